What follows belongs to an exercise in optimizing a design on an open flow for small area; a production flow would make more cautious choices. In this exercise RTL edits were held to simulation tests only and were not proved equivalent to the original. Runs are listed by start time; runs that overlapped did not see each other's results, and the first one shown may already differ from the original design. The series may have gaps, and a smaller design here may also do less where the tests do not look. In runs 5 to 8 the design's own scripts or RTL, not TritonCTS, make the clock network. The clock port is modelled as an ideal driver, which makes a skipped or thinned clock tree look cheaper than it is; a real chip needs a root buffer or a tree.

<file path="flow/design.v">
module Index
#(
  parameter CincoSegundos = 500000,  
  parameter UmSegundo = 100,      
  parameter MeioSegundo = 50      
)
(
  input reset, clock,
  input [1:0] Nivel_Jogo,                                
  input Modo_Jogo,                                       
  input Iniciar_Jogo,                                    
  input Bot_Ultima_Sequencia,                            
  input Bot_Vermelho, Bot_Azul, Bot_Amarelo, Bot_Verde,  
  output reg [2:0] Led_RGB,                              
  output [2:0] Fase                                      
);
  reg exibindo_sequencia;
  reg Copia_Modo_Jogo;
  reg [1:0] botao;
  reg [2:0] estado;
  reg [63:0] Sequencia_Cores;  
  integer ContaSegundo, ContaMeioSegundo, ContaCincoSegundos,
          Sequencia_Maxima, AUXSequencia_Atual, Sequencia_Atual;
  assign Fase = estado;
  function automatic logic bit_cor(input [63:0] s, input integer i);
    if (i >= 0 && i < 64) bit_cor = s[i];
    else bit_cor = 1'b0;
  endfunction
  always @(posedge clock) begin : maquina
    reg        v_exib, v_copia;
    reg [1:0]  v_botao;
    reg [2:0]  v_prox, v_led;
    reg [63:0] v_seq;
    integer    v_cs, v_cms, v_c5, v_max, v_aux, v_atual;
    v_exib = exibindo_sequencia; v_copia = Copia_Modo_Jogo; v_botao = botao;
    v_prox = estado; v_led = Led_RGB; v_seq = Sequencia_Cores;
    v_cs = ContaSegundo; v_cms = ContaMeioSegundo; v_c5 = ContaCincoSegundos;
    v_max = Sequencia_Maxima; v_aux = AUXSequencia_Atual; v_atual = Sequencia_Atual;
    case (estado)
    3'b000: begin  
      if (Iniciar_Jogo & v_exib == 0)
        v_prox = 3'b001;
      else if (Bot_Ultima_Sequencia | v_exib)
        if ((v_aux/2) <= v_atual) begin
          v_botao[0] = bit_cor(v_seq, v_aux);
          v_botao[1] = bit_cor(v_seq, v_aux+1);
          case (v_botao)
            2'b00: v_led = 3'b011;  
            2'b01: v_led = 3'b110;  
            2'b10: v_led = 3'b001;  
            2'b11: v_led = 3'b101;  
          endcase
          if (v_cs < UmSegundo)
            v_cs = v_cs + 1;
          else begin
            v_aux = v_aux + 2;
            v_cs = 0;
          end
          v_exib = 1'b1;
        end else
          v_exib = 1'b0;
    end
    3'b001: begin  
      v_cs = 0;
      v_cms = 0;
      v_c5 = 0;
      v_aux = 0;
      v_atual = 0;
      v_led = 3'b111;
      v_copia = Modo_Jogo;
      if (v_copia == 0) begin  
        v_prox = 3'b010;
        case (Nivel_Jogo)
          2'b00: v_max = 8;
          2'b01: v_max = 16;
          2'b10: v_max = 20;
          2'b11: v_max = 32;
          default: v_max = 8;
        endcase
        v_seq = 64'b1110001001101000110010001011110110100011111000101110011110010111;
      end else begin  
        v_prox = 3'b011;
        v_max = 32;
      end
    end
    3'b010: begin  
      if (v_cms < MeioSegundo) begin
        v_led = 3'b100;
        v_cms = v_cms + 1;
      end else if ((v_aux/2) <= v_atual) begin
        v_botao[0] = bit_cor(v_seq, v_aux);
        v_botao[1] = bit_cor(v_seq, v_aux+1);
        case (v_botao)
          2'b00: v_led = 3'b011;
          2'b01: v_led = 3'b110;
          2'b10: v_led = 3'b001;
          2'b11: v_led = 3'b101;
        endcase
        if (v_cs < UmSegundo)
          v_cs = v_cs + 1;
        else begin
          v_aux = v_aux + 2;
          v_cs = 0;
        end
        v_prox = 3'b010;
      end else begin
        v_cms = 0;
        v_cs = 0;
        v_c5 = 55;
        v_aux = 0;
        v_prox = 3'b100;
      end
    end
    3'b011: begin  
      if (v_cms < MeioSegundo) begin
        v_led = 3'b100;
        v_cms = v_cms + 1;
        v_prox = 3'b011;
      end else
        v_prox = 3'b100;
      v_led = 3'b111;
      if (Bot_Vermelho) begin
        v_c5 = 0;
        if (v_aux >= 0 && v_aux < 64)     v_seq[v_aux]   = 1'b0;
        if (v_aux+1 >= 0 && v_aux+1 < 64) v_seq[v_aux+1] = 1'b0;
        v_led = 3'b011;
      end else if (Bot_Azul) begin
        v_c5 = 0;
        if (v_aux >= 0 && v_aux < 64)     v_seq[v_aux]   = 1'b1;
        if (v_aux+1 >= 0 && v_aux+1 < 64) v_seq[v_aux+1] = 1'b0;
        v_led = 3'b110;
      end else if (Bot_Amarelo) begin
        v_c5 = 0;
        if (v_aux >= 0 && v_aux < 64)     v_seq[v_aux]   = 1'b0;
        if (v_aux+1 >= 0 && v_aux+1 < 64) v_seq[v_aux+1] = 1'b1;
        v_led = 3'b001;
      end else if (Bot_Verde) begin
        v_c5 = 0;
        if (v_aux >= 0 && v_aux < 64)     v_seq[v_aux]   = 1'b1;
        if (v_aux+1 >= 0 && v_aux+1 < 64) v_seq[v_aux+1] = 1'b1;
        v_led = 3'b101;
      end else
        if (v_c5 < CincoSegundos) begin
          v_c5 = v_c5 + 1;
          v_prox = 3'b011;
        end else
          v_prox = 3'b110;
    end
    3'b100: begin  
      v_prox = 3'b101;
      if (Bot_Vermelho)
        v_botao = 2'b00;
      else if (Bot_Azul)
        v_botao = 2'b01;
      else if (Bot_Amarelo)
        v_botao = 2'b10;
      else if (Bot_Verde)
        v_botao = 2'b11;
      else
        if (v_c5 < CincoSegundos) begin
          v_c5 = v_c5 + 1;
          v_prox = 3'b100;
        end else
          v_prox = 3'b110;
    end
    3'b101: begin  
      v_c5 = 0;
      if ((bit_cor(v_seq, v_aux) == v_botao[0]) &&
          (bit_cor(v_seq, v_aux+1) == v_botao[1]))
        if ((v_aux/2) == v_max)
          v_prox = 3'b111;  
        else if ((v_aux/2) == v_atual) begin
          v_atual = v_atual + 1;
          if (v_copia == 0)
            v_prox = 3'b010;
          else
            v_prox = 3'b011;
        end else begin
          v_aux = v_aux + 2;
          v_prox = 3'b100;
        end
      else
        v_prox = 3'b110;  
    end
    3'b110: begin  
      v_led = 3'b010;
      v_prox = 3'b000;
    end
    3'b111: begin  
      v_led = 3'b000;
      v_prox = 3'b000;
    end
    default: v_prox = 3'b000;
    endcase
    if (reset) begin
      estado <= 3'b000;
      exibindo_sequencia <= 1'b0;
      Copia_Modo_Jogo <= 1'b0;
      botao <= 2'b00;
      Led_RGB <= 3'b111;
      Sequencia_Cores <= 64'd0;
      ContaSegundo <= 0;
      ContaMeioSegundo <= 0;
      ContaCincoSegundos <= 0;
      Sequencia_Maxima <= 0;
      AUXSequencia_Atual <= 0;
      Sequencia_Atual <= 0;
    end else begin
      estado <= v_prox;
      exibindo_sequencia <= v_exib;
      Copia_Modo_Jogo <= v_copia;
      botao <= v_botao;
      Led_RGB <= v_led;
      Sequencia_Cores <= v_seq;
      ContaSegundo <= v_cs;
      ContaMeioSegundo <= v_cms;
      ContaCincoSegundos <= v_c5;
      Sequencia_Maxima <= v_max;
      AUXSequencia_Atual <= v_aux;
      Sequencia_Atual <= v_atual;
    end
  end
endmodule
</file>
<file path="flow/constraint.sdc">
create_clock -name core_clock -period 10.0 [get_ports {clock}]
set_input_delay 2.0000 -clock core_clock [delete_from_list [all_inputs] [get_ports {clock}]]
set_output_delay 2.0000 -clock core_clock [all_outputs]
set_load 0.01 [all_outputs]
</file>
<file path="flow/config.mk">
export PLATFORM = sky130hd
export DESIGN_NAME = Index
export DESIGN_NICKNAME = Index
export VERILOG_FILES = /design/flow/design.v
export SDC_FILE = /design/flow/constraint.sdc
export NUM_CORES = 4
export LEC_CHECK = 0
export CAP_MARGIN = 20
export CORE_MARGIN = 2
export CORE_UTILIZATION = 40
export SLEW_MARGIN = 20
</file>
<file path="flow/run.sh">
#!/bin/bash
# synth_recipe.tcl (not shown) runs the flow's synth.tcl, then flattens the netlist and writes it again
# the make line also repeats each setting of config.mk as NAME=value (left out here)
make -C /OpenROAD-flow-scripts/flow DESIGN_CONFIG=/design/flow/config.mk WORK_HOME=/design/flow/orfs CLKGATE_MAP_FILE= SYNTH_SCRIPT=/design/flow/synth_recipe.tcl finish
</file>
==> impl_metrics.csv, run 1 <==
group,metric,value,unit
synth,ys_ff_latch,237,
routing,route.detailed.drc,0,
clocking,cts_htree_levels,1,
final_layout,fin_util,44.0,%
sta,fin_setup_tns,0,ps
final_layout,final_common_cell,"dfxtp_1",
sta,setup_ws,4090,ps
placed_design,port_buffers,16,
sta,fmax,0.169,GHz
placed_design,hpwl,32800,um
worst_setup_path,cpMaxStageDelayCell,"or4_1",
sta,setup_viol_count_final,0,
floorplanning,fp.dieH,201,um
worst_setup_path,cp_common_cell,"nand3_1",
global_route,antenna_found_initial,0,
synth,seq_area_frac_synth,30.4,%
routing,first_pass_iters,5,
sta,slew-limit-headroom,28.2,%
worst_setup_path,crit_arrival,6360,ps
final_layout,num_antenna_cells,0,
clocking,cts_buffers,29,
synth,syn_nets,2099,
floorplanning,start_util,40.4,%
run_status,outcome,"complete, no violations",
synth,synthDistinctLibCells,83,
worst_setup_path,timing_worst_setup_path_type,"flip-flop to flip-flop",
synth,synth.avg_cell_area,7.63,um2
clocking,cts_resized,0,
final_layout,stdcell_area,17000,um2
floorplanning,die_x,201,um
routing,num_vias,15500,
final_layout,fin_nets,2014,
synth,synthCells,2043,
clocking,post-cts-setup-buffers,0,
sta,tightest_slew,1070,ps
placed_design,gp_congestion,0.924,
floorplanning,row_count,72,
worst_setup_path,worstPathRequired,10460,ps
synth,synth_area,15600,um2
clocking,clk_latency,570,ps
global_route,gr-total-overflow,0,
sta,post-route-min-period,5910,ps
sta,post-route-period-util,59.1,%
worst_setup_path,r2r_cells,15,
job,maxCapViolations,0,
synth,synth_edf_count,0,
worst_setup_path,worstSetupStartpointType,"flip-flop",
synth,synthArstFlopShare,0,%
clocking,clk_root_buffer_cell,"clkbuf_16",
worst_setup_path,end_kind,"flip-flop",
placed_design,pre_cts_ws,4330,ps
worst_setup_path,crit_chain,"or4_1, nor2_1, nand3_1, or3_1, ha_1, nor3_1, o31ai_1, a211oi_1, nand3_1, xnor2_1, nor4_2, and3_1, o21ai_0, buf_4, o41ai_1",
sta,drv_slew,0,
final_layout,n_fill_cell,3919,
global_route,grt_pass1_wl,78300,um
clocking,hold_buffers,0,
sta,finClkSkew,9.91,ps
worst_setup_path,crit_fanout,16,
clocking,cts_max_path_buffers,3,
worst_hold_path,worstHoldPathCells,2,
sta,hold_viol_final,0,
worst_hold_path,holdCritPathClass,"flip-flop to flip-flop",
placed_design,dpl_cell_area,16000,um2
routing,drt_iter0_markers,1598,
final_layout,area_delta_synth_final,8.81,%
synth,ys_warn_count,1,
floorplanning,fp.dieArea,40600,um2
routing,vias_per_cell,6.21,
synth,synth_ff_type,"dfxtp_1",
floorplanning,io-pin-count,17,
clocking,cts.sinks,237,
final_layout,layout_common_cells,"dfxtp_1 (237), nor2_1 (163), nand2_1 (159)",
final_layout,drive_gt1_share,6.71,%
routing,drtAntennaViolNets,0,
routing,drt-total-wl,47300,um
routing,wire_per_inst,18.9,um
global_route,track_usage,22.9,%
clocking,cts_tree,"yes",
worst_setup_path,crit_path_max_incr_delay,720,ps
global_route,grt_max_degree,63,
floorplanning,core_region_area,38600,um2
global_route,grt_pass1_vias,14700,
clocking,clk_pin_slew,60,ps
sta,rsz0062_at_grt,"false",
worst max-delay path: cells and delay by family (launching register included):
kind                     cells  cell delay, ps
XOR/XNOR                     1             220
AND/OR/NAND/NOR              8            3460
buffers and inverters        1             320
flip-flops                   1             480
AO/OA/AOI/OAI                4            1040
adder cells (fa/ha/maj)      1             240
area by class of cell:
cell class                      count  area [um2]  area share [%]
Multi-Input combinational cell   1569        9960            58.7
Sequential cell                   237        4740            28.0
Clock buffer                       43         858            5.06
Tap cell                          518         648            3.82
Timing Repair Buffer               49         414            2.44
Inverter                           72         270            1.59
Clock inverter                     11        72.6           0.428
kinds of logic (layout without fill, tap and decap cells):
logic type               count (synthesis)  after routing  synth area share [%]
other                                    2              2                0.0482
multiplexers                            39             39                  3.63
flip-flops                             237            237                  30.4
XOR/XNOR                                85             85                  4.77
adder cells (fa/ha/maj)                 45             45                  3.61
buffers and inverters                  237            175                  5.96
AND/OR/NAND/NOR                        881            881                  29.7
AO/OA/AOI/OAI                          517            517                  21.9
synth_stat cells (28+ instances only):
cell type / instances / area (um2)
ha_1: 45 / 563
inv_1: 70 / 263
o21ai_0: 106 / 531
dfxtp_1: 237 / 4740
a211oi_1: 29 / 218
nand2_1: 160 / 601
nor4_1: 43 / 269
nand4_1: 75 / 469
clkbuf_1: 138 / 518
xor2_1: 28 / 245
nor2_1: 164 / 616
or3_1: 64 / 400
nand3_1: 97 / 485
nor3_1: 96 / 480
o31ai_1: 36 / 270
xnor2_1: 57 / 499
a21oi_1: 156 / 781
and3_1: 54 / 338
stage by stage:
stage               hold slack, ps  cells
floorplan                      424   2043
global placement               441   2442
detailed placement             444   2443
CTS                            453   2497
global route                   482   2499
finish                         454   2499
routing by layer:
| layer | GRT usage [%] | share of wire, % |
|---|---|---|
| met5 | 0 | 0 |
| met4 | 5.83 | 2.0 |
| met3 | 3.74 | 7.7 |
| met2 | 37.0 | 45 |
| met1 | 31.8 | 46 |
flip-flops by register name, indices dropped and copies added, names as in the netlist, 3 cells and up:
| register | cells |
|---|---|
| ContaMeioSegundo | 32 |
| Sequencia_Cores | 64 |
| ContaSegundo | 32 |
| estado | 3 |
| Sequencia_Atual | 32 |
| AUXSequencia_Atual | 31 |
| Led_RGB | 3 |
| ContaCincoSegundos | 32 |
| Sequencia_Maxima | 4 |
final timing paths:
check,from,end,slack (ps)
hold reg to reg,ContaMeioSegundo[31]$_SDFFE_PP0P_,ContaMeioSegundo[31]$_SDFFE_PP0P_,450
setup / recovery,AUXSequencia_Atual[10]$_SDFFE_PP0P_,AUXSequencia_Atual[27]$_SDFFE_PP0P_,4090
setup reg to reg,AUXSequencia_Atual[10]$_SDFFE_PP0P_,AUXSequencia_Atual[27]$_SDFFE_PP0P_,4090
hold / removal,ContaMeioSegundo[31]$_SDFFE_PP0P_,ContaMeioSegundo[31]$_SDFFE_PP0P_,450
Power of run 1 is not shown: the default activity estimate is doubtful for this run.
==> inputs of run 2 (changes only) <==
==> flow/design.v (replaced) <==
module Index
#(
  parameter CincoSegundos = 500000,  
  parameter UmSegundo = 100,      
  parameter MeioSegundo = 50      
)
(
  input reset, clock,
  input [1:0] Nivel_Jogo,
  input Modo_Jogo,
  input Iniciar_Jogo,
  input Bot_Ultima_Sequencia,
  input Bot_Vermelho, Bot_Azul, Bot_Amarelo, Bot_Verde,
  output reg [2:0] Led_RGB,
  output [2:0] Fase
);
  localparam [63:0] SIMON = 64'b1110001001101000110010001011110110100011111000101110011110010111;
  function automatic [5:0] nx6(input [5:0] q);
    nx6 = {q[4:0], ~(q[5] ^ q[4])};
  endfunction
  function automatic [5:0] code6(input integer k);
    integer i;
    code6 = 6'd0;
    for (i = 0; i < k; i = i + 1) code6 = nx6(code6);
  endfunction
  function automatic [18:0] nx19(input [18:0] q);
    nx19 = {q[17:0], ~(q[18] ^ q[17] ^ q[16] ^ q[13])};
  endfunction
  localparam [18:0] C19_55     = 19'b0011110001010010001;
  localparam [18:0] C19_100    = 19'b1001001101010010011;
  localparam [18:0] C19_500000 = 19'b1010110100010010111;
  localparam [5:0]  C6_50 = code6(MeioSegundo);
  reg [2:0]  estado;
  reg        exib, copia, acerto;
  reg [1:0]  nivel;           
  reg [5:0]  aux, atual;      
  reg [5:0]  cms;             
  reg [18:0] cnt;             
  reg [63:0] seq;
  assign Fase = estado;
  wire st0 = estado == 3'd0;
  wire st1 = estado == 3'd1;
  wire st2 = estado == 3'd2;
  wire st3 = estado == 3'd3;
  wire st4 = estado == 3'd4;
  wire st5 = estado == 3'd5;
  wire st6 = estado == 3'd6;
  wire st7 = estado == 3'd7;
  wire [31:0] dec;
  genvar g;
  generate for (g = 0; g < 32; g = g + 1) begin : g_dec
    assign dec[g] = (aux == code6(g));
  end endgenerate
  reg [1:0] col;
  integer j;
  always @* begin
    col = 2'b00;
    for (j = 0; j < 32; j = j + 1)
      col = col | ({2{dec[j]}} & seq[2*j +: 2]);
  end
  function automatic [2:0] ledcol(input [1:0] c);
    case (c)
      2'b00: ledcol = 3'b011;
      2'b01: ledcol = 3'b110;
      2'b10: ledcol = 3'b001;
      default: ledcol = 3'b101;
    endcase
  endfunction
  wire btn = Bot_Vermelho | Bot_Azul | Bot_Amarelo | Bot_Verde;
  wire [1:0] bcol = Bot_Vermelho ? 2'b00 : Bot_Azul ? 2'b01 : Bot_Amarelo ? 2'b10 : 2'b11;
  wire inr    = aux != nx6(atual);            
  wire t100   = cnt == C19_100;
  wire t5     = cnt == C19_500000;
  wire cmsok  = cms == C6_50;
  wire eqat   = aux == atual;
  wire eqmax  = (nivel == 2'd0) ? (aux == code6(8))  :
                (nivel == 2'd1) ? (aux == code6(16)) :
                (nivel == 2'd2) ? (aux == code6(20)) : (aux == code6(32));
  wire go    = st0 & Iniciar_Jogo & ~exib;
  wire rep   = st0 & ~go & (Bot_Ultima_Sequencia | exib);
  wire disp  = (rep | (st2 & cmsok)) & inr;
  wire fim2  = st2 & cmsok & ~inr;
  wire wr    = st3 & btn;
  wire ok5   = st5 & acerto;
  always @(posedge clock) begin
    if (reset) estado <= 3'd0;
    else case (estado)
      3'd0: estado <= go ? 3'd1 : 3'd0;
      3'd1: estado <= Modo_Jogo ? 3'd3 : 3'd2;
      3'd2: estado <= fim2 ? 3'd4 : 3'd2;
      3'd3: estado <= btn ? (cmsok ? 3'd4 : 3'd3) : (t5 ? 3'd6 : 3'd3);
      3'd4: estado <= btn ? 3'd5 : (t5 ? 3'd6 : 3'd4);
      3'd5: estado <= ~acerto ? 3'd6 : eqmax ? 3'd7 : eqat ? (copia ? 3'd3 : 3'd2) : 3'd4;
      default: estado <= 3'd0;
    endcase
    if (reset | st1) Led_RGB <= 3'b111;
    else if (st6) Led_RGB <= 3'b010;
    else if (st7) Led_RGB <= 3'b000;
    else if (st2 & ~cmsok) Led_RGB <= 3'b100;
    else if (disp) Led_RGB <= ledcol(col);
    else if (st3) Led_RGB <= btn ? ledcol(bcol) : 3'b111;
    exib <= ~reset & rep & inr;
    acerto <= bcol == col;
    if (st1) begin
      copia <= Modo_Jogo;
      nivel <= Modo_Jogo ? 2'd3 : Nivel_Jogo;
    end
    if (reset | st1 | fim2) aux <= 6'd0;
    else if ((disp & t100) | (ok5 & ~eqmax & ~eqat)) aux <= nx6(aux);
    if (reset | st1) atual <= 6'd0;
    else if (ok5 & ~eqmax & eqat) atual <= nx6(atual);
    if (reset) cnt <= 19'd0;
    else if ((disp & ~t100) | ((st3 | st4) & ~btn & ~t5)) cnt <= nx19(cnt);
    else if (fim2) cnt <= C19_55;
    else cnt <= 19'd0;
    if (st1 | fim2) cms <= 6'd0;
    else if ((st2 | st3) & ~cmsok) cms <= nx6(cms);
    if (reset) seq <= 64'd0;
    else if (st1 & ~Modo_Jogo) seq <= SIMON;
    else if (wr)
      for (j = 0; j < 32; j = j + 1)
        if (dec[j]) seq[2*j +: 2] <= bcol;
  end
endmodule
==> impl_metrics.csv, run 2 <==
group,metric,value,unit
floorplanning,die_x,124,um
routing,drt-total-wl,15100,um
placed_design,pre_cts_ws,5100,ps
synth,ys_warn_count,1,
synth,synth_compound_area_share,14.9,%
global_route,grt_max_degree,44,
synth,synth_top_cell_area_share,38.1,%
synth,synth_top_cell_by_area,"dfxtp_1",
floorplanning,start_util,41.1,%
global_route,antenna_found_initial,1,
synth,seq_area_frac_synth,39.7,%
global_route,grt_pass1_wl,24400,um
routing,drt_iter0_markers,339,
run_status,outcome,"complete, no violations",
worst_setup_path,crit_fanout,13,
job,maxCapViolations,0,
sta,setup_viol_count_final,0,
sta,tightest_slew,951,ps
sta,fmax,0.217,GHz
global_route,track_usage,20.7,%
worst_setup_path,crit_start,"Bot_Vermelho",
clocking,cts_tree,"yes",
synth,synth_top_family_by_area,"simple AND/OR/NAND/NOR gates",
final_layout,stdcell_count,830,
final_layout,final_common_cell,"dfxtp_1",
synth,yosys-top-cells-count,"dfxtp_1 (109), mux2i_1 (64), a21oi_1 (62), nand2_1 (62), nor2_1 (58)",
global_route,gr-total-overflow,0,
placed_design,gp_congestion,0.926,
worst_hold_path,holdCritPathClass,"flip-flop to flip-flop",
worst_hold_path,hp-start,"cnt[0]$_SDFF_PP0_",
sta,rsz0062_at_grt,"false",
final_layout,area_delta_synth_final,8.81,%
synth,synth.avg_cell_area,8.74,um2
synth,synthArstFlopShare,0,%
sta,post-route-min-period,4600,ps
placed_design,dp_cells,814,
worst_hold_path,worstHoldPathCells,1,
placed_design,port_buffers,16,
worst_setup_path,worstPathRequired,10220,ps
placed_design,hpwl,10200,um
synth,synthXorXnorAreaFrac,2.71,%
clocking,post-cts-setup-buffers,0,
worst_setup_path,timing_worst_setup_path_type,"input pin to flip-flop",
global_route,grt_pass1_vias,4551,
final_layout,layout_common_cells,"dfxtp_1 (109), mux2i_1 (64), nand2_1 (62), a21oi_1 (62), nor2_1 (57)",
floorplanning,fp.dieH,124,um
synth,synthMuxAreaShare,11.7,%
routing,vias_per_cell,5.80,
worst_setup_path,worstSetupStartpointType,"input pin",
clocking,clk_pin_slew,70,ps
sta,post-route-period-util,46.0,%
floorplanning,io-pin-count,17,
clocking,hold_buffers,0,
synth,synthDistinctLibCells,74,
clocking,clk_latency,360,ps
routing,first_pass_iters,5,
synth,yosysMostFrequentCell,"dfxtp_1",
sta,drv_slew,0,
worst_setup_path,crit_arrival,4820,ps
sta,hold_viol_final,0,
clocking,cts_resized,0,
synth,synthAdderAreaFrac,1.09,%
worst_hold_path,whs_endpoint,"cnt[1]$_SDFF_PP0_",
clocking,cts_buffers,9,
final_layout,num_antenna_cells,0,
floorplanning,core_region_area,13900,um2
worst_setup_path,r2r_start,"aux[5]$_SDFFE_PP0P_",
sta,slew-limit-headroom,36.3,%
synth,synth_ff_type,"dfxtp_1",
routing,num_vias,4814,
final_layout,largest-register,"seq",
sta,setup_ws,5400,ps
worst_setup_path,r2r_cells,7,
floorplanning,fp.dieArea,15300,um2
clocking,cts.sinks,112,
synth,synthSimpleGateAreaFrac,24.7,%
synth,syn_nets,671,
sta,fin_setup_tns,0,ps
final_layout,fin_nets,661,
final_layout,largest_reg_flops,64,
clocking,cts_htree_levels,3,
routing,drtAntennaViolNets,0,
synth,synthCells,655,
clocking,cts_max_path_buffers,2,
routing,route.detailed.drc,0,
sta,timing.hold.ws,458,ps
synth,ys_ff_latch,112,
synth,synth_edf_count,3,
synth,synth_area_leaders,"dfxtp_1 (38%), mux2i_1 (11%), a21oi_1 (5.4%)",
clocking,clk_root_buffer_cell,"clkbuf_16",
worst_setup_path,rrSetupSlack,7110,ps
synth,synth_area,5720,um2
worst_setup_path,end_kind,"flip-flop",
sta,finClkSkew,12.5,ps
worst_setup_path,reg2reg_to,"acerto$_DFF_P_",
final_layout,largestRegisters,"seq (64), cnt (19)",
floorplanning,row_count,43,
routing,wire_per_inst,18.2,um
final_layout,drive_gt1_share,7.38,%
run 2: cell types whose count changed after synthesis, sizes merged, moves of 64 or more:
cell    previous run  this run
nand3             99        27
nand2            160        62
dfxtp            237       109
or3               64         0
nor2             164        61
o21ai            108        24
nor3              96        11
clkbuf           139        22
a21oi            156        64
run 2: worst max-delay path, cell delays in order:
cell,delay (ps)
clkdlybuf4s50_1,760
nor4_1,180
nor3_2,790
nand2_1,400
nor3_1,370
mux2i_1,230
a21oi_1,80
run 2: through the flow:
| stage | area, um2 | utilization, % |
|---|---|---|
| 3_3_place_gp | 5930 | 42.5 |
| 2_1_floorplan | 5720 | - |
| 6_report | 6230 | 44.7 |
| 4_1_cts | 6230 | 44.7 |
| 5_1_grt | 6230 | 44.7 |
| 3_5_place_dp | 5930 | 42.5 |
run 2: layer usage:
metal,vias up,global-route usage (%),routed length (um)
li1,2319,-,-
met1,2289,28.3,6910
met2,163,32.3,6900
met3,41,4.67,915
met4,2,7.10,344
met5,-,0,13
run 2: kinds of logic (layout without fill, tap and decap cells):
group | after synthesis | after routing
multiplexers | 66 | 66
AO/OA/AOI/OAI | 135 | 135
AND/OR/NAND/NOR | 262 | 262
XOR/XNOR | 16 | 16
buffers and inverters | 59 | 54
flip-flops | 112 | 112
adder cells (fa/ha/maj) | 5 | 5
run 2: final cells by class:
cell class / count / area [um2]
timing repair buffer: 25 / 228
sequential: 112 / 2270
multi-input combinational: 484 / 3150
clock inverter: 6 / 61.3
tap: 180 / 225
fill: 1355 / 7710
clock buffer: 10 / 239
inverter: 13 / 48.8
run 2: worst max path at each step:
stage,end,slack [ps],cells past startpoint
global placement,seq[43]$_SDFFE_PP0P_,5240,7
floorplan,seq[31]$_SDFFE_PP0P_,6620,6
finish,seq[43]$_SDFFE_PP0P_,5400,7
CTS,seq[43]$_SDFFE_PP0P_,5500,7
global route,seq[43]$_SDFFE_PP0P_,5170,7
detailed placement,seq[43]$_SDFFE_PP0P_,5100,7
Power of run 2 is not shown: the default activity estimate is doubtful for this run.
==> inputs of run 3 (changes only) <==
==> flow/design.v (replaced) <==
module Index
#(
  parameter CincoSegundos = 500000,  
  parameter UmSegundo = 100,      
  parameter MeioSegundo = 50      
)
(
  input reset, clock,
  input [1:0] Nivel_Jogo,
  input Modo_Jogo,
  input Iniciar_Jogo,
  input Bot_Ultima_Sequencia,
  input Bot_Vermelho, Bot_Azul, Bot_Amarelo, Bot_Verde,
  output reg [2:0] Led_RGB,
  output [2:0] Fase
);
  localparam [63:0] SIMON = 64'b1110001001101000110010001011110110100011111000101110011110010111;
  function automatic [18:0] nx19(input [18:0] q);
    nx19 = {q[17:0], ~(q[18] ^ q[17] ^ q[16] ^ q[13])};
  endfunction
  localparam [18:0] C19_55     = 19'b0011110001010010001;
  localparam [18:0] C19_100    = 19'b1001001101010010011;
  localparam [18:0] C19_500000 = 19'b1010110100010010111;
  reg [2:0]  estado;
  reg        exib, copia, acerto;
  reg [1:0]  nivel;           
  reg [5:0]  aux, atual;      
  reg        meio;            
  reg [18:0] cnt;             
  reg [63:0] ring;            
  reg [4:0]  r;               
  reg        sweep;           
  reg        wv;              
  reg [1:0]  wc;              
  assign Fase = estado;
  wire st0 = estado == 3'd0;
  wire st1 = estado == 3'd1;
  wire st2 = estado == 3'd2;
  wire st3 = estado == 3'd3;
  wire st4 = estado == 3'd4;
  wire st5 = estado == 3'd5;
  wire st6 = estado == 3'd6;
  wire st7 = estado == 3'd7;
  function automatic [2:0] ledcol(input [1:0] c);
    case (c)
      2'b00: ledcol = 3'b011;
      2'b01: ledcol = 3'b110;
      2'b10: ledcol = 3'b001;
      default: ledcol = 3'b101;
    endcase
  endfunction
  wire btn = Bot_Vermelho | Bot_Azul | Bot_Amarelo | Bot_Verde;
  wire [1:0] bcol = Bot_Vermelho ? 2'b00 : Bot_Azul ? 2'b01 : Bot_Amarelo ? 2'b10 : 2'b11;
  wire inr    = aux <= atual;
  wire t100   = cnt[0] & cnt[1] & ~cnt[16] & cnt[18];    
  wire t49    = ~cnt[0] & ~cnt[11] & cnt[13];            
  wire t5     = cnt == C19_500000;
  wire a49    = atual[5] & atual[4] & atual[0];          
  wire cmsok  = meio;
  wire eqat   = aux == atual;
  wire eqmax  = (nivel == 2'd0) ? (aux == 6'd8)  :
                (nivel == 2'd1) ? (aux == 6'd16) :
                (nivel == 2'd2) ? (aux == 6'd20) : (aux == 6'd32);
  wire go    = st0 & Iniciar_Jogo & ~exib;
  wire rep   = st0 & ~go & (Bot_Ultima_Sequencia | exib);
  wire disp  = (rep | (st2 & cmsok)) & inr;
  wire fim2  = st2 & cmsok & ~inr;
  wire ok5   = st5 & acerto;
  wire load  = st1 & ~Modo_Jogo;
  wire       aux_clr = st1 | fim2;
  wire       aux_inc = (disp & t100) | (ok5 & ~eqmax & ~eqat);
  wire [5:0] aux_nx  = aux_clr ? 6'd0 : aux_inc ? aux + 6'd1 : aux;
  wire       hit  = ~sweep & (r == aux[4:0]);
  wire [1:0] col  = (sweep | aux[5]) ? 2'b00 : ring[1:0];
  wire [4:0] tgt  = (st2 & disp & eqat) ? 5'd0 : aux_nx[4:0];
  wire       rot  = sweep | (r != tgt);
  wire [1:0] fill = st2 ? SIMON[2*r +: 2] : 2'b00;
  wire [1:0] tail = sweep ? fill : ring[1:0];
  wire       wdir = st3 & btn & hit;
  always @(posedge clock) begin
    if (reset) estado <= 3'd0;
    else case (estado)
      3'd0: estado <= go ? 3'd1 : 3'd0;
      3'd1: estado <= Modo_Jogo ? 3'd3 : 3'd2;
      3'd2: estado <= fim2 ? 3'd4 : 3'd2;
      3'd3: estado <= btn ? (cmsok ? 3'd4 : 3'd3) : (t5 ? 3'd6 : 3'd3);
      3'd4: estado <= btn ? 3'd5 : (t5 ? 3'd6 : 3'd4);
      3'd5: estado <= ~acerto ? 3'd6 : eqmax ? 3'd7 : eqat ? (copia ? 3'd3 : 3'd2) : 3'd4;
      default: estado <= 3'd0;
    endcase
    if (reset | st1) Led_RGB <= 3'b111;
    else if (st6) Led_RGB <= 3'b010;
    else if (st7) Led_RGB <= 3'b000;
    else if (st2 & ~cmsok) Led_RGB <= 3'b100;
    else if (disp) begin
      if (sweep | (r == aux[4:0])) Led_RGB <= ledcol(col);
    end
    else if (st3) Led_RGB <= btn ? ledcol(bcol) : 3'b111;
    exib <= ~reset & rep & inr;
    acerto <= bcol == col;
    if (st1) begin
      copia <= Modo_Jogo;
      nivel <= Modo_Jogo ? 2'd3 : Nivel_Jogo;
    end
    if (reset) aux <= 6'd0;
    else aux <= aux_nx;
    if (reset | st1 | (st3 & ~meio & a49)) atual <= 6'd0;
    else if ((ok5 & ~eqmax & eqat) | (st3 & ~meio)) atual <= atual + 6'd1;
    if (reset) cnt <= 19'd0;
    else if ((disp & ~t100) | (st2 & ~meio & ~t49) | ((st3 | st4) & ~btn & ~t5)) cnt <= nx19(cnt);
    else if (fim2) cnt <= C19_55;
    else cnt <= 19'd0;
    if (st1 | fim2) meio <= 1'b0;
    else if ((st2 & t49) | (st3 & a49)) meio <= 1'b1;
    if (rot) ring <= {tail, ring[63:2]};
    else if (wdir) ring[1:0] <= bcol;
    else if (wv) ring[1:0] <= wc;
    if (reset | load) r <= 5'd0;
    else if (rot) r <= r + 5'd1;
    if (reset | load) sweep <= 1'b1;
    else if (r == 5'd31) sweep <= 1'b0;
    if (reset | hit) wv <= 1'b0;
    else if (st3 & btn) wv <= 1'b1;
    if (st3 & btn) wc <= bcol;
  end
endmodule
==> flow/flow/run.sh (new file) <==
#!/bin/bash
# Own layout flow: the standard synthesis, then the combinational logic re-mapped
# for area (every flip-flop kept as synthesis made it), then the standard ORFS layout
# with small port buffers and a clock tree of small buffers.
set -euo pipefail
W=$(pwd)
R=$W/orfs/results/${FLOW_PLATFORM:-sky130hd}/Index/base
KN=(
  "BUFFER_PORTS_ARGS=-buffer_cell sky130_fd_sc_hd__buf_1"
  "CTS_ARGS=-sink_clustering_enable -repair_clock_nets -dont_use_dummy_load -buf_list sky130_fd_sc_hd__clkbuf_4 -root_buf sky130_fd_sc_hd__clkbuf_4 -sink_clustering_size 30 -sink_clustering_max_diameter 60"
)
bash standard.sh synth > $W/synth.log 2>&1
cp $R/1_2_yosys.v $R/1_2_yosys.std.v
bash flow/remap.sh $R/1_2_yosys.std.v $R/1_2_yosys.v > $W/remap.log 2>&1
rm -f $R/1_synth.odb $R/1_synth.sdc
bash standard.sh "${KN[@]}" synth > $W/synth_odb.log 2>&1
bash standard.sh "${KN[@]}" > $W/layout.log 2>&1
test -s $W/out/final.def
==> flow/flow/remap.sh (new file) <==
#!/bin/bash
# remap.sh IN.v OUT.v : re-map the combinational logic of a mapped sky130hd netlist for area,
# keeping every flip-flop instance (name, cell type, connections) as it is.
set -euo pipefail
IN=$1; OUT=$2
P=${FLOW_HOME:-/OpenROAD-flow-scripts/flow}/platforms/sky130hd
L=$P/lib/sky130_fd_sc_hd__tt_025C_1v80.lib
DU=$(sed -n '/DONT_USE_CELLS +=/,/^$/p' $P/config.mk | grep -o 'sky130_fd_sc_hd__[a-z0-9_]*' | sed 's/^/-dont_use /' | tr '\n' ' ')
FF=$(grep -o 'sky130_fd_sc_hd__[a-z0-9_]*' $IN | sort -u | grep -E '__(e|s|se)?df|__dl' | tr '\n' ' ' || true)
D=$(mktemp -d)
printf 'strash\n&get -n\n&deepsyn -T 60\n&dch\n&nf -R 1000\n&put\ntopo\n' > $D/nf.abc
cat > $D/remap.ys <<EOY
read_liberty -ignore_miss_func $L
setattr -mod -set keep_hierarchy 1 $FF
read_verilog $IN
hierarchy -top Index
flatten
rename -hide w:* i:* o:* %u %d
opt_clean -purge
abc -script $D/nf.abc -liberty $L $DU
opt_clean -purge
splitnets
opt_clean -purge
hilomap -singleton -hicell sky130_fd_sc_hd__conb_1 HI -locell sky130_fd_sc_hd__conb_1 LO
stat -liberty $L
select Index
write_verilog -noattr -nohex -nodec -selected $OUT.tmp
EOY
cat > $D/check.ys <<EOY
read_liberty -lib $L
read_verilog $OUT.tmp
hierarchy -top Index
check -assert -mapped
stat -liberty $L
EOY
yosys -s $D/remap.ys
yosys -s $D/check.ys
cp $OUT.tmp $OUT; rm -f $OUT.tmp; rm -rf $D
==> flow/standard.sh (new file) <==
#!/bin/bash
# synth_recipe.tcl (not shown) runs the flow's synth.tcl, then flattens the netlist and writes it again
# the make line also repeats each setting of config.mk as NAME=value (left out here)
make -C /OpenROAD-flow-scripts/flow DESIGN_CONFIG=/design/flow/config.mk WORK_HOME=/design/flow/orfs CLKGATE_MAP_FILE= SYNTH_SCRIPT=/design/flow/synth_recipe.tcl "${@:-finish}"
removed: flow/run.sh
==> impl_metrics.csv, run 3 <==
group,metric,value,unit
final_layout,area_delta_synth_final,8.39,%
synth,synth_area,4420,um2
clocking,hold_buffers,0,
sta,fin_setup_tns,0,ps
sta,post-route-period-util,50.3,%
routing,first_pass_iters,4,
global_route,grt_max_degree,71,
floorplanning,die_x,109,um
routing,drt-total-wl,8180,um
routing,drtAntennaViolNets,0,
placed_design,hpwl,5510,um
worst_setup_path,reg2reg_to,"r[4]$_SDFFE_PP0P_",
worst_setup_path,r2r_start,"aux[4]$_SDFF_PP0_",
placed_design,dpl_cell_area,4660,um2
worst_hold_path,holdCritPathClass,"flip-flop to flip-flop",
floorplanning,row_count,38,
worst_setup_path,crit_arrival,5360,ps
sta,post-route-min-period,5030,ps
synth,ys_warn_count,1,
worst_hold_path,whs_endpoint,"ring[41]$_DFFE_PP_",
global_route,antenna_found_initial,0,
clocking,post-cts-setup-buffers,0,
clocking,cts_buffers,17,
floorplanning,fp.dieH,109,um
worst_setup_path,worstPathRequired,10330,ps
clocking,clk_pin_slew,100,ps
final_layout,final_common_cell,"edfxtp_1",
final_layout,fin_util,44.4,%
sta,drv_slew,0,
final_layout,largest_reg_flops,64,
sta,fmax,0.199,GHz
routing,vias_per_cell,5.32,
synth,synthCells,364,
worst_setup_path,timing_worst_setup_path_type,"flip-flop to flip-flop",
final_layout,layout_common_cells,"edfxtp_1 (69), dfxtp_1 (47), nor2_1 (33)",
sta,setup_viol_count_final,0,
clocking,cts_tree,"yes",
global_route,grt_pass1_wl,13900,um
placed_design,port_buffers,16,
worst_setup_path,worstSetupStartpointType,"flip-flop",
routing,route.detailed.drc,0,
global_route,grtUsageMet2,24.0,%
global_route,grt-busiest-layer,"met2",
floorplanning,start_util,40.9,%
worst_hold_path,worstHoldPathCells,0,
final_layout,stdcell_area,4790,um2
clocking,cts_max_path_buffers,2,
final_layout,drive_gt1_share,4.77,%
run_status,outcome,"complete, no violations",
clocking,clk_latency,500,ps
routing,drt_iter0_markers,170,
floorplanning,io-pin-count,17,
routing,wire_per_inst,15.2,um
sta,rsz0062_at_grt,"false",
worst_hold_path,hp-start,"ring[43]$_DFFE_PP_",
global_route,globalRouteMet1Util,20.5,%
clocking,cts.sinks,116,
floorplanning,fp.dieArea,11900,um2
synth,syn_nets,375,
placed_design,gp_congestion,0.899,
worst_setup_path,crit_fanout,70,
worst_setup_path,rrSetupSlack,4970,ps
sta,tightest_slew,1010,ps
worst_setup_path,r2r_cells,21,
clocking,cts_htree_levels,4,
routing,num_vias,2861,
clocking,clk_root_buffer_cell,"clkbuf_4",
placed_design,pre_cts_ws,4530,ps
job,maxCapViolations,0,
sta,hold_viol_final,0,
global_route,gr-usage-met3,5.26,%
final_layout,largest-register,"ring",
global_route,track_usage,15.7,%
worst_setup_path,end_kind,"flip-flop",
final_layout,fin_nets,411,
global_route,gr-total-overflow,0,
final_layout,num_antenna_cells,0,
clocking,cts_resized,0,
synth,synth.avg_cell_area,12.1,um2
sta,finClkSkew,36.7,ps
global_route,grt_pass1_vias,2779,
final_layout,largestRegisters,"ring (64), cnt (19)",
sta,setup_ws,4970,ps
sta,slew-limit-headroom,32.6,%
floorplanning,core_region_area,10800,um2
-- run 3: cell type report --
class                           count  area (um2)
Clock buffer                       17         128
Fill cell                         987        6010
Inverter                           20        75.1
Multi-Input combinational cell    228        1330
Sequential cell                   116        3010
Tap cell                          140         175
Timing Repair Buffer               17        67.6
-- run 3: worst max-delay path by stage --
stage / start / to / slack [ps] / cells past startpoint
floorplan: Bot_Ultima_Sequencia / r[4]$_SDFFE_PP0P_ / 3190 / 14
global placement: Bot_Ultima_Sequencia / r[4]$_SDFFE_PP0P_ / 4680 / 16
detailed placement: Iniciar_Jogo / r[4]$_SDFFE_PP0P_ / 4530 / 16
CTS: aux[4]$_SDFF_PP0_ / r[4]$_SDFFE_PP0P_ / 5000 / 21
global route: aux[4]$_SDFF_PP0_ / r[4]$_SDFFE_PP0P_ / 4320 / 21
finish: aux[4]$_SDFF_PP0_ / r[4]$_SDFFE_PP0P_ / 4970 / 21
-- run 3: worst max-delay path, cell delays in order (launching register included) --
cell and delay [ps]:
dfxtp_1 460, clkinv_1 190, a22oi_1 250, nand2_1 70, o221ai_1 110, a31oi_1 70, a21oi_1 250, clkinv_1 140
or4_1 530, nand2b_1 170, o22ai_1 170, and3_1 300, and3_1 270, xor2_1 160, a21oi_1 130, or2_2 110
buf_4 630, nor2b_1 290, and2_0 230, nand2_1 100, xor2_1 150, nor2_1 50
-- run 3: routing by layer --
metal / vias to the layer above / routed length, um
met1: 1361 / 3840
li1: 1412 / -
met5: - / 0
met2: 76 / 3730
met3: 12 / 491
met4: 0 / 114
-- run 3: stage by stage --
step / hold slack [ps] / cells
floorplan: 400 / 364
global placement: 404 / 521
detailed placement: 405 / 521
CTS: 409 / 538
global route: 421 / 538
finish: 405 / 538
Power of run 3 is not shown: the default activity estimate is doubtful for this run.
==> inputs of run 4 (changes only) <==
--- a/flow/design.v
+++ b/flow/design.v
@@ -31,6 +31,5 @@
   reg [4:0]  r;               
   reg        sweep;           
-  reg        wv;              
-  reg [1:0]  wc;              
+  reg        lag;             
   assign Fase = estado;
   wire st0 = estado == 3'd0;
@@ -54,4 +53,5 @@
   wire inr    = aux <= atual;
   wire t100   = cnt[0] & cnt[1] & ~cnt[16] & cnt[18];    
+  wire t0     = ~(cnt[0] | cnt[1] | cnt[9] | cnt[11] | cnt[15]);  
   wire t49    = ~cnt[0] & ~cnt[11] & cnt[13];            
   wire t5     = cnt == C19_500000;
@@ -59,7 +59,7 @@
   wire cmsok  = meio;
   wire eqat   = aux == atual;
-  wire eqmax  = (nivel == 2'd0) ? (aux == 6'd8)  :
-                (nivel == 2'd1) ? (aux == 6'd16) :
-                (nivel == 2'd2) ? (aux == 6'd20) : (aux == 6'd32);
+  wire eqmax  = (copia | nivel == 2'd3) ? (aux == 6'd32) :
+                (nivel == 2'd0) ? (aux == 6'd8)  :
+                (nivel == 2'd1) ? (aux == 6'd16) : (aux == 6'd20);
   wire go    = st0 & Iniciar_Jogo & ~exib;
   wire rep   = st0 & ~go & (Bot_Ultima_Sequencia | exib);
@@ -71,8 +71,9 @@
   wire       aux_inc = (disp & t100) | (ok5 & ~eqmax & ~eqat);
   wire [5:0] aux_nx  = aux_clr ? 6'd0 : aux_inc ? aux + 6'd1 : aux;
-  wire       hit  = ~sweep & (r == aux[4:0]);
-  wire [1:0] col  = (sweep | aux[5]) ? 2'b00 : ring[1:0];
-  wire [4:0] tgt  = (st2 & disp & eqat) ? 5'd0 : aux_nx[4:0];
+  wire       pre  = st2 & cmsok & (eqat | ~inr);        
+  wire [4:0] tgt  = pre ? 5'd0 : aux[4:0];
   wire       rot  = sweep | (r != tgt);
+  wire       hit  = ~rot;                              
+  wire [1:0] col  = (sweep | aux[5]) ? 2'b00 : lag ? ring[3:2] : ring[1:0];
   wire [1:0] fill = st2 ? SIMON[2*r +: 2] : 2'b00;
   wire [1:0] tail = sweep ? fill : ring[1:0];
@@ -94,13 +95,12 @@
     else if (st2 & ~cmsok) Led_RGB <= 3'b100;
     else if (disp) begin
-      if (sweep | (r == aux[4:0])) Led_RGB <= ledcol(col);
+      if (t0) Led_RGB <= ledcol(col);
     end
     else if (st3) Led_RGB <= btn ? ledcol(bcol) : 3'b111;
-    exib <= ~reset & rep & inr;
+    exib <= ~reset & ((rep & inr) | (st3 & ~hit & (btn | exib)));
     acerto <= bcol == col;
-    if (st1) begin
-      copia <= Modo_Jogo;
-      nivel <= Modo_Jogo ? 2'd3 : Nivel_Jogo;
-    end
+    if (st1) copia <= Modo_Jogo;
+    if (st1) nivel <= Nivel_Jogo;
+    else if (st3 & btn) nivel <= bcol;
     if (reset) aux <= 6'd0;
     else aux <= aux_nx;
@@ -115,12 +115,10 @@
     if (rot) ring <= {tail, ring[63:2]};
     else if (wdir) ring[1:0] <= bcol;
-    else if (wv) ring[1:0] <= wc;
+    else if (st3 & exib) ring[1:0] <= nivel;
     if (reset | load) r <= 5'd0;
     else if (rot) r <= r + 5'd1;
+    lag <= aux_inc;
     if (reset | load) sweep <= 1'b1;
     else if (r == 5'd31) sweep <= 1'b0;
-    if (reset | hit) wv <= 1'b0;
-    else if (st3 & btn) wv <= 1'b1;
-    if (st3 & btn) wc <= bcol;
   end
 endmodule
==> impl_metrics.csv, run 4 <==
group,metric,value,unit
run_status,outcome,"complete, no violations",
floorplanning,fp.dieH,108,um
final_layout,largest_reg_flops,64,
sta,post-route-period-util,37.5,%
clocking,clk_latency,500,ps
worst_hold_path,holdCritPathClass,"flip-flop to flip-flop",
clocking,clk_pin_slew,90,ps
floorplanning,start_util,41.6,%
clocking,hold_buffers,0,
worst_setup_path,r2r_start,"atual[2]$_SDFFE_PP0P_",
final_layout,largest-register,"ring",
final_layout,layout_common_cells,"edfxtp_1 (67), dfxtp_1 (47), nor2_1 (39)",
floorplanning,row_count,37,
worst_setup_path,cpMaxStageDelayCell,"a21oi_1",
clocking,cts_tree,"yes",
synth,synth_area,4330,um2
global_route,gr-total-overflow,0,
routing,drtAntennaViolNets,0,
synth,synthCells,360,
worst_setup_path,end_kind,"flip-flop",
final_layout,n_fill_cell,1000,
final_layout,area_delta_synth_final,8.84,%
final_layout,fin_nets,409,
routing,drt-total-wl,7950,um
clocking,cts_max_path_buffers,2,
sta,setup_viol_count_final,0,
sta,fin_setup_tns,0,ps
routing,first_pass_iters,5,
worst_setup_path,crit_arrival,4130,ps
sta,slew-limit-headroom,41.5,%
final_layout,largestRegisters,"ring (64), cnt (19)",
routing,drt_iter0_markers,143,
synth,synth.avg_cell_area,12.0,um2
final_layout,drive_gt1_share,5.30,%
worst_setup_path,cp_num_buf_inv,1,
placed_design,hpwl,5200,um
worst_setup_path,crit_fanout,7,
clocking,clk_root_buffer_cell,"clkbuf_4",
routing,num_vias,2850,
sta,post-route-min-period,3750,ps
global_route,grt_max_degree,63,
final_layout,final_common_cell,"edfxtp_1",
sta,rsz0062_at_grt,"false",
final_layout,fin_util,45.3,%
floorplanning,die_x,108,um
sta,drv_slew,0,
floorplanning,fp.dieArea,11700,um2
floorplanning,io-pin-count,17,
synth,ys_warn_count,1,
worst_setup_path,timing_worst_setup_path_type,"input pin to flip-flop",
worst_setup_path,reg2reg_to,"aux[5]$_SDFFE_PP0P_",
placed_design,gp_congestion,0.862,
global_route,track_usage,15.1,%
sta,finClkSkew,36.2,ps
sta,fmax,0.267,GHz
worst_setup_path,cp_top_family,"compound AO/OA/AOI/OAI gates",
routing,route.detailed.drc,0,
global_route,grt_pass1_wl,13200,um
clocking,cts_resized,0,
global_route,grt_pass1_vias,2671,
synth,syn_nets,371,
clocking,cts_htree_levels,4,
final_layout,num_antenna_cells,0,
worst_hold_path,whs_endpoint,"ring[55]$_DFFE_PP_",
routing,vias_per_cell,5.36,
clocking,post-cts-setup-buffers,0,
job,maxCapViolations,0,
clocking,cts.sinks,114,
routing,wire_per_inst,14.9,um
worst_setup_path,worstPathRequired,10380,ps
clocking,cts_buffers,17,
sta,tightest_slew,855,ps
worst_hold_path,hp-start,"ring[57]$_DFFE_PP_",
worst_setup_path,worstSetupStartpointType,"input pin",
worst_setup_path,crit_path_max_incr_delay,420,ps
worst_setup_path,crit_chain,"buf_1, nor2b_1, o21ai_0, a21oi_1, a22o_1, and2_0, and3_1, and2_0, a21oi_1, a311oi_1",
worst_setup_path,rrSetupSlack,6910,ps
placed_design,port_buffers,16,
global_route,antenna_found_initial,0,
floorplanning,core_region_area,10400,um2
worst_setup_path,r2r_cells,12,
worst_hold_path,worstHoldPathCells,0,
sta,hold_viol_final,0,
-- run 4: per-layer routing --
layer | vias to the layer above | part of all wire (%) | track usage, %
met2 | 86 | 43 | 20.6
met4 | 0 | 0.86 | 6.32
met5 | - | 0 | 0
met1 | 1349 | 50 | 21.3
li1 | 1411 | - | -
met3 | 4 | 5.8 | 5.79
-- run 4: area by class of cell --
class,count,area [um2],share of cell area (%)
Clock buffer,17,128,2.71
Inverter,19,73.8,1.57
Multi-Input combinational cell,227,1310,27.7
Sequential cell,114,2950,62.6
Tap cell,136,170,3.61
Timing Repair Buffer,19,82.6,1.75
-- run 4: how the worst max path moves through the flow --
| stage | start | endpoint | cells after the start |
|---|---|---|---|
| CTS | Iniciar_Jogo | aux[5]$_SDFFE_PP0P_ | 10 |
| detailed placement | Iniciar_Jogo | aux[5]$_SDFFE_PP0P_ | 10 |
| finish | Iniciar_Jogo | aux[5]$_SDFFE_PP0P_ | 10 |
| global route | Bot_Ultima_Sequencia | aux[5]$_SDFFE_PP0P_ | 10 |
| global placement | Bot_Ultima_Sequencia | aux[5]$_SDFFE_PP0P_ | 10 |
| floorplan | aux[1]$_SDFFE_PP0P_ | ring[10]$_DFFE_PP_ | 7 |
-- run 4: stage by stage --
step                      cells  instance area, um2  worst slack [ps]  hold slack, ps
after detailed placement    515                4590              5770             406
after floorplan             360                4330              5960             400
after CTS                   532                4710              6330             401
final                       532                4710              6250             399
after global routing        532                4710              6120             419
after global placement      515                4580              5970             405
Power of run 4 is not shown: the default activity estimate is doubtful for this run.
==> inputs of run 5 (changes only) <==
==> flow/flow/run.sh (replaced) <==
#!/bin/bash
# Own layout flow: the standard synthesis, then the combinational logic re-mapped
# for area (every flip-flop kept as synthesis made it), then the standard ORFS layout
# with small port buffers, and a one-level clock tree of a few large clock buffers
# built in place of ORFS's CTS step.
set -euo pipefail
W=$(pwd)
R=$W/orfs/results/${FLOW_PLATFORM:-sky130hd}/Index/base
KN=(
  "BUFFER_PORTS_ARGS=-buffer_cell sky130_fd_sc_hd__buf_1"
)
bash standard.sh synth > $W/synth.log 2>&1
cp $R/1_2_yosys.v $R/1_2_yosys.std.v
bash flow/remap.sh $R/1_2_yosys.std.v $R/1_2_yosys.v > $W/remap.log 2>&1
rm -f $R/1_synth.odb $R/1_synth.sdc
bash standard.sh "${KN[@]}" synth > $W/synth_odb.log 2>&1
bash standard.sh "${KN[@]}" place > $W/place.log 2>&1
MCTS_RESULTS=$R MCTS_N=4 MCTS_BUF=sky130_fd_sc_hd__clkbuf_16 openroad -no_init -exit flow/mcts_run.tcl > $W/mcts.log 2>&1
cp $R/4_1_cts.odb $R/4_cts.odb
touch $R/4_cts.sdc
bash standard.sh "${KN[@]}" > $W/layout.log 2>&1
test -s $W/out/final.def
==> flow/flow/mcts.tcl (new file) <==
# Manual clock tree: the clock port drives NCLUST clock buffers (BUF), each driving the
# flip-flops of one cluster (k-means on the flip-flops' positions).
proc mcts_build {nclust bufmaster} {
  set db [ord::get_db]
  set block [ord::get_db_block]
  set master [$db findMaster $bufmaster]
  set clk [$block findNet clock]
  $clk setSigType CLOCK
  set sinks {}
  foreach it [$clk getITerms] {
    if {[$it isInputSignal]} { lappend sinks $it }
  }
  set pts {}
  foreach it $sinks {
    set inst [$it getInst]
    set bb [$inst getBBox]
    lappend pts [list [expr {([$bb xMin]+[$bb xMax])/2}] [expr {([$bb yMin]+[$bb yMax])/2}]]
  }
  set n [llength $pts]
  # k-means: start from points spread along the sorted order
  set order [lsort -integer -indices [lmap p $pts {expr {[lindex $p 0]*4+[lindex $p 1]}}]]
  set cent {}
  for {set k 0} {$k < $nclust} {incr k} {
    lappend cent [lindex $pts [lindex $order [expr {int(($k+0.5)*$n/$nclust)}]]]
  }
  for {set iter 0} {$iter < 50} {incr iter} {
    set asg {}
    foreach p $pts {
      set best 0; set bd 1e30
      for {set k 0} {$k < $nclust} {incr k} {
        set c [lindex $cent $k]
        set d [expr {abs([lindex $p 0]-[lindex $c 0]) + abs([lindex $p 1]-[lindex $c 1])}]
        if {$d < $bd} { set bd $d; set best $k }
      }
      lappend asg $best
    }
    set newc {}
    for {set k 0} {$k < $nclust} {incr k} {
      set sx 0; set sy 0; set m 0
      foreach p $pts a $asg { if {$a == $k} { set sx [expr {$sx+[lindex $p 0]}]; set sy [expr {$sy+[lindex $p 1]}]; incr m } }
      if {$m > 0} { lappend newc [list [expr {$sx/$m}] [expr {$sy/$m}]] } else { lappend newc [lindex $cent $k] }
    }
    set cent $newc
  }
  for {set k 0} {$k < $nclust} {incr k} {
    set inst [odb::dbInst_create $block $master "mcts_buf_$k"]
    set c [lindex $cent $k]
    $inst setLocation [lindex $c 0] [lindex $c 1]
    $inst setPlacementStatus PLACED
    set net [odb::dbNet_create $block "mcts_net_$k"]
    $net setSigType CLOCK
    [$inst findITerm A] connect $clk
    [$inst findITerm X] connect $net
    foreach it $sinks a $asg {
      if {$a == $k} { $it disconnect; $it connect $net }
    }
    puts "mcts: buffer $k at $c drives [llength [lsearch -all $asg $k]] flip-flops"
  }
}
==> flow/flow/mcts_run.tcl (new file) <==
# Clock tree step in place of ORFS's CTS: reads the placed design, lets the clock port drive
# a few clock buffers, each driving one cluster of flip-flops, legalizes, and writes what
# ORFS's CTS step writes.
set P $::env(FLOW_HOME)/platforms/$::env(FLOW_PLATFORM)
set R $::env(MCTS_RESULTS)
read_lef $P/lef/sky130_fd_sc_hd.tlef
read_lef $P/lef/sky130_fd_sc_hd_merged.lef
read_liberty $P/lib/sky130_fd_sc_hd__tt_025C_1v80.lib
read_db $R/3_place.odb
read_sdc $R/3_place.sdc
source $P/setRC.tcl
source [file dirname [info script]]/mcts.tcl
mcts_build $::env(MCTS_N) $::env(MCTS_BUF)
detailed_placement
check_placement -verbose
set_propagated_clock [all_clocks]
estimate_parasitics -placement
report_clock_skew
report_worst_slack -min
report_worst_slack -max
set w 0
foreach p [get_pins -hier */CLK] { set s [get_property $p slew_max]; if {$s > $w} {set w $s} }
puts "mcts: worst clock pin slew $w"
write_db $R/4_1_cts.odb
unset_propagated_clock [all_clocks]
write_sdc $R/4_cts.sdc
--- a/flow/config.mk
+++ b/flow/config.mk
@@ -8,4 +8,5 @@
 export CAP_MARGIN = 20
 export CORE_MARGIN = 2
-export CORE_UTILIZATION = 40
+export CORE_UTILIZATION = 70
+export PLACE_DENSITY = 0.8
 export SLEW_MARGIN = 20
==> impl_metrics.csv, run 5 <==
group,metric,value,unit
routing,vias_per_cell,6.26,
sta,fmax,0.248,GHz
synth,synthCells,360,
worst_setup_path,cp_top_family,"compound AO/OA/AOI/OAI gates",
worst_setup_path,r2r_start,"aux[1]$_SDFFE_PP0P_",
final_layout,multi_input_area,1320,um2
worst_setup_path,crit_path_max_incr_delay,440,ps
floorplanning,start_util,72.7,%
worst_setup_path,crit_fanout,7,
final_layout,largest-register,"ring",
sta,tightest_slew,1020,ps
placed_design,gp_congestion,0.939,
floorplanning,fp.dieArea,6830,um2
floorplanning,io-pin-count,17,
global_route,antenna_found_initial,0,
placed_design,port_buffers,16,
sta,post-route-period-util,40.3,%
worst_setup_path,worstSetupStartpointType,"input pin",
worst_setup_path,crit_start,"Iniciar_Jogo",
global_route,grt_pass1_wl,12900,um
synth,ys_warn_count,1,
synth,syn_nets,371,
final_layout,fin_nets,396,
global_route,grt_max_degree,34,
final_layout,num_antenna_cells,0,
final_layout,area_delta_synth_final,6.85,%
routing,num_vias,2865,
final_layout,area.sequential,2950,um2
worst_setup_path,crit_chain,"buf_1, nor2b_1, o21ai_0, a21oi_1, a22o_1, and2_0, and3_1, and2_0, a21oi_1, a311oi_1",
worst_setup_path,r2r_cells,12,
routing,drtAntennaViolNets,0,
worst_hold_path,holdCritPathClass,"flip-flop to flip-flop",
clocking,clk_pin_slew,110,ps
clocking,clk_latency,170,ps
routing,drt_iter0_markers,247,
worst_hold_path,whs_endpoint,"ring[8]$_DFFE_PP_",
routing,first_pass_iters,6,
worst_setup_path,timing_worst_setup_path_type,"input pin to flip-flop",
global_route,gr-total-overflow,0,
worst_setup_path,reg2reg_to,"aux[5]$_SDFFE_PP0P_",
floorplanning,row_count,28,
floorplanning,fp.dieH,82.7,um
worst_setup_path,crit_arrival,4090,ps
final_layout,layout_common_cells,"edfxtp_1 (67), dfxtp_1 (47), nor2_1 (39)",
final_layout,largest_reg_flops,64,
floorplanning,core_region_area,5960,um2
routing,drt-total-wl,8110,um
synth,synth.avg_cell_area,12.0,um2
placed_design,hpwl,5600,um
worst_setup_path,end_kind,"flip-flop",
sta,post-route-min-period,4030,ps
floorplanning,die_x,82.7,um
final_layout,n_fill_cell,375,
final_layout,drive_gt1_share,2.35,%
synth,synth_area,4330,um2
final_layout,final_common_cell,"edfxtp_1",
global_route,track_usage,24.9,%
worst_setup_path,rrSetupSlack,7050,ps
routing,route.detailed.drc,0,
sta,setup_viol_count_final,0,
sta,finClkSkew,25.0,ps
sta,drv_slew,0,
worst_hold_path,worstHoldPathCells,0,
job,maxCapViolations,0,
worst_setup_path,cp_num_buf_inv,1,
final_layout,largestRegisters,"ring (64), cnt (19)",
worst_setup_path,worstPathRequired,10060,ps
sta,hold_viol_final,0,
routing,wire_per_inst,17.7,um
worst_setup_path,cpMaxStageDelayCell,"a21oi_1",
worst_hold_path,hp-start,"ring[10]$_DFFE_PP_",
sta,slew-limit-headroom,30.6,%
sta,fin_setup_tns,0,ps
global_route,grt_pass1_vias,2594,
run_status,outcome,"complete, no violations",
sta,rsz0062_at_grt,"false",
-- run 5: per-layer routing --
layer | vias to the layer above | wire [um] | global-route usage [%]
met5 | - | 0 | 0
met4 | 0 | 100 | 3.77
met3 | 13 | 608 | 2.07
met2 | 140 | 3870 | 41.0
met1 | 1335 | 3540 | 37.2
li1 | 1377 | - | -
-- run 5: cell type report --
| type | count | share of cell area (%) |
|---|---|---|
| Multi-Input combinational cell | 227 | 28.4 |
| Tap cell | 75 | 2.03 |
| Sequential cell | 114 | 63.8 |
| Buffer | 4 | 2.16 |
| Timing Repair Buffer | 19 | 2.05 |
| Inverter | 19 | 1.54 |
-- run 5: worst max path at each step --
stage / end / slack (ps) / cells after the start
3_5_place_dp: aux[5]$_SDFFE_PP0P_ / 5860 / 10
2_1_floorplan: ring[10]$_DFFE_PP_ / 5960 / 7
3_3_place_gp: cnt[7]$_SDFF_PP0_ / 5930 / 5
6_report: aux[5]$_SDFFE_PP0P_ / 5970 / 10
5_1_grt: aux[5]$_SDFFE_PP0P_ / 5780 / 10
-- run 5: per-stage QoR --
stage,cell area (um2),util (%),setup slack (ps),std cells,hold WS [ps]
after global routing,4630,77.7,5780,458,443
after global placement,4500,75.6,5930,453,404
after detailed placement,4530,76.0,5860,454,405
after floorplan,4330,-,5960,360,400
final,4630,77.7,5970,458,427
Power of run 5 is not shown: the default activity estimate is doubtful for this run.
==> inputs of run 6 (changes only) <==
--- a/flow/design.v
+++ b/flow/design.v
@@ -59,7 +59,7 @@
   wire cmsok  = meio;
   wire eqat   = aux == atual;
-  wire eqmax  = (copia | nivel == 2'd3) ? (aux == 6'd32) :
-                (nivel == 2'd0) ? (aux == 6'd8)  :
-                (nivel == 2'd1) ? (aux == 6'd16) : (aux == 6'd20);
+  wire eqmax  = (copia | nivel == 2'd3) ? aux[5] :               
+                (nivel == 2'd0) ? aux[3] :                        
+                (nivel == 2'd1) ? aux[4] : (aux[4] & aux[2]);     
   wire go    = st0 & Iniciar_Jogo & ~exib;
   wire rep   = st0 & ~go & (Bot_Ultima_Sequencia | exib);
==> flow/flow/remap.sh (replaced) <==
#!/bin/bash
# remap.sh IN.v OUT.v : re-map the combinational logic of a mapped sky130hd netlist for area,
# keeping every flip-flop instance (name, cell type, connections) as it is. Several ABC
# scripts run in parallel; the netlist with the smallest cell area is kept.
set -euo pipefail
IN=$1; OUT=$2
P=${FLOW_HOME:-/OpenROAD-flow-scripts/flow}/platforms/sky130hd
L=$P/lib/sky130_fd_sc_hd__tt_025C_1v80.lib
DU=$(sed -n '/DONT_USE_CELLS +=/,/^$/p' $P/config.mk | grep -o 'sky130_fd_sc_hd__[a-z0-9_]*' | sed 's/^/-dont_use /' | tr '\n' ' ')
FF=$(grep -o 'sky130_fd_sc_hd__[a-z0-9_]*' $IN | sort -u | grep -E '__(e|s|se)?df|__dl' | tr '\n' ' ' || true)
D=$(mktemp -d)
SCRIPTS=(
  "strash;&get -n;&deepsyn -T 60;&dch;&nf -R 1000;&put;topo"
  "strash;&get -n;&deepsyn -T 60 -S 2;&dch;&nf -R 1000;&put;topo"
  "strash;&get -n;&deepsyn -T 60 -S 3;&dch -f;&nf -R 1000;&put;topo"
  "strash;&get -n;&dch;&nf -R 1000;&put;topo"
)
run() {
  k=$1
  echo "${SCRIPTS[$k]}" | tr ';' '\n' > $D/s$k.abc
  cat > $D/remap$k.ys <<EOY
read_liberty -ignore_miss_func $L
setattr -mod -set keep_hierarchy 1 $FF
read_verilog $IN
hierarchy -top Index
flatten
rename -hide w:* i:* o:* %u %d
opt_clean -purge
abc -script $D/s$k.abc -liberty $L $DU
opt_clean -purge
splitnets
opt_clean -purge
hilomap -singleton -hicell sky130_fd_sc_hd__conb_1 HI -locell sky130_fd_sc_hd__conb_1 LO
select Index
write_verilog -noattr -nohex -nodec -selected $D/out$k.v
EOY
  yosys -s $D/remap$k.ys > $D/log$k.txt 2>&1 || return 0
  cat > $D/check$k.ys <<EOY
read_liberty -lib $L
read_verilog $D/out$k.v
hierarchy -top Index
check -assert -mapped
tee -o $D/stat$k.txt stat -liberty $L
EOY
  yosys -s $D/check$k.ys > $D/clog$k.txt 2>&1 || rm -f $D/stat$k.txt
}
for k in "${!SCRIPTS[@]}"; do run $k & done
wait
best=""; besta=""
for k in "${!SCRIPTS[@]}"; do
  cat $D/log$k.txt
  [[ -f $D/stat$k.txt ]] || { echo "variant $k: failed"; continue; }
  a=$(grep "Chip area for module" $D/stat$k.txt | awk '{print $NF}')
  echo "variant $k (${SCRIPTS[$k]}): area $a"
  if [[ -z "$besta" ]] || awk "BEGIN{exit !($a < $besta)}"; then best=$k; besta=$a; fi
done
[[ -n "$best" ]]
echo "kept variant $best: area $besta"
cp $D/out$best.v $OUT
rm -rf $D
==> impl_metrics.csv, run 6 <==
group,metric,value,unit
sta,hold_viol_final,0,
sta,post-route-period-util,38.0,%
floorplanning,row_count,28,
final_layout,num_antenna_cells,0,
global_route,antenna_found_initial,0,
final_layout,largestRegisters,"ring (64), cnt (19)",
placed_design,port_buffers,16,
sta,fmax,0.263,GHz
synth,synth.avg_cell_area,12.4,um2
floorplanning,fp.dieArea,6730,um2
worst_setup_path,crit_chain,"clkinv_1, nor3_1, nand2_1, nor2_1, a31oi_1, a211oi_1, buf_4, clkinv_2",
sta,post-route-min-period,3800,ps
sta,tightest_slew,952,ps
sta,drv_slew,0,
global_route,gr-total-overflow,0,
worst_setup_path,r2r_start,"estado[1]$_SDFF_PP0_",
sta,finClkSkew,35.7,ps
worst_setup_path,reg2reg_to,"ring[2]$_DFFE_PP_",
final_layout,area_delta_synth_final,6.25,%
global_route,grt_pass1_vias,2501,
sta,setup_viol_count_final,0,
floorplanning,io-pin-count,17,
routing,drt-total-wl,7820,um
final_layout,final_common_cell,"edfxtp_1",
final_layout,fin_nets,378,
routing,first_pass_iters,6,
sta,slew-limit-headroom,36.5,%
worst_setup_path,rrSetupSlack,6200,ps
routing,drtAntennaViolNets,0,
placed_design,hpwl,5250,um
floorplanning,fp.dieH,82.1,um
synth,synth_area,4260,um2
routing,route.detailed.drc,0,
worst_setup_path,worstSetupStartpointType,"flip-flop",
sta,rsz0062_at_grt,"false",
synth,syn_nets,355,
synth,ys_warn_count,1,
clocking,clk_pin_slew,100,ps
global_route,track_usage,23.2,%
worst_hold_path,whs_endpoint,"ring[31]$_DFFE_PP_",
worst_setup_path,r2r_cells,8,
worst_setup_path,timing_worst_setup_path_type,"flip-flop to flip-flop",
worst_hold_path,holdCritPathClass,"flip-flop to flip-flop",
floorplanning,start_util,72.0,%
global_route,grt_max_degree,63,
worst_setup_path,worstPathRequired,9600,ps
worst_hold_path,worstHoldPathCells,0,
routing,drt_iter0_markers,275,
final_layout,drive_gt1_share,1.92,%
run_status,outcome,"complete, no violations",
routing,wire_per_inst,17.8,um
worst_setup_path,crit_fanout,62,
synth,synthCells,344,
sta,fin_setup_tns,0,ps
routing,vias_per_cell,6.24,
worst_hold_path,hp-start,"ring[33]$_DFFE_PP_",
global_route,grt_pass1_wl,12000,um
routing,num_vias,2747,
final_layout,layout_common_cells,"edfxtp_1 (67), dfxtp_1 (47), nor2_1 (35)",
final_layout,largest-register,"ring",
floorplanning,core_region_area,5920,um2
placed_design,gp_congestion,0.936,
floorplanning,die_x,82.1,um
job,maxCapViolations,0,
final_layout,multi_input_area,1250,um2
worst_setup_path,crit_path_max_incr_delay,730,ps
worst_setup_path,end_kind,"flip-flop",
worst_setup_path,cpMaxStageDelayCell,"clkinv_2",
worst_setup_path,crit_arrival,3400,ps
final_layout,n_fill_cell,367,
final_layout,largest_reg_flops,64,
final_layout,area.sequential,2950,um2
clocking,clk_latency,170,ps
==> run 6: worst max-delay path, delay by kind of cell, from the launching register on <==
family                 cells  cell delay, ps
AND/OR/NAND/NOR            3            1180
buffers and inverters      3            1170
flip-flops                 1             560
AO/OA/AOI/OAI              2             310
==> run 6: stage by stage <==
stage	hold WS [ps]	instances	setup WS (ps)	cell area (um2)	utilization [%]
3_3_place_gp	402	436	6050	4430	74.7
3_5_place_dp	405	436	6000	4430	74.7
5_1_grt	436	440	5760	4530	76.5
2_1_floorplan	400	344	5870	4260	-
6_report	429	440	6200	4530	76.5
==> run 6: cell type report <==
cell class / count / area share, %
plain buffers: 4 / 2.21
inverters: 18 / 1.52
multi-input cells: 212 / 27.5
flip-flops and latches: 114 / 65.2
well taps: 75 / 2.07
repair buffers: 17 / 1.49
==> run 6: layer usage <==
layer | vias up | global-route usage (%) | share of wire [%]
met3 | 9 | 1.65 | 4.8
met2 | 92 | 37.3 | 46
met5 | - | 0 | 0
met1 | 1327 | 35.5 | 48
met4 | 0 | 4.50 | 1.5
li1 | 1319 | - | -
==> run 6: worst max path at each step <==
stage,from,endpoint,slack [ps]
floorplan,estado[1]$_SDFF_PP0_,ring[10]$_DFFE_PP_,5870
global placement,Iniciar_Jogo,cnt[16]$_SDFF_PP0_,6050
detailed placement,Bot_Vermelho,cnt[11]$_SDFF_PP0_,6000
global route,estado[1]$_SDFF_PP0_,ring[2]$_DFFE_PP_,5760
finish,estado[1]$_SDFF_PP0_,ring[2]$_DFFE_PP_,6200
Power of run 6 is not shown: the default activity estimate is doubtful for this run.
==> inputs of run 7 (changes only) <==
--- a/flow/design.v
+++ b/flow/design.v
@@ -27,5 +27,7 @@
   reg [5:0]  aux, atual;      
   reg        meio;            
-  reg [18:0] cnt;             
+  reg [18:0] cntq;            
+  localparam [18:0] CPOL = 19'b0101010101010101010;    
+  wire [18:0] cnt = cntq ^ CPOL;
   reg [63:0] ring;            
   reg [4:0]  r;               
@@ -107,8 +109,8 @@
     if (reset | st1 | (st3 & ~meio & a49)) atual <= 6'd0;
     else if ((ok5 & ~eqmax & eqat) | (st3 & ~meio)) atual <= atual + 6'd1;
-    if (reset) cnt <= 19'd0;
-    else if ((disp & ~t100) | (st2 & ~meio & ~t49) | ((st3 | st4) & ~btn & ~t5)) cnt <= nx19(cnt);
-    else if (fim2) cnt <= C19_55;
-    else cnt <= 19'd0;
+    if (reset) cntq <= CPOL;
+    else if ((disp & ~t100) | (st2 & ~meio & ~t49) | ((st3 | st4) & ~btn & ~t5)) cntq <= nx19(cnt) ^ CPOL;
+    else if (fim2) cntq <= C19_55 ^ CPOL;
+    else cntq <= CPOL;
     if (st1 | fim2) meio <= 1'b0;
     else if ((st2 & t49) | (st3 & a49)) meio <= 1'b1;
==> impl_metrics.csv, run 7 <==
group,metric,value,unit
run_status,outcome,"complete, no violations",
routing,drtAntennaViolNets,0,
placed_design,gp_congestion,0.921,
final_layout,final_common_cell,"edfxtp_1",
final_layout,fin_nets,390,
synth,synthCells,355,
placed_design,hpwl,5390,um
worst_hold_path,holdCritPathClass,"flip-flop to flip-flop",
sta,setup_viol_count_final,0,
sta,post-route-min-period,4880,ps
sta,fmax,0.205,GHz
final_layout,num_antenna_cells,0,
synth,synth_area,4240,um2
global_route,gr-total-overflow,0,
routing,drt-total-wl,7610,um
placed_design,port_buffers,16,
worst_setup_path,crit_arrival,4980,ps
final_layout,largest_reg_flops,64,
final_layout,largest-register,"ring",
synth,synth.avg_cell_area,11.9,um2
routing,drt_iter0_markers,195,
sta,hold_viol_final,0,
floorplanning,die_x,81.8,um
final_layout,area_delta_synth_final,6.35,%
floorplanning,start_util,72.0,%
floorplanning,row_count,28,
floorplanning,io-pin-count,17,
sta,fin_setup_tns,0,ps
floorplanning,fp.dieH,81.8,um
global_route,track_usage,23.6,%
floorplanning,fp.dieArea,6690,um2
synth,syn_nets,366,
final_layout,largestRegisters,"ring (64), cntq (19)",
sta,slew-limit-headroom,50.0,%
sta,finClkSkew,18.8,ps
synth,ys_warn_count,1,
routing,first_pass_iters,5,
global_route,grt_pass1_vias,2599,
routing,route.detailed.drc,0,
worst_setup_path,crit_fanout,11,
sta,drv_slew,0,
global_route,grt_pass1_wl,12300,um
routing,num_vias,2728,
routing,wire_per_inst,16.8,um
routing,vias_per_cell,6.04,
global_route,antenna_found_initial,0,
final_layout,layout_common_cells,"edfxtp_1 (67), dfxtp_1 (47), nor2_1 (45)",
worst_setup_path,end_kind,"flip-flop",
worst_setup_path,worstSetupStartpointType,"input pin",
sta,post-route-period-util,48.8,%
clocking,clk_pin_slew,100,ps
final_layout,drive_gt1_share,1.86,%
global_route,grt_max_degree,64,
sta,rsz0062_at_grt,"false",
clocking,clk_latency,170,ps
job,maxCapViolations,0,
worst_setup_path,timing_worst_setup_path_type,"input pin to flip-flop",
floorplanning,core_region_area,5890,um2
worst_setup_path,worstPathRequired,10100,ps
sta,tightest_slew,750,ps
worst_setup_path,rrSetupSlack,6520,ps
[run 7: metal layers]
| metal | GRT usage (%) | vias up | part of all wire (%) |
|---|---|---|---|
| met5 | 0 | - | 0 |
| li1 | - | 1335 | - |
| met3 | 2.31 | 10 | 6.8 |
| met4 | 5.00 | 0 | 1.8 |
| met2 | 38.7 | 115 | 46 |
| met1 | 34.9 | 1268 | 46 |
[run 7: path summary, 6_finish.rpt]
path | cells after the start | to | from
worst min register to register | 1 | cntq[11]$_SDFF_PP1_ | cntq[10]$_SDFF_PP0_
worst min-delay path | 1 | cntq[11]$_SDFF_PP1_ | cntq[10]$_SDFF_PP0_
worst max register to register | 13 | aux[5]$_SDFFE_PP0P_ | aux[4]$_SDFFE_PP0P_
worst max-delay path | 10 | cntq[13]$_SDFF_PP1_ | Bot_Azul
[run 7: cell type report]
type / instances / area, um2
repair buffers: 18 / 75.1
fillers: 368 / 1380
multi-input cells: 228 / 1230
flip-flops and latches: 114 / 2950
inverters: 13 / 48.8
well taps: 75 / 93.8
plain buffers: 4 / 100
[run 7: critical path: stages]
cell and delay [ps]:
buf_1 110, or2_0 260, nand2b_1 250, or3_1 380, nor4_1 470, nor3_1 120
a211oi_1 610, or2_0 510, nand2_1 180, o21ai_0 100
[run 7: metrics by stage]
stage / util [%] / cell area, um2 / instances / hold slack [ps] / worst slack [ps]
after floorplan: - / 4240 / 355 / 358 / 5650
after global routing: 76.5 / 4500 / 452 / 420 / 4840
final: 76.5 / 4500 / 452 / 400 / 5120
after global placement: 74.8 / 4400 / 448 / 370 / 5200
after detailed placement: 74.8 / 4400 / 448 / 374 / 5000
Power of run 7 is not shown: the default activity estimate is doubtful for this run.
==> inputs of run 8 (changes only) <==
--- a/flow/flow/remap.sh
+++ b/flow/flow/remap.sh
@@ -11,9 +11,14 @@
 D=$(mktemp -d)
 SCRIPTS=(
+  "strash;&get -n;&dch;&nf -R 1000;&put;topo"
   "strash;&get -n;&deepsyn -T 60;&dch;&nf -R 1000;&put;topo"
   "strash;&get -n;&deepsyn -T 60 -S 2;&dch;&nf -R 1000;&put;topo"
   "strash;&get -n;&deepsyn -T 60 -S 3;&dch -f;&nf -R 1000;&put;topo"
-  "strash;&get -n;&dch;&nf -R 1000;&put;topo"
+  "strash;&get -n;&deepsyn -T 60 -S 5;&dch;&nf -R 1000;&put;topo"
+  "strash;&get -n;&deepsyn -T 60 -S 6 -I 2;&dch;&nf -R 1000;&put;topo"
+  "strash;&get -n;&deepsyn -T 60 -S 7;&dch;&nf -R 1000;&put;topo"
+  "strash;&get -n;&deepsyn -T 60 -S 9;&dch;&nf -R 1000;&put;topo"
 )
+NP=${NUM_CORES:-4}
 run() {
   k=$1
@@ -45,5 +50,9 @@
   yosys -s $D/check$k.ys > $D/clog$k.txt 2>&1 || rm -f $D/stat$k.txt
 }
-for k in "${!SCRIPTS[@]}"; do run $k & done
+# NP variants at a time
+for k in "${!SCRIPTS[@]}"; do
+  run $k &
+  if (( (k + 1) % NP == 0 )); then wait; fi
+done
 wait
 best=""; besta=""
==> impl_metrics.csv, run 8 <==
group,metric,value,unit
run_status,outcome,"complete, no violations",
worst_setup_path,rrSetupSlack,6520,ps
final_layout,largest-register,"ring",
final_layout,num_antenna_cells,0,
global_route,track_usage,23.6,%
final_layout,stdcell_count,452,
routing,route.detailed.drc,0,
worst_setup_path,crit_chain,"buf_1, or2_0, nand2b_1, or3_1, nor4_1, nor3_1, a211oi_1, or2_0, nand2_1, o21ai_0",
worst_setup_path,crit_path_max_incr_delay,610,ps
worst_setup_path,end_kind,"flip-flop",
synth,synth_area,4240,um2
floorplanning,start_util,72.0,%
worst_setup_path,cp_common_cell,"or2_0",
worst_setup_path,crit_fanout,11,
final_layout,largestRegisters,"ring (64), cntq (19)",
final_layout,fin_nets,390,
sta,post-route-min-period,4880,ps
sta,slew-limit-headroom,50.0,%
placed_design,gp_congestion,0.921,
routing,vias_per_cell,6.04,
sta,setup_viol_count_final,0,
floorplanning,die_x,81.8,um
worst_setup_path,cpMaxStageDelayCell,"a211oi_1",
worst_hold_path,holdCritPathClass,"flip-flop to flip-flop",
sta,tightest_slew,750,ps
clocking,clk_pin_slew,100,ps
routing,drtAntennaViolNets,0,
routing,num_vias,2728,
placed_design,dpl_cell_area,4400,um2
job,maxCapViolations,0,
final_layout,area_delta_synth_final,6.35,%
placed_design,hpwl,5390,um
floorplanning,io-pin-count,17,
sta,fmax,0.205,GHz
final_layout,final_common_cell,"edfxtp_1",
sta,hold_viol_final,0,
final_layout,stdcell_area,4500,um2
routing,drt_iter0_markers,195,
worst_setup_path,worstSetupStartpointType,"input pin",
final_layout,largest_reg_flops,64,
global_route,grt_max_degree,64,
worst_setup_path,worstPathRequired,10100,ps
worst_setup_path,crit_arrival,4980,ps
synth,ys_warn_count,1,
floorplanning,fp.dieArea,6690,um2
routing,wire_per_inst,16.8,um
global_route,grt_pass1_wl,12300,um
worst_setup_path,cp_num_buf_inv,1,
global_route,antenna_found_initial,0,
final_layout,drive_gt1_share,1.86,%
routing,drt-total-wl,7610,um
floorplanning,core_region_area,5890,um2
worst_setup_path,cp_top_family,"simple AND/OR/NAND/NOR gates",
global_route,gr-total-overflow,0,
placed_design,dp_cells,448,
sta,drv_slew,0,
sta,rsz0062_at_grt,"false",
placed_design,port_buffers,16,
floorplanning,row_count,28,
synth,syn_nets,366,
floorplanning,fp.dieH,81.8,um
sta,timing.hold.ws,400,ps
routing,first_pass_iters,5,
clocking,clk_latency,170,ps
synth,synthCells,355,
worst_setup_path,timing_worst_setup_path_type,"input pin to flip-flop",
final_layout,layout_common_cells,"edfxtp_1 (67), dfxtp_1 (47), nor2_1 (45)",
synth,synth.avg_cell_area,11.9,um2
sta,post-route-period-util,48.8,%
sta,fin_setup_tns,0,ps
global_route,grt_pass1_vias,2599,
sta,finClkSkew,18.8,ps
run 8: cell counts in the layout (fill, tap and decap cells not counted):
Identical to the previous run, type by type.
run 8: final cells by class:
cell class / instances / area [um2]
plain buffers: 4 / 100
well taps: 75 / 93.8
inverters: 13 / 48.8
fillers: 368 / 1380
multi-input cells: 228 / 1230
repair buffers: 18 / 75.1
flip-flops and latches: 114 / 2950
run 8: worst paths after layout:
path | start | end | cells past startpoint
hold / removal | cntq[10]$_SDFF_PP0_ | cntq[11]$_SDFF_PP1_ | 1
setup reg to reg | aux[4]$_SDFFE_PP0P_ | aux[5]$_SDFFE_PP0P_ | 13
hold reg to reg | cntq[10]$_SDFF_PP0_ | cntq[11]$_SDFF_PP1_ | 1
setup / recovery | Bot_Azul | cntq[13]$_SDFF_PP1_ | 10
run 8: routing by layer:
metal	global-route usage, %	vias to the layer above	wire (um)
met1	34.9	1268	3460
met4	5.00	0	138
li1	-	1335	-
met5	0	-	0
met2	38.7	115	3480
met3	2.31	10	520
run 8: stage by stage:
stage / worst slack (ps) / utilization [%]
final: 5120 / 76.5
after global routing: 4840 / 76.5
after detailed placement: 5000 / 74.8
after global placement: 5200 / 74.8
after floorplan: 5650 / -
Power of run 8 is not shown: the default activity estimate is doubtful for this run.

what the ideal ports hide:
Ports are ideal in the flow. The routed layouts listed here were re-timed in OpenROAD. Step 1: set_driving_cell puts a clkbuf_16 on clock and a buf_2 on each other input, an assumption about the parent block. Step 2 adds t to the input delays and takes it off the output delays; t is the mean of the earliest and latest rising clock arrival at the registers after step 1. Input paths then give back, and output paths get back, about the clock's delay inside the block. Three values: ideal ports, drivers, drivers and shift; two values: the first two.
| run | t, ns | setup WS [ns] | hold WS [ns] | clock arrival spread, ns | slew at the worst register clock pin (ns) |
|---|---|---|---|---|---|
| run 1 | 0.623 | 4.094 / 4.094 / 4.094 | 0.454 / 0.454 / 0.454 | 0.010 / 0.011 | 0.06 / 0.06 |
| run 2 | 0.398 | 5.401 / 5.420 / 5.023 | 0.458 / 0.458 / 0.458 | 0.012 / 0.013 | 0.08 / 0.08 |
| run 3 | 0.508 | 4.965 / 4.965 / 4.480 | 0.405 / 0.405 / 0.405 | 0.037 / 0.037 | 0.10 / 0.10 |
| run 4 | 0.512 | 6.252 / 6.263 / 5.751 | 0.399 / 0.399 / 0.399 | 0.036 / 0.036 | 0.10 / 0.10 |
| run 5 | 0.235 | 5.974 / 6.029 / 5.794 | 0.427 / 0.427 / 0.427 | 0.025 / 0.025 | 0.11 / 0.11 |
| run 6 | 0.231 | 6.196 / 6.196 / 6.043 | 0.429 / 0.429 / 0.429 | 0.036 / 0.035 | 0.11 / 0.11 |
| run 7 | 0.234 | 5.116 / 5.172 / 4.937 | 0.400 / 0.400 / 0.400 | 0.019 / 0.019 | 0.10 / 0.10 |
| run 8 | 0.234 | 5.116 / 5.172 / 4.937 | 0.400 / 0.400 / 0.400 | 0.019 / 0.019 | 0.10 / 0.10 |
After both steps setup and hold are still met in every run listed. The setup slack of run 4, which loses most, moves by +0.011 ns with the drivers and by -0.501 ns with both steps.
